This design comes from an exercise in tuning for small area and a short achievable clock period on the open sky130 flow, not from production work.
In this exercise RTL edits were held to simulation tests only and were not proved equivalent to the original.
Order is by start time. A run may have started before the one above it ended, and the first run may already hold edits.
Some runs may be left out. An edit can pass the tests and still lose a function that they never use.

<file path="flow/config.mk">
export PLATFORM = sky130hd
export DESIGN_NAME = core
export DESIGN_NICKNAME = core
export VERILOG_FILES = /design/flow/design.v
export SDC_FILE = /design/flow/constraint.sdc
export NUM_CORES = 4
export LEC_CHECK = 0
export CAP_MARGIN = 20
export CORE_MARGIN = 2
export CORE_UTILIZATION = 40
export PLACE_DENSITY = 0.6
export SLEW_MARGIN = 20
</file>
<file path="flow/run.sh">
#!/bin/bash
# synth_recipe.tcl (not shown) runs the flow's synth.tcl, then flattens the netlist and writes it again
# the make line also repeats each setting of config.mk as NAME=value (left out here)
make -C /OpenROAD-flow-scripts/flow DESIGN_CONFIG=/design/flow/config.mk WORK_HOME=/design/flow/orfs CLKGATE_MAP_FILE= SYNTH_SCRIPT=/design/flow/synth_recipe.tcl finish
</file>
<file path="flow/constraint.sdc">
create_clock -name core_clock -period 12.5 [get_ports {clk_i}]
set_input_delay 2.5000 -clock core_clock [delete_from_list [all_inputs] [get_ports {clk_i}]]
set_output_delay 2.5000 -clock core_clock [all_outputs]
set_load 0.01 [all_outputs]
</file>
<file path="flow/design.v">
module mux2 (
input logic  [31:0] a_1,
input logic  [31:0] b_0,
input logic         sel,
output logic [31:0] c
);
assign c = sel ? a_1:b_0;
endmodule
module mux32x3 (
input  logic [31:0] in0,
input  logic [31:0] in1,
input  logic [31:0] in2,
input  logic [01:0] sel,
output logic [31:0] out
);
always_comb begin
  case(sel)
    2'd0: out = in0;
    2'd1: out = in1;
    2'd2: out = in2;
    default: out = '0;
  endcase
end
endmodule
module mux32x5 (
input  logic [31:0] in0,
input  logic [31:0] in1,
input  logic [31:0] in2,
input  logic [31:0] in3,
input  logic [31:0] in4,
input  logic [02:0] sel,
output logic [31:0] out
);
always_comb begin
  case(sel)
    3'd0: out = in0;
    3'd1: out = in1;
    3'd2: out = in2;
    3'd3: out = in3;
    3'd4: out = in4;
    default: out = '0;
  endcase
end
endmodule
module and_32_b (
input [31:0] A,
  input [31:0] B,
  output [31:0] out_and
);
assign out_and = A & B;
endmodule
module or_32_b (
  input [31:0] A,
  input [31:0] B,
  output [31:0] out_or
);
assign out_or = A | B;
endmodule
module comp_menshe (
  input [31:0] A,
  input [31:0] B,
  output out
);
wire [31:0] S;
assign S = A-B;
assign out = (A[31] & ~B[31]) | (~A[31] & ~B[31] & S[31]) | (A[31] & B[31] & S[31]);
endmodule
module ALU (
  input [4:0] Upr_ALU,
  input [31:0] A,
  input [31:0] B,
  output C,
  output [31:0] Out_ALU
);
parameter ADD   = 5'b00000;
parameter SUB   = 5'b01000;
parameter SLL   = 5'b00001;
parameter SLTS  = 5'b00010;
parameter SLTU  = 5'b00011;
parameter XOR   = 5'b00100;
parameter SRL   = 5'b00101;
parameter SRA   = 5'b01101;
parameter OR    = 5'b00110;
parameter AND   = 5'b00111;
parameter EQ    = 5'b11000;
parameter NE    = 5'b11001;
parameter LTS   = 5'b11100;
parameter GES   = 5'b11101;
parameter LTU   = 5'b11110;
parameter GEU   = 5'b11111;
wire [31:0] out_or;
wire [31:0] out_and;
wire [31:0] out_add;
wire [31:0] out_sub;
wire [31:0] out_xor;
wire [31:0] out_sll;
wire [31:0] out_slts;
wire [31:0] out_sltu;
wire [31:0] out_srl;
wire [31:0] out_sra;
wire out_A_menshe_B_zn;
wire out_A_ne_menshe_B_zn;
wire out_A_menshe_B;
wire out_A_ne_menshe_B;
wire out_equal;
wire out_notequal;
assign out_A_ne_menshe_B_zn = ~out_A_menshe_B_zn;
assign out_A_ne_menshe_B = ~out_A_menshe_B;
assign out_equal = (A==B) ? 1'b1 : 1'b0;
assign out_A_menshe_B = (A<B) ? 1'b1 : 1'b0;
assign out_notequal = ~out_equal;
assign out_add = A+B;
assign out_sub = A-B;
assign out_sll = A << B[4:0];
assign out_slts = out_A_menshe_B_zn;
assign out_sltu = out_A_menshe_B;
assign out_srl = A >> B[4:0];
assign out_sra = $signed(A) >>> B[4:0];
assign Out_ALU = (Upr_ALU == ADD) ? out_add:
            (Upr_ALU == SUB) ? out_sub:
            (Upr_ALU == SLL) ? out_sll:
            (Upr_ALU == SLTS) ? out_slts:
            (Upr_ALU == SLTU) ? out_sltu:
            (Upr_ALU == XOR) ? out_xor:
            (Upr_ALU == SRL) ? out_srl: 
            (Upr_ALU == SRA) ? out_sra:
            (Upr_ALU == OR) ? out_or:
            (Upr_ALU == AND) ? out_and:32'b0;
assign C = (Upr_ALU == EQ) ? out_equal:
        (Upr_ALU == NE) ? out_notequal:
        (Upr_ALU == LTS) ? out_A_menshe_B_zn:
        (Upr_ALU == GES) ? out_A_ne_menshe_B_zn:
        (Upr_ALU == LTU) ? out_A_menshe_B:
        (Upr_ALU == GEU) ? out_A_ne_menshe_B:1'b0;
or_32_b or_ALU (
  .A(A),
  .B(B),
  .out_or(out_or)
);
and_32_b and_ALU (
  .A(A),
  .B(B),
  .out_and(out_and)
);
assign out_xor = A ^ B;
comp_menshe zn_comp (
  .A(A),
  .B(B),
  .out(out_A_menshe_B_zn)
);      
endmodule
module REG_FILE (
input clk,
input WE,              
input [4:0] WA,        
input [31:0] WD,       
input [4:0] RA1,       
input [4:0] RA2,       
output [31:0] RD1,     
output [31:0] RD2      
);
logic [31:0] register [0:31];
always @(posedge clk) begin
  if (WE)
    register[WA] <= WD;
end
assign RD1 = (RA1 == 5'b0) ? 32'b0 : register[RA1];
assign RD2 = (RA2 == 5'b0) ? 32'b0 : register[RA2];
endmodule
module Decoder_R (
	input [6:0] opcode,
	input [2:0] func3,
	input [6:0] func7,
	output jalr,
	output enpc,
	output jal,
	output b,
	output ws,
	output [4:0] memi,
	output mwe,
	output rfwe,
	output [4:0] aop,
	output [2:0] srcB,
	output [1:0] srcA
);
parameter opcode_R = 7'd51;
parameter opcode_I_1 = 7'd19;
parameter opcode_I_2 = 7'd3;
parameter opcode_I_3 = 7'd103;
parameter opcode_S = 7'd35;
parameter opcode_B= 7'd99;
parameter opcode_J = 7'd111;
parameter opcode_U_lui = 7'd55;
parameter opcode_U_auipc = 7'd23;
wire [31:0] ZAT;	 
assign ZAT = 32'd0;
assign srcA = (opcode == opcode_R) ? 2'd0 :
				  (opcode == opcode_I_1) ? 2'd0 :
				  (opcode == opcode_I_2) ? 2'd0 : 
				  (opcode == opcode_I_3) ? 2'd1 :
				  (opcode == opcode_S) ? 2'd0 :
				  (opcode == opcode_B) ? 2'd0 :
				  (opcode == opcode_J) ? 2'd1 :
				  (opcode == opcode_U_lui) ? 2'd2 :
				  (opcode == opcode_U_auipc) ? 2'd1 : ZAT[1:0];
assign srcB = (opcode == opcode_R) ? 3'd0 :
				  (opcode == opcode_I_1) ? 3'd1 : 
				  (opcode == opcode_I_2) ? 3'd1 :
				  (opcode == opcode_I_3) ? 3'd4 :
				  (opcode == opcode_S) ? 3'd3 :
				  (opcode == opcode_B) ? 3'd0 :
				  (opcode == opcode_J) ? 3'd4 :
				  ((opcode == opcode_U_lui) |(opcode == opcode_U_auipc))  ? 3'd2 : ZAT[2:0];
assign memi = (opcode == opcode_R) ? 5'd0 :
				  (opcode == opcode_I_1) ? 5'd0 :
				  (opcode == opcode_I_2) ? {func3, 1'b0, 1'b1} :  
				  (opcode == opcode_I_3) ? 5'd0 :
				  (opcode == opcode_S) ? {func3, 1'b1, 1'b0} :  
				  (opcode == opcode_B) ? 5'd0 :
				  (opcode == opcode_J) ? 5'd0 : 
				  ((opcode == opcode_U_lui) |(opcode == opcode_U_auipc))  ? 5'd0 : ZAT[4:0];
assign aop = (opcode == opcode_R) ? {func7[6:5], func3} :
				 (opcode == opcode_I_1) ? ((func3 == 3'd5) ? {1'b0, func7[5], func3} : {2'd0, func3}) :
				 (opcode == opcode_I_2) ? 5'd0 :   
				 (opcode == opcode_I_3) ? 5'd0 :
				 (opcode == opcode_S) ? 5'd0 :
				 (opcode == opcode_B) ? {2'd3, func3} : 
				 (opcode == opcode_J) ? 5'd0 :
				 ((opcode == opcode_U_lui) |(opcode == opcode_U_auipc))  ? 5'd0 : ZAT[4:0];
assign enpc = (opcode == opcode_R) ? 1'd1 :
				  (opcode == opcode_I_1) ? 1'd1 :
				  (opcode == opcode_I_2) ? 1'd1 :
				  (opcode == opcode_I_3) ? 1'd1 :
				  (opcode == opcode_S) ? 1'd1 :
				  (opcode == opcode_B) ? 1'd1 :
				  (opcode == opcode_J) ? 1'd1 :
				  ((opcode == opcode_U_lui) |(opcode == opcode_U_auipc))  ? 1'd1 : ZAT[0];
assign ws = (opcode == opcode_R) ? 1'd0 : 
				(opcode == opcode_I_1) ? 1'd0 :
				(opcode == opcode_I_2) ? 1'd1 :
				(opcode == opcode_I_3) ? 1'd0 :
				(opcode == opcode_S) ? 1'd1 : 
				(opcode == opcode_B) ? 1'd0 : 
				(opcode == opcode_J) ? 1'd0 :
				((opcode == opcode_U_lui) |(opcode == opcode_U_auipc))  ? 1'd0 : ZAT[0];
assign mwe = (opcode == opcode_R) ? 1'd0 :
				 (opcode == opcode_I_1) ? 1'd0 :
				 (opcode == opcode_I_2) ? 1'd0 :  
				 (opcode == opcode_I_3) ? 1'd0 :
				 (opcode == opcode_S) ? 1'd1 :
				 (opcode == opcode_B) ? 1'd0 :
				 (opcode == opcode_J) ? 1'd0 :
				 ((opcode == opcode_U_lui) |(opcode == opcode_U_auipc))  ? 1'd0 : ZAT[0];
assign rfwe = (opcode == opcode_R) ? 1'd1 :
				  (opcode == opcode_I_1) ? 1'd1 :
				  (opcode == opcode_I_2) ? 1'd1 :
				  (opcode == opcode_I_3) ? 1'd1 :
				  (opcode == opcode_S) ? 1'd0 :
				  (opcode == opcode_B) ? 1'd0 :
				  (opcode == opcode_J) ? 1'd1 : 
				  ((opcode == opcode_U_lui) |(opcode == opcode_U_auipc))  ? 1'd1 : ZAT[0];
assign jalr = (opcode == opcode_R) ? 1'd0 :
				  (opcode == opcode_I_1) ? 1'd0 :
				  (opcode == opcode_I_2) ? 1'd0 :
				  (opcode == opcode_I_3) ? 1'd1 :
				  (opcode == opcode_S) ? 1'd0 :
				  (opcode == opcode_B) ? 1'd0 :
				  (opcode == opcode_J) ? 1'd0 :
				  ((opcode == opcode_U_lui) |(opcode == opcode_U_auipc))  ? 1'd0 : ZAT[0];
assign jal = (opcode == opcode_R) ? 1'd0 :
				 (opcode == opcode_I_1) ? 1'd0 :
				 (opcode == opcode_I_2) ? 1'd0 :
				 (opcode == opcode_I_3) ? 1'd0 :
				 (opcode == opcode_S) ? 1'd0 :
				 (opcode == opcode_B) ? 1'd0 :
				 (opcode == opcode_J) ? 1'd1 :
				 ((opcode == opcode_U_lui) |(opcode == opcode_U_auipc))  ? 1'd0 : ZAT[0];
assign b = (opcode == opcode_R) ? 1'd0 :
			  (opcode == opcode_I_1) ? 1'd0 :
			  (opcode == opcode_I_2) ? 1'd0 :
			  (opcode == opcode_I_3) ? 1'd0 :
			  (opcode == opcode_S) ? 1'd0 :
			  (opcode == opcode_B) ? 1'd1 : 
			  (opcode == opcode_J) ? 1'd0 :
			  ((opcode == opcode_U_lui) |(opcode == opcode_U_auipc))  ? 1'd0 : ZAT[0];
endmodule
module core (
input  logic         clk_i,
input  logic         rst_i,
input  logic [31:0] instr_i,
output logic [31:0] instr_addr_o,
input  logic [31:0] mem_rd_i,
output logic [31:0] mem_wd_o,
output logic [31:0] mem_addr_o,
output logic [04:0] memi_o,
output logic        mem_we_o
);
logic [31:0] pc;
logic [31:0] pc_next;
logic pc_en;
always_ff @(posedge clk_i) begin
  if (rst_i) begin
    pc <= '0;
  end else begin
    if (pc_en) begin
      pc <= pc_next;
    end
  end
end
assign instr_addr_o = pc;
logic [31:0] fetched_instr;
assign fetched_instr = instr_i;
logic [11:0] cI;
logic [11:0] cS;
logic [12:0] cB;
logic [20:0] cJ;
logic [19:0] cU;
logic [31:0] I;
logic [31:0] S;
logic [31:0] B;
logic [31:0] J;
logic [31:0] U;
assign cI =   fetched_instr[31:20];
assign cS = {
              fetched_instr[31:25], 
              fetched_instr[11:7]
            };
assign cB = {
              fetched_instr[31], 
              fetched_instr[7], 
              fetched_instr[30:25], 
              fetched_instr[11:8], 
              1'b0
            };
assign cJ = {
              fetched_instr[31], 
              fetched_instr[19:12], 
              fetched_instr[20], 
              fetched_instr[30:21], 
              1'b0
            };
assign cU =   fetched_instr[31:12];
assign  I = {{20{cI[11]}}, cI};
assign  S = {{20{cS[11]}}, cS};
assign  B = {{19{cB[12]}}, cB};
assign  J = {{11{cJ[20]}}, cJ};
assign  U = {cU, 12'b0};
logic [1:0]   a_sel;
logic [2:0]   b_sel;
logic [4:0]   alu_oper;
logic [2:0]   csr_oper;
logic         csr_we;
logic         mem_we;
logic         gpr_we;
logic [1:0]   wb_sel;
logic         illegal_instr;
logic         branch;
logic         jal;
logic         jalr;
logic         mret;
logic [4:0]   memi;
assign memi_o     = memi;
assign mem_we_o   = mem_we;
assign pc_en      = illegal_instr;
logic [6:0]  opcode;
logic [2:0]  func3;
logic [6:0]  func7;
assign opcode     = fetched_instr[6:0];
assign func3      = fetched_instr[14:12];
assign func7      = fetched_instr[31:25];
Decoder_R dc2 (
  .opcode(opcode),
  .func3(func3),
  .func7(func7),
  .jalr(jalr),
  .enpc(illegal_instr),
  .jal(jal),
  .b(branch),
  .ws(wb_sel[0]),
  .memi(memi),
  .mwe(mem_we),
  .rfwe(gpr_we),
  .aop(alu_oper),
  .srcB(b_sel),
  .srcA(a_sel)
);
logic [4:0]   ra1; 
logic [4:0]   ra2; 
logic [4:0]   wa; 
logic         we; 
logic [31:0]  wdata; 
logic [31:0]  rd1; 
logic [31:0]  rd2;
assign we  = gpr_we;
assign ra1 = fetched_instr[19:15];
assign ra2 = fetched_instr[24:20];
assign wa  = fetched_instr[11:7];
assign mem_wd_o = rd2;
REG_FILE meme1 (
  .clk(clk_i),
  .WE(we),
  .WA(wa),
  .WD(wdata),
  .RA1(ra1),
  .RA2(ra2),
  .RD1(rd1),
  .RD2(rd2)
);
logic [31:0]  alu_a;
logic [31:0]  alu_b;
logic [31:0]  alu_res;
logic         flag;
assign mem_addr_o = alu_res;
mux32x3 mux_selA(
  .in0(rd1),
  .in1(pc),
  .in2('0),
  .sel(a_sel),
  .out(alu_a)
);
mux32x5 mux_selB(
  .in0(rd2),
  .in1(I),
  .in2(U),
  .in3(S),
  .in4(32'd4),
  .sel(b_sel),
  .out(alu_b)
);
ALU alu1 (
  .A(alu_a),
  .B(alu_b),
  .Upr_ALU(alu_oper),
  .C(flag),
  .Out_ALU(alu_res)
);
mux2 mux_regWD(
  .a_1(mem_rd_i),
  .b_0(alu_res),
  .sel(wb_sel[0]),
  .c(wdata)
);
logic [31:0]  I_addr;
logic [31:0]  bj;
logic [31:0]  bj4;
logic [31:0]  bj4_addr;
logic         bj_sel;
logic         bj4_sel;
assign I_addr   = rd1 + I;
assign bj4_addr = bj4 + pc;
assign bj_sel   = branch;
assign bj4_sel  = jal | (flag & branch);
mux2 mux_bj (
  .a_1(B),
  .b_0(J),
  .sel(bj_sel),
  .c(bj)
);
mux2 mux_bj4 (
  .a_1(bj),
  .b_0(32'd4),
  .sel(bj4_sel),
  .c(bj4)
);
mux2 mux_pc_next (
  .a_1(I_addr),
  .b_0(bj4_addr),
  .sel(jalr),
  .c(pc_next)
);
endmodule
</file>
==> flow_summary.json, run 1 <==
{
  "hold_path_class": "flop to flop",
  "ys_seq_area_frac": 0.501,
  "grt_setup_unrepaired": "false",
  "synthDistinctLibCells": 108,
  "synth_flop_cell": "edfxtp_1",
  "synth-seq-cells": 1056,
  "syn_area_sq_um": 62700,
  "crit_arrival_ns": 9.59,
  "setup_viol_count_final": 0,
  "cts_buffers": 109,
  "drv_slew": 0,
  "dieArea_sq_um": 160000,
  "synth_edf_count": 1024,
  "area_growth_pct": 13.8,
  "place.gp.congestion": 1.09,
  "start_util": 0.402,
  "worstPathRequired_ns": 10.00,
  "dieHeight_um": 400,
  "drc": 0,
  "antenna_left": 0,
  "finalCritPeriodShare": 0.967,
  "synthArstFlopShare": 0,
  "cp_max_fo": 21,
  "tightest_slew_ns": 1.28,
  "track_usage": 0.316,
  "startpoint_type": "primary input",
  "antenna_found_initial": 13,
  "fin_nets": 5153,
  "maxSlewHeadroom": 0.143,
  "gr-total-overflow": 0,
  "cts.sinks": 1056,
  "num-fill-cells": 13900,
  "post-route-min-period_ns": 12.09,
  "die_w_um": 400,
  "clock_latency_ns": 0.77,
  "cts_setup_buffers": 0,
  "drtPass1Iterations": 8,
  "status": "finished clean",
  "setup_tns_ns": 0,
  "row_count": 145,
  "wl_per_cell_um": 36.3,
  "htreeDepth": 3,
  "synthCells": 4709,
  "drtIter0Drc": 7163,
  "worstSetupPathType": "primary input to primary output",
  "synth.avg_cell_area_sq_um": 13.3,
  "fmax_mhz": 82.7,
  "grt_max_degree": 69,
  "routed-via-count": 47900,
  "grt_pass1_vias": 45600,
  "dp_hpwl_mm": 170,
  "routed_wl_mm": 257,
  "finalClockSkew_ns": 0.0620,
  "drive_gt1_frac": 0.204,
  "cts_resized": 0,
  "yosysWarnings": 4,
  "vias_per_cell": 6.77,
  "clockBufferDepth": 3,
  "end_kind": "primary output",
  "clkSlewWorstSetupHoldPaths_ns": 0.06,
  "ioPinCount": 168,
  "cts_tree": "yes",
  "hold_viol": 0,
  "core_sq_um": 156000,
  "io_buffers": 167,
  "cts-root-buf": "clkbuf_16",
  "drv_cap": 0,
  "grt_pass1_wl_mm": 354,
  "postCtsHoldBufs": 0
}
## layout by cell type (no fill, tap or decap), drive strengths merged, types with 158 or more instances in the layout
cell           Yosys  layout
a21oi            286     286
a22oi            188     188
buf              169     290
clkdlybuf4s50      0     160
edfxtp          1024    1024
ha               158     158
mux2i            454     454
mux4             402     402
nand2            285     285
nor2             231     231
o21ai            174     174
## cells in the mapped netlist, drive strengths merged (10+ instances only)
| master | instances | share of area |
|---|---|---|
| edfxtp | 1024 | 0.49 |
| mux2i | 454 | 0.073 |
| mux4 | 402 | 0.14 |
| a21oi | 286 | 0.023 |
| nand2 | 285 | 0.017 |
| nor2 | 231 | 0.014 |
| a22oi | 188 | 0.023 |
| clkbuf | 177 | 0.011 |
| o21ai | 174 | 0.014 |
| buf | 169 | 0.019 |
| ha | 158 | 0.032 |
| inv | 121 | 0.0073 |
| nand3 | 78 | 0.0062 |
| o211ai | 72 | 0.0095 |
| nor3 | 60 | 0.0050 |
| mux2 | 52 | 0.0093 |
| a221oi | 50 | 0.0076 |
| a21o | 46 | 0.0055 |
| nor2b | 46 | 0.0046 |
| nand2b | 34 | 0.0034 |
| o221ai | 33 | 0.0047 |
| o22ai | 33 | 0.0033 |
| dfxtp | 32 | 0.010 |
| a211oi | 30 | 0.0037 |
| a22o | 27 | 0.0038 |
| xnor2 | 27 | 0.0038 |
| a31oi | 26 | 0.0028 |
| and2 | 26 | 0.0026 |
| and3 | 26 | 0.0026 |
| nand4 | 26 | 0.0027 |
| xor2 | 25 | 0.0035 |
| o21bai | 23 | 0.0028 |
| nor4 | 22 | 0.0022 |
| o31ai | 21 | 0.0026 |
| or4 | 17 | 0.0021 |
| o21a | 16 | 0.0019 |
| or3 | 15 | 0.0015 |
| a221o | 14 | 0.0022 |
| a21boi | 12 | 0.0016 |
| a211o | 10 | 0.0014 |
| a32oi | 10 | 0.0014 |
## flip-flops by register name, summed over array words and instances, names as in the netlist
register	cells
meme1.register	1024
pc	32
## stage by stage
stage | utilization | std cells | hold WS, ns | instance area, sq um | setup slack [ns]
4_1_cts | 0.457 | 7069 | 0.552 | 71300 | 0.611
6_report | 0.457 | 7077 | 0.569 | 71400 | 0.413
2_1_floorplan | - | 4709 | 0.493 | 62700 | 0.869
3_3_place_gp | 0.435 | 6870 | 0.540 | 67900 | 0.443
3_5_place_dp | 0.436 | 6871 | 0.543 | 68000 | 0.508
5_1_grt | 0.457 | 7069 | 0.573 | 71300 | 0.110
## final timing paths
check / start / endpoint / slack (ns) / cells past startpoint
hold / removal: pc[0]$_SDFFE_PP0P_ / pc[0]$_SDFFE_PP0P_ / 0.57 / 2
setup / recovery: instr_i[6] / mem_addr_o[20] / 0.41 / 24
setup reg to reg: meme1.register[12][0]$_DFFE_PP_ / pc[19]$_SDFFE_PP0P_ / 3.31 / 40
hold reg to reg: pc[0]$_SDFFE_PP0P_ / pc[0]$_SDFFE_PP0P_ / 0.57 / 2
## per-layer routing
layer / part of all wire / up-vias / GRT usage
li1: - / 19400 / -
met1: 0.37 / 24300 / 0.418
met2: 0.44 / 3489 / 0.478
met3: 0.13 / 726 / 0.0781
met4: 0.065 / 18 / 0.171
met5: 0.00046 / - / 0
## worst max-delay path, cell delays in order
cell	delay (ns)
clkdlybuf4s50_1	0.68
nand2b_1	0.33
nor3_2	0.37
buf_4	0.39
nor3_2	0.08
buf_4	0.24
a22oi_1	0.32
buf_4	0.22
inv_1	0.06
ha_1	0.22
fa_1	0.41
inv_1	0.09
o21ai_0	0.09
a21oi_1	0.28
o21ai_0	0.29
a311o_1	0.47
a2111oi_0	0.73
o31ai_1	0.18
a21o_1	0.24
nand2_1	0.09
nor3_1	0.06
o31ai_1	0.46
and2_1	0.20
clkdlybuf4s50_1	0.57
## logic make-up (layout without fill, tap and decap cells)
kind of cell | count (synthesis) | count (layout) | synth area share
xor gates and xnor gates | 52 | 52 | 0.00726
AOI/OAI and AO/OA | 1147 | 1147 | 0.126
adders and majority gates | 163 | 163 | 0.0331
muxes | 908 | 908 | 0.227
DFF | 1056 | 1056 | 0.501
buffers and inverters | 468 | 770 | 0.0366
and+or+nand+nor | 915 | 915 | 0.0702
other | 0 | 8 | 0
## layout make-up
type	instances	area, sq um	area share
tap	2058	2570	0.0361
clock buffer	135	2850	0.0399
antenna	8	20.0	0.000281
clock inverter	63	522	0.00731
inverter	122	460	0.00645
sequential	1056	31400	0.440
timing repair buffer	450	4030	0.0565
multi-input combinational	3185	29500	0.414
Power of run 1 is not shown: the default activity estimate is doubtful for this run.
==> inputs of run 2 (changes only) <==
==> flow/design.v (replaced) <==
module mux2 (
input  logic [31:0] d,
input  logic [31:0] q,
input  logic        wr,
input  logic        hold,
output logic [31:0] y
);
assign y = ({32{wr}} & d) | ({32{hold}} & q);
endmodule
module mux32x3 (
input  logic [31:1] sel,
input  logic [31:1] d,
output logic        y
);
assign y = |(sel & d);
endmodule
module mux32x5 (
input  logic [31:0] in0,
input  logic [31:0] in1,
input  logic [31:0] in2,
input  logic [31:0] in3,
input  logic [31:0] in4,
input  logic [02:0] sel,
output logic [31:0] out
);
always_comb begin
  case(sel)
    3'd0: out = in0;
    3'd1: out = in1;
    3'd2: out = in2;
    3'd3: out = in3;
    3'd4: out = in4;
    default: out = '0;
  endcase
end
endmodule
module and_32_b (
input [31:0] A,
  input [31:0] B,
  output [31:0] out_and
);
assign out_and = A & B;
endmodule
module or_32_b (
  input [31:0] A,
  input [31:0] B,
  output [31:0] out_or
);
assign out_or = A | B;
endmodule
module comp_menshe (
  input [31:0] A,
  input [31:0] B,
  output out
);
wire [31:0] S;
assign S = A-B;
assign out = (A[31] & ~B[31]) | (~A[31] & ~B[31] & S[31]) | (A[31] & B[31] & S[31]);
endmodule
module ALU (
  input  logic [31:0] A,
  input  logic [31:0] B,
  input  logic        sub,      
  input  logic        sra,      
  input  logic        left,     
  input  logic [7:0]  sel,
  output logic [31:0] Out_ALU,
  output logic        eq,
  output logic        lt,
  output logic        ltu
);
logic [31:0] bb, sum, x, y, xr, yr, xo;
assign bb  = B ^ {32{sub}};
assign sum = A + bb + {31'b0, sub};
assign xo  = A ^ B;
assign eq  = ~|xo;
assign lt  = (A[31] ^ B[31]) ? A[31] : sum[31];
assign ltu = (A[31] ^ B[31]) ? B[31] : sum[31];
always_comb for (int i = 0; i < 32; i++) xr[i] = A[31-i];
assign x = left ? xr : A;
assign y = $signed({sra & ~left & A[31], x}) >>> B[4:0];
always_comb for (int i = 0; i < 32; i++) yr[i] = y[31-i];
assign Out_ALU = ({32{sel[0]}} & sum)
               | ({32{sel[1]}} & yr)
               | ({32{sel[2]}} & {31'b0, lt})
               | ({32{sel[3]}} & {31'b0, ltu})
               | ({32{sel[4]}} & xo)
               | ({32{sel[5]}} & y)
               | ({32{sel[6]}} & (A | B))
               | ({32{sel[7]}} & (A & B));
endmodule
module REG_FILE (
  input  logic        clk,
  input  logic        WE,
  input  logic [4:0]  WA,
  input  logic [31:0] WD,
  input  logic [4:0]  RA1,
  input  logic [4:0]  RA2,
  output logic [31:0] RD1,
  output logic [31:0] RD2
);
logic [31:1][31:0] regs, nxt;
logic [31:1]       s1, s2, wsel, hold;
logic [31:0][31:1] col;
always_comb begin
  for (int k = 1; k < 32; k++) begin
    s1[k]   = (RA1 == 5'(k));
    s2[k]   = (RA2 == 5'(k));
    wsel[k] = WE & (WA == 5'(k));
    hold[k] = ~wsel[k];
  end
end
for (genvar k = 1; k < 32; k++) begin : t
  for (genvar b = 0; b < 32; b++) begin : u
    assign col[b][k] = regs[k][b];
  end
end
for (genvar k = 1; k < 32; k++) begin : w
  mux2 upd (.d(WD), .q(regs[k]), .wr(wsel[k]), .hold(hold[k]), .y(nxt[k]));
end
always_ff @(posedge clk) regs <= nxt;
for (genvar b = 0; b < 32; b++) begin : r
  mux32x3 rd1 (.sel(s1), .d(col[b]), .y(RD1[b]));
  mux32x3 rd2 (.sel(s2), .d(col[b]), .y(RD2[b]));
end
endmodule
module Decoder_R (
	input [6:0] opcode,
	input [2:0] func3,
	input [6:0] func7,
	output jalr,
	output enpc,
	output jal,
	output b,
	output ws,
	output [4:0] memi,
	output mwe,
	output rfwe,
	output [4:0] aop,
	output [2:0] srcB,
	output [1:0] srcA
);
parameter opcode_R = 7'd51;
parameter opcode_I_1 = 7'd19;
parameter opcode_I_2 = 7'd3;
parameter opcode_I_3 = 7'd103;
parameter opcode_S = 7'd35;
parameter opcode_B= 7'd99;
parameter opcode_J = 7'd111;
parameter opcode_U_lui = 7'd55;
parameter opcode_U_auipc = 7'd23;
wire [31:0] ZAT;	 
assign ZAT = 32'd0;
assign srcA = (opcode == opcode_R) ? 2'd0 :
				  (opcode == opcode_I_1) ? 2'd0 :
				  (opcode == opcode_I_2) ? 2'd0 : 
				  (opcode == opcode_I_3) ? 2'd1 :
				  (opcode == opcode_S) ? 2'd0 :
				  (opcode == opcode_B) ? 2'd0 :
				  (opcode == opcode_J) ? 2'd1 :
				  (opcode == opcode_U_lui) ? 2'd2 :
				  (opcode == opcode_U_auipc) ? 2'd1 : ZAT[1:0];
assign srcB = (opcode == opcode_R) ? 3'd0 :
				  (opcode == opcode_I_1) ? 3'd1 : 
				  (opcode == opcode_I_2) ? 3'd1 :
				  (opcode == opcode_I_3) ? 3'd4 :
				  (opcode == opcode_S) ? 3'd3 :
				  (opcode == opcode_B) ? 3'd0 :
				  (opcode == opcode_J) ? 3'd4 :
				  ((opcode == opcode_U_lui) |(opcode == opcode_U_auipc))  ? 3'd2 : ZAT[2:0];
assign memi = (opcode == opcode_R) ? 5'd0 :
				  (opcode == opcode_I_1) ? 5'd0 :
				  (opcode == opcode_I_2) ? {func3, 1'b0, 1'b1} :  
				  (opcode == opcode_I_3) ? 5'd0 :
				  (opcode == opcode_S) ? {func3, 1'b1, 1'b0} :  
				  (opcode == opcode_B) ? 5'd0 :
				  (opcode == opcode_J) ? 5'd0 : 
				  ((opcode == opcode_U_lui) |(opcode == opcode_U_auipc))  ? 5'd0 : ZAT[4:0];
assign aop = (opcode == opcode_R) ? {func7[6:5], func3} :
				 (opcode == opcode_I_1) ? ((func3 == 3'd5) ? {1'b0, func7[5], func3} : {2'd0, func3}) :
				 (opcode == opcode_I_2) ? 5'd0 :   
				 (opcode == opcode_I_3) ? 5'd0 :
				 (opcode == opcode_S) ? 5'd0 :
				 (opcode == opcode_B) ? {2'd3, func3} : 
				 (opcode == opcode_J) ? 5'd0 :
				 ((opcode == opcode_U_lui) |(opcode == opcode_U_auipc))  ? 5'd0 : ZAT[4:0];
assign enpc = (opcode == opcode_R) ? 1'd1 :
				  (opcode == opcode_I_1) ? 1'd1 :
				  (opcode == opcode_I_2) ? 1'd1 :
				  (opcode == opcode_I_3) ? 1'd1 :
				  (opcode == opcode_S) ? 1'd1 :
				  (opcode == opcode_B) ? 1'd1 :
				  (opcode == opcode_J) ? 1'd1 :
				  ((opcode == opcode_U_lui) |(opcode == opcode_U_auipc))  ? 1'd1 : ZAT[0];
assign ws = (opcode == opcode_R) ? 1'd0 : 
				(opcode == opcode_I_1) ? 1'd0 :
				(opcode == opcode_I_2) ? 1'd1 :
				(opcode == opcode_I_3) ? 1'd0 :
				(opcode == opcode_S) ? 1'd1 : 
				(opcode == opcode_B) ? 1'd0 : 
				(opcode == opcode_J) ? 1'd0 :
				((opcode == opcode_U_lui) |(opcode == opcode_U_auipc))  ? 1'd0 : ZAT[0];
assign mwe = (opcode == opcode_R) ? 1'd0 :
				 (opcode == opcode_I_1) ? 1'd0 :
				 (opcode == opcode_I_2) ? 1'd0 :  
				 (opcode == opcode_I_3) ? 1'd0 :
				 (opcode == opcode_S) ? 1'd1 :
				 (opcode == opcode_B) ? 1'd0 :
				 (opcode == opcode_J) ? 1'd0 :
				 ((opcode == opcode_U_lui) |(opcode == opcode_U_auipc))  ? 1'd0 : ZAT[0];
assign rfwe = (opcode == opcode_R) ? 1'd1 :
				  (opcode == opcode_I_1) ? 1'd1 :
				  (opcode == opcode_I_2) ? 1'd1 :
				  (opcode == opcode_I_3) ? 1'd1 :
				  (opcode == opcode_S) ? 1'd0 :
				  (opcode == opcode_B) ? 1'd0 :
				  (opcode == opcode_J) ? 1'd1 : 
				  ((opcode == opcode_U_lui) |(opcode == opcode_U_auipc))  ? 1'd1 : ZAT[0];
assign jalr = (opcode == opcode_R) ? 1'd0 :
				  (opcode == opcode_I_1) ? 1'd0 :
				  (opcode == opcode_I_2) ? 1'd0 :
				  (opcode == opcode_I_3) ? 1'd1 :
				  (opcode == opcode_S) ? 1'd0 :
				  (opcode == opcode_B) ? 1'd0 :
				  (opcode == opcode_J) ? 1'd0 :
				  ((opcode == opcode_U_lui) |(opcode == opcode_U_auipc))  ? 1'd0 : ZAT[0];
assign jal = (opcode == opcode_R) ? 1'd0 :
				 (opcode == opcode_I_1) ? 1'd0 :
				 (opcode == opcode_I_2) ? 1'd0 :
				 (opcode == opcode_I_3) ? 1'd0 :
				 (opcode == opcode_S) ? 1'd0 :
				 (opcode == opcode_B) ? 1'd0 :
				 (opcode == opcode_J) ? 1'd1 :
				 ((opcode == opcode_U_lui) |(opcode == opcode_U_auipc))  ? 1'd0 : ZAT[0];
assign b = (opcode == opcode_R) ? 1'd0 :
			  (opcode == opcode_I_1) ? 1'd0 :
			  (opcode == opcode_I_2) ? 1'd0 :
			  (opcode == opcode_I_3) ? 1'd0 :
			  (opcode == opcode_S) ? 1'd0 :
			  (opcode == opcode_B) ? 1'd1 : 
			  (opcode == opcode_J) ? 1'd0 :
			  ((opcode == opcode_U_lui) |(opcode == opcode_U_auipc))  ? 1'd0 : ZAT[0];
endmodule
module core (
input  logic         clk_i,
input  logic         rst_i,
input  logic [31:0] instr_i,
output logic [31:0] instr_addr_o,
input  logic [31:0] mem_rd_i,
output logic [31:0] mem_wd_o,
output logic [31:0] mem_addr_o,
output logic [04:0] memi_o,
output logic        mem_we_o
);
logic [31:0] pc;
logic [31:0] ins;
assign ins          = instr_i;
assign instr_addr_o = pc;
logic [6:0] opcode;
logic [2:0] f3;
assign opcode = ins[6:0];
assign f3     = ins[14:12];
logic is_op, is_opi, is_ld, is_st, is_br, is_jal, is_jalr, is_lui, is_auipc;
logic valid, rfwe;
assign is_op    = (opcode == 7'b0110011);
assign is_opi   = (opcode == 7'b0010011);
assign is_ld    = (opcode == 7'b0000011);
assign is_st    = (opcode == 7'b0100011);
assign is_br    = (opcode == 7'b1100011);
assign is_jal   = (opcode == 7'b1101111);
assign is_jalr  = (opcode == 7'b1100111);
assign is_lui   = (opcode == 7'b0110111);
assign is_auipc = (opcode == 7'b0010111);
assign rfwe  = is_op | is_opi | is_ld | is_jal | is_jalr | is_lui | is_auipc;
assign valid = rfwe | is_st | is_br;
assign memi_o   = {f3 & {3{is_ld | is_st}}, is_st, is_ld};
assign mem_we_o = is_st;
logic [31:0] immI, immS, immB, immJ, immU;
assign immI = {{20{ins[31]}}, ins[31:20]};
assign immS = {{20{ins[31]}}, ins[31:25], ins[11:7]};
assign immB = {{19{ins[31]}}, ins[31], ins[7], ins[30:25], ins[11:8], 1'b0};
assign immJ = {{11{ins[31]}}, ins[31], ins[19:12], ins[20], ins[30:21], 1'b0};
assign immU = {ins[31:12], 12'b0};
logic [31:0] rs1v, rs2v, wdata;
REG_FILE meme1 (
  .clk(clk_i),
  .WE(rfwe),
  .WA(ins[11:7]),
  .WD(wdata),
  .RA1(ins[19:15]),
  .RA2(ins[24:20]),
  .RD1(rs1v),
  .RD2(rs2v)
);
assign mem_wd_o = rs2v;
logic [31:0] agu;
assign agu        = rs1v + (is_st ? immS : immI);
assign mem_addr_o = agu;
logic        alu_any, zero_res, sub;
logic [7:0]  sel;
logic [31:0] alu_res;
logic        eq, lt, ltu;
assign alu_any  = is_op | is_opi;
assign zero_res = is_op & (ins[31] | (ins[30] & (f3 != 3'd0) & (f3 != 3'd5)));
assign sub      = is_br | (f3[2:1] == 2'b01) | (is_op & ins[30] & (f3 == 3'd0));
always_comb for (int k = 0; k < 8; k++) sel[k] = alu_any & ~zero_res & (f3 == 3'(k));
ALU alu1 (
  .A(rs1v),
  .B((is_op | is_br) ? rs2v : immI),
  .sub(sub),
  .sra(ins[30]),
  .left(~f3[2]),
  .sel(sel),
  .Out_ALU(alu_res),
  .eq(eq),
  .lt(lt),
  .ltu(ltu)
);
logic cond;
assign cond = f3[2] ? ((f3[1] ? ltu : lt) ^ f3[0]) : (~f3[1] & (eq ^ f3[0]));
logic [31:0] pc4, tgt;
assign pc4 = pc + 32'd4;
assign tgt = pc + (is_jal ? immJ : is_auipc ? immU : immB);
always_ff @(posedge clk_i) begin
  if (rst_i)
    pc <= '0;
  else if (valid) begin
    if (is_jalr)
      pc <= agu;
    else if (is_jal | (is_br & cond))
      pc <= tgt;
    else
      pc <= pc4;
  end
end
assign wdata = ({32{is_ld}}            & mem_rd_i)
             | ({32{is_lui}}           & immU)
             | ({32{is_auipc}}         & tgt)
             | ({32{is_jal | is_jalr}} & pc4)
             | alu_res;
endmodule
--- a/flow/config.mk
+++ b/flow/config.mk
@@ -11,2 +11,3 @@
 export PLACE_DENSITY = 0.6
 export SLEW_MARGIN = 20
+export SYNTH_HIERARCHICAL = 1
==> run 2 against run 1 <==
Still clean. Critical path depth shrank 7. Via count grew 16%. Non-clock buffer count shrank 64. First-iteration DRC count grew 45%. Final cell count grew 7.7%. Global-route usage grew 7.4 points. Design area shrank 12%. Fmax grew 0.26%. Worst setup slack gained 0.032 ns. Core utilization shrank 0.10 points. Sequential cell count shrank 32. Critical path type unchanged.
==> flow_summary.json, run 2 <==
{
  "status": "finished clean",
  "drtIter0Drc": 10400,
  "grt_setup_unrepaired": "false",
  "start_util": 0.402,
  "cts-root-buf": "clkbuf_16",
  "multi_input_area_sq_um": 32300,
  "maxSlewHeadroom": 0.149,
  "synth.avg_cell_area_sq_um": 9.92,
  "vias_per_cell": 7.33,
  "yosysWarnings": 9,
  "netlist_top_cells_count": "1024 x dfxtp_1, 994 x a22o_1, 782 x a22oi_1",
  "maxUsedRoutingLayer": "met5",
  "synth-seq-cells": 1024,
  "clock_latency_ns": 0.78,
  "yosysTopAreaCell": "dfxtp_1",
  "cp_max_fo": 25,
  "cts.sinks": 1024,
  "postCtsHoldBufs": 0,
  "area_growth_pct": 13.6,
  "row_count": 136,
  "post-route-min-period_ns": 12.06,
  "rr_worst_depth": 20,
  "synth_edf_count": 0,
  "wl_met3_mm": 39.1,
  "place.gp.congestion": 1.06,
  "top_register": "meme1.regs",
  "final_cell_mix": "1024 x dfxtp_1, 994 x a22o_1, 782 x a22oi_1",
  "fin_nets": 5946,
  "drv_slew": 0,
  "tightest_slew_ns": 1.28,
  "startpoint_type": "primary input",
  "worstPathRequired_ns": 10.00,
  "drtPass1Iterations": 10,
  "setup_tns_ns": 0,
  "finalCritPeriodShare": 0.964,
  "grt_pass1_wl_mm": 399,
  "drc": 0,
  "clockBufferDepth": 3,
  "grt_pass1_vias": 50800,
  "synth_flop_cell": "dfxtp_1",
  "setup_viol_count_final": 0,
  "register_area_sq_um": 20500,
  "met2_wirelength_mm": 116,
  "hold_path_class": "flop to flop",
  "layout_commonest_cell": "dfxtp_1",
  "syn_area_sq_um": 55100,
  "reg_top3": "meme1.regs: 992 flops, pc: 32 flops",
  "synthDistinctLibCells": 100,
  "fin_util": 0.456,
  "track_usage": 0.390,
  "finalClockSkew_ns": 0.0433,
  "antenna_left": 0,
  "antenna_found_initial": 49,
  "core_sq_um": 137000,
  "routed-via-count": 55800,
  "dieArea_sq_um": 141000,
  "end_kind": "primary output",
  "die_w_um": 375,
  "hold_viol": 0,
  "whs_path_depth": 1,
  "synth_top_cell_area_share": 0.372,
  "gr-total-overflow": 0,
  "synthArstFlopShare": 0,
  "ioPinCount": 168,
  "drive_gt1_frac": 0.128,
  "clkSlewWorstSetupHoldPaths_ns": 0.05,
  "cts_resized": 0,
  "num-fill-cells": 13000,
  "routed_wl_mm": 288,
  "synth_area_leaders": "dfxtp_1 37%, a22o_1 16%, a22oi_1 11%",
  "ys_seq_area_frac": 0.372,
  "synthCells": 5558,
  "cts_setup_buffers": 0,
  "grt_max_degree": 51,
  "wl_per_cell_um": 37.7,
  "dp_hpwl_mm": 195,
  "largest_reg_flops": 992,
  "io_buffers": 167,
  "cts_tree": "yes",
  "worstSetupPathType": "primary input to primary output",
  "fmax_mhz": 83.0,
  "synthMostInstantiatedCell": "dfxtp_1",
  "wl_met1_mm": 106,
  "cts_buffers": 108,
  "crit_arrival_ns": 9.56,
  "dieHeight_um": 375,
  "htreeDepth": 3,
  "drv_cap": 0
}
## run 2: changes by cell type after synthesis, moves of 61 or more
cell,delta
edfxtp_1,-1024
a22oi_1,+595
buf_6,+151
nand4_1,+144
a222oi_1,+96
a21oi_1,-143
nand3_1,+97
mux4_2,-375
a22o_2,+61
clkbuf_1,-72
a22o_1,+968
dfxtp_1,+992
mux2i_1,-432
## run 2: final cells by class
cell class,instances,area share
multi-input combinational,4072,0.515
sequential,1024,0.328
timing repair buffer,386,0.0540
clock buffer,158,0.0514
tap,1794,0.0359
inverter,128,0.00768
clock inverter,36,0.00724
antenna,21,0.000840
## run 2: cells by family after synthesis
logic type               synth area share
XOR/XNOR                           0.0227
AND/OR/NAND/NOR                     0.101
flip-flops                          0.372
adder cells (fa/ha/maj)            0.0367
buffers and inverters              0.0586
AO/OA/AOI/OAI                       0.386
multiplexers                       0.0229
## run 2: final timing paths
path,start,end,slack (ns)
worst min register to register,meme1.regs[904]$_DFF_P_,meme1.regs[904]$_DFF_P_,0.50
worst max-delay path,instr_i[16],mem_addr_o[31],0.44
worst max register to register,meme1.regs[352]$_DFF_P_,meme1.regs[990]$_DFF_P_,5.36
worst min-delay path,meme1.regs[904]$_DFF_P_,meme1.regs[904]$_DFF_P_,0.50
## run 2: layer usage
layer  vias up  GRT usage
li1      23100          -
met1     27300      0.486
met2      4368      0.548
met3       989      0.133
met4        54      0.302
met5         -          0
## run 2: modules after synthesis (local to each module, per instance)
| module | flip-flops and latches | area, sq um | times used |
|---|---|---|---|
| mux2 | 0 | 350 | 31 |
| core | 32 | 7170 | 1 |
| mux32x3 | 0 | 154 | 64 |
| ALU | 0 | 6420 | 1 |
| REG_FILE | 992 | 20800 | 1 |
## run 2: metrics by stage
stage / setup WS [ns] / hold slack (ns) / instances / instance area [sq um]
finish: 0.445 / 0.497 / 7619 / 62600
global placement: 0.831 / 0.474 / 7401 / 58800
detailed placement: 0.803 / 0.478 / 7403 / 58800
global route: 0.557 / 0.508 / 7603 / 62500
CTS: 0.790 / 0.496 / 7597 / 62500
floorplan: 2.51 / 0.460 / 5558 / 55100
## run 2: critical path, stage by stage
cell and delay (ns):
clkdlybuf4s50_1 0.90, nand2b_1 0.86, nor2_4 0.39, buf_4 0.30, a22oi_1 0.18, nand4_1 0.68
or4_1 1.03, ha_1 0.34, a21oi_1 0.25, o21bai_1 0.14, a211o_1 0.34, or2_1 0.26
a21oi_1 0.32, o211a_1 0.23, xor2_1 0.23, inv_1 0.08, clkdlybuf4s50_1 0.48
Power of run 2 is not shown: the default activity estimate is doubtful for this run.
==> inputs of run 3 (changes only) <==
==> flow/flow/run.sh (new file) <==
#!/bin/bash
# Standard ORFS layout (standard.sh, unchanged synthesis), with the port
# buffers that buffer_ports inserts made plain buf_2 cells instead of the
# default delay-buffer cells. The make output goes to flow_make.log here.
set -euo pipefail
bash standard.sh "BUFFER_PORTS_ARGS=-buffer_cell sky130_fd_sc_hd__buf_2" finish > flow_make.log 2>&1
==> flow/standard.sh (new file) <==
#!/bin/bash
# synth_recipe.tcl (not shown) runs the flow's synth.tcl, then flattens the netlist and writes it again
# the make line also repeats each setting of config.mk as NAME=value (left out here)
make -C /OpenROAD-flow-scripts/flow DESIGN_CONFIG=/design/flow/config.mk WORK_HOME=/design/flow/orfs CLKGATE_MAP_FILE= SYNTH_SCRIPT=/design/flow/synth_recipe.tcl "${@:-finish}"
--- a/flow/config.mk
+++ b/flow/config.mk
@@ -10,4 +10,6 @@
 export CORE_UTILIZATION = 40
 export PLACE_DENSITY = 0.6
+export SETUP_SLACK_MARGIN = 4.0
 export SLEW_MARGIN = 20
 export SYNTH_HIERARCHICAL = 1
+export TNS_END_PERCENT = 0
removed: flow/run.sh
==> run 3 against run 2 <==
Core utilization up 1.4 points. Hold slack worse by 0.015 ns. Final cell count up 1.3%. Critical path type unchanged. Clock-buffer cell count up 1. Still clean. Highest routed layer unchanged.
==> flow_summary.json, run 3 <==
{
  "wl_per_cell_um": 38.1,
  "start_util": 0.402,
  "drv_slew": 0,
  "track_usage": 0.396,
  "clkSlewWorstSetupHoldPaths_ns": 0.06,
  "cts_buffers": 108,
  "finalCritPeriodShare": 0.742,
  "largest_reg_flops": 992,
  "synth.avg_cell_area_sq_um": 9.92,
  "die_w_um": 375,
  "final_cell_mix": "1024 x dfxtp_1, 993 x a22o_1, 771 x a22oi_1",
  "slowest_stage": "or4_4",
  "setup_tns_ns": 0,
  "synth_flop_cell": "dfxtp_1",
  "grt_util_met2": 0.534,
  "yosysTopAreaCell": "dfxtp_1",
  "synth_top_cell_area_share": 0.372,
  "use_met1": 0.514,
  "reg_top3": "meme1.regs: 992 flops, pc: 32 flops",
  "synthCells": 5558,
  "synth-adder-area-share": 0.0367,
  "drive_gt1_frac": 0.202,
  "dp_hpwl_mm": 191,
  "core_sq_um": 137000,
  "tightest_slew_ns": 1.32,
  "path_cells": "buf_12 -> or3b_4 -> buf_4 -> nor2_4 -> buf_6 -> a22oi_2 -> nand4_1 -> or4_4 -> ha_4 -> a211oi_4 -> o211a_4 -> nor4_4 -> buf_4 -> o21ai_4 -> nand2_1 -> a21o_1 -> xnor2_2 -> inv_1 -> buf_2",
  "io_buffers": 167,
  "yosys.area_share.simple": 0.101,
  "grt_max_degree": 51,
  "synthDistinctLibCells": 100,
  "holdWs_ns": 0.482,
  "fmax_mhz": 108,
  "cp_max_fo": 17,
  "ys_seq_area_frac": 0.372,
  "final_area_sq_um": 64400,
  "num-fill-cells": 12900,
  "gr-total-overflow": 0,
  "antenna_found_initial": 41,
  "synth_top_family_by_area": "compound AO/OA/AOI/OAI gates",
  "layout_commonest_cell": "dfxtp_1",
  "cts.sinks": 1024,
  "synth_area_leaders": "dfxtp_1 37%, a22o_1 16%, a22oi_1 11%",
  "dieArea_sq_um": 141000,
  "grt_setup_unrepaired": "true",
  "crit_path_max_incr_delay_ns": 0.76,
  "finalClockSkew_ns": 0.0683,
  "dieHeight_um": 375,
  "status": "finished clean",
  "maxSlewHeadroom": 0.122,
  "worstPathRequired_ns": 10.00,
  "syn_area_sq_um": 55100,
  "htreeDepth": 3,
  "grt_pass1_vias": 50600,
  "synthArstFlopShare": 0,
  "vias_per_cell": 7.38,
  "synth-compound-area-share": 0.386,
  "row_count": 136,
  "crit_arrival_ns": 6.77,
  "crit_top_cell": "buf_4",
  "synth_edf_count": 0,
  "synth.mux.area_fraction": 0.0229,
  "r2r_slack_ns": 5.86,
  "setup_viol_count_final": 0,
  "top_usage_layer": "met2",
  "worstSetupPathType": "primary input to primary output",
  "top_register": "meme1.regs",
  "ioPinCount": 168,
  "hold_viol": 0,
  "routed-via-count": 57000,
  "clockBufferDepth": 3,
  "cts_tree": "yes",
  "synth-seq-cells": 1024,
  "clock_latency_ns": 0.79,
  "fin_nets": 6049,
  "cts-root-buf": "clkbuf_16",
  "drc": 0,
  "synthXorXnorAreaFrac": 0.0227,
  "drtIter0Drc": 9856,
  "place_area_sq_um": 57700,
  "place.gp.congestion": 1.03,
  "netlist_top_cells_count": "1024 x dfxtp_1, 994 x a22o_1, 782 x a22oi_1",
  "post-route-min-period_ns": 9.27,
  "antenna_left": 0,
  "drv_cap": 0,
  "gr-usage-met3": 0.165,
  "area_growth_pct": 16.9,
  "end_kind": "primary output",
  "hold_path_class": "flop to flop",
  "yosysWarnings": 9,
  "drtPass1Iterations": 12,
  "routed_wl_mm": 294,
  "startpoint_type": "primary input",
  "grt_pass1_wl_mm": 404,
  "synthMostInstantiatedCell": "dfxtp_1"
}
==> run 3: modules after synthesis (local to each module, per instance) <==
module | cells inside | flops+latches | area, sq um
ALU | 893 | 0 | 6420
REG_FILE | 1184 | 992 | 20800
core | 1023 | 32 | 7170
mux2 | 38 | 0 | 350
mux32x3 | 20 | 0 | 154
==> run 3: worst paths after layout <==
path | start | end | depth (start not counted)
setup / recovery | instr_i[15] | mem_addr_o[29] | 19
hold / removal | pc[0]$_SDFFE_PP0P_ | pc[0]$_SDFFE_PP0P_ | 2
setup reg to reg | meme1.regs[447]$_DFF_P_ | meme1.regs[366]$_DFF_P_ | 17
hold reg to reg | pc[0]$_SDFFE_PP0P_ | pc[0]$_SDFFE_PP0P_ | 2
==> run 3: final cells by class <==
class,instances,area [sq um],share of cell area
multi-input cells,4073,33400,0.519
flip-flops and latches,1024,20500,0.318
repair buffers,488,3910,0.0607
clock buffers,159,3230,0.0502
well taps,1794,2240,0.0348
clock inverters,38,592,0.00918
inverters,128,480,0.00746
diodes,13,32.5,0.000505
==> run 3: stage by stage <==
stage	utilization	setup WS (ns)	std cells
after CTS	0.463	3.42	7658
after global routing	0.470	3.26	7705
final	0.470	3.23	7717
after global placement	0.421	1.86	7364
after floorplan	-	3.66	5558
after detailed placement	0.421	1.80	7365
==> run 3: timing repair <==
| item | in CTS | in global routing |
|---|---|---|
| buffers inserted | 93 | 37 |
| hold buffers | 0 | 0 |
| resized for setup | 226 | 96 |
| pin swaps | 123 | 70 |
| setup endpoints to repair | 1029 | 1052 |
| cloned | 3 | 4 |
==> run 3: logic make-up (layout without fill, tap and decap cells) <==
group	Yosys count	in the layout
AND/OR/NAND/NOR	1073	1074
buffers and inverters	462	813
adder cells (fa/ha/maj)	160	160
other	0	13
multiplexers	79	79
XOR/XNOR	143	143
flip-flops	1024	1024
AO/OA/AOI/OAI	2617	2617
==> run 3: routing by layer <==
layer  wire (um)  vias to the layer above  part of all wire
met5         246                        -           0.00084
met4       23900                       34             0.082
met3       45600                      978              0.16
met2      113000                     4700              0.39
met1      111000                    27900              0.38
li1            -                    23300                 -
==> run 3: critical path, delay by kind of cell <==
family / cells / cell delay [ns]
and+or+nand+nor: 6 / 2.07
buffers and inverters: 6 / 0.92
AOI/OAI and AO/OA: 5 / 0.76
adders and majority gates: 1 / 0.33
xor gates and xnor gates: 1 / 0.16
Power of run 3 is not shown: the default activity estimate is doubtful for this run.
==> inputs of run 4 (changes only) <==
--- a/flow/design.v
+++ b/flow/design.v
@@ -35,10 +35,96 @@
 end
 endmodule
+module ks_pre (
+input  logic [31:0] a,
+input  logic [31:0] b,
+input  logic        cin,
+output logic [31:0] g,
+output logic [31:0] t
+);
+assign g = (a & b) | {31'b0, (a[0] | b[0]) & cin};
+assign t = a | b;
+endmodule
+module ks_xor (
+input  logic [31:0] a,
+input  logic [31:0] b,
+output logic [31:0] y
+);
+assign y = a ^ b;
+endmodule
+module ks_xnor (
+input  logic [31:0] a,
+input  logic [31:0] b,
+output logic [31:0] y
+);
+assign y = ~(a ^ b);
+endmodule
+module ks_aoi (
+input  logic gh, th, gl, tl,
+output logic gn, tn
+);
+assign gn = ~(gh | (th & gl));
+assign tn = ~(th & tl);
+endmodule
+module ks_oai (
+input  logic ghn, thn, gln, tln,
+output logic g, t
+);
+assign g = ~(ghn & (thn | gln));
+assign t = ~(thn | tln);
+endmodule
+module ks_inv (
+input  logic a, b,
+output logic an, bn
+);
+assign an = ~a;
+assign bn = ~b;
+endmodule
 module and_32_b (
-input [31:0] A,
-  input [31:0] B,
-  output [31:0] out_and
+input  logic [31:0] a,
+input  logic [31:0] b,
+input  logic        cin,
+output logic [31:0] s
 );
-assign out_and = A & B;
+logic [31:0] g0, t0, h, c;
+logic [31:0] g1, t1, g2, t2, g3, t3, g4, t4, g5, t5;
+ks_pre pre (.a(a), .b(b), .cin(cin), .g(g0), .t(t0));
+ks_xor hx  (.a(a), .b(b), .y(h));
+for (genvar i = 0; i < 32; i++) begin : l1
+  if (i >= 1) begin : n
+    ks_aoi c (.gh(g0[i]), .th(t0[i]), .gl(g0[i-1]), .tl(t0[i-1]), .gn(g1[i]), .tn(t1[i]));
+  end else begin : p
+    ks_inv c (.a(g0[i]), .b(t0[i]), .an(g1[i]), .bn(t1[i]));
+  end
+end
+for (genvar i = 0; i < 32; i++) begin : l2
+  if (i >= 2) begin : n
+    ks_oai c (.ghn(g1[i]), .thn(t1[i]), .gln(g1[i-2]), .tln(t1[i-2]), .g(g2[i]), .t(t2[i]));
+  end else begin : p
+    ks_inv c (.a(g1[i]), .b(t1[i]), .an(g2[i]), .bn(t2[i]));
+  end
+end
+for (genvar i = 0; i < 32; i++) begin : l3
+  if (i >= 4) begin : n
+    ks_aoi c (.gh(g2[i]), .th(t2[i]), .gl(g2[i-4]), .tl(t2[i-4]), .gn(g3[i]), .tn(t3[i]));
+  end else begin : p
+    ks_inv c (.a(g2[i]), .b(t2[i]), .an(g3[i]), .bn(t3[i]));
+  end
+end
+for (genvar i = 0; i < 32; i++) begin : l4
+  if (i >= 8) begin : n
+    ks_oai c (.ghn(g3[i]), .thn(t3[i]), .gln(g3[i-8]), .tln(t3[i-8]), .g(g4[i]), .t(t4[i]));
+  end else begin : p
+    ks_inv c (.a(g3[i]), .b(t3[i]), .an(g4[i]), .bn(t4[i]));
+  end
+end
+for (genvar i = 0; i < 32; i++) begin : l5
+  if (i >= 16) begin : n
+    ks_aoi c (.gh(g4[i]), .th(t4[i]), .gl(g4[i-16]), .tl(t4[i-16]), .gn(g5[i]), .tn(t5[i]));
+  end else begin : p
+    ks_inv c (.a(g4[i]), .b(t4[i]), .an(g5[i]), .bn(t5[i]));
+  end
+end
+assign c = {g5[30:0], ~cin};
+ks_xnor sx (.a(h), .b(c), .y(s));
 endmodule
 module or_32_b (
@@ -50,11 +136,35 @@
 endmodule
 module comp_menshe (
-  input [31:0] A,
-  input [31:0] B,
-  output out
+  input  logic [31:0] A,
+  input  logic [31:0] B,
+  output logic        eq,
+  output logic        lt,
+  output logic        ltu
 );
-wire [31:0] S;
-assign S = A-B;
-assign out = (A[31] & ~B[31]) | (~A[31] & ~B[31] & S[31]) | (A[31] & B[31] & S[31]);
+logic [31:0] g0, t0;
+logic [15:0] g1, t1;
+logic [7:0]  g2, t2;
+logic [3:0]  g3, t3;
+logic [1:0]  g4, t4;
+logic        g5, t5;
+logic [31:0] d;
+ks_pre pre (.a(~A), .b(B), .cin(1'b0), .g(g0), .t(t0));
+for (genvar i = 0; i < 16; i++) begin : l1
+  ks_aoi c (.gh(g0[2*i+1]), .th(t0[2*i+1]), .gl(g0[2*i]), .tl(t0[2*i]), .gn(g1[i]), .tn(t1[i]));
+end
+for (genvar i = 0; i < 8; i++) begin : l2
+  ks_oai c (.ghn(g1[2*i+1]), .thn(t1[2*i+1]), .gln(g1[2*i]), .tln(t1[2*i]), .g(g2[i]), .t(t2[i]));
+end
+for (genvar i = 0; i < 4; i++) begin : l3
+  ks_aoi c (.gh(g2[2*i+1]), .th(t2[2*i+1]), .gl(g2[2*i]), .tl(t2[2*i]), .gn(g3[i]), .tn(t3[i]));
+end
+for (genvar i = 0; i < 2; i++) begin : l4
+  ks_oai c (.ghn(g3[2*i+1]), .thn(t3[2*i+1]), .gln(g3[2*i]), .tln(t3[2*i]), .g(g4[i]), .t(t4[i]));
+end
+ks_aoi l5 (.gh(g4[1]), .th(t4[1]), .gl(g4[0]), .tl(t4[0]), .gn(g5), .tn(t5));
+assign ltu = ~g5;
+assign lt  = ~g5 ^ A[31] ^ B[31];
+ks_xor dx (.a(A), .b(B), .y(d));
+assign eq = ~|d;
 endmodule
 module ALU (
@@ -66,5 +176,4 @@
   input  logic [7:0]  sel,
   output logic [31:0] Out_ALU,
-  output logic        eq,
   output logic        lt,
   output logic        ltu
@@ -74,5 +183,4 @@
 assign sum = A + bb + {31'b0, sub};
 assign xo  = A ^ B;
-assign eq  = ~|xo;
 assign lt  = (A[31] ^ B[31]) ? A[31] : sum[31];
 assign ltu = (A[31] ^ B[31]) ? B[31] : sum[31];
@@ -295,5 +403,5 @@
 assign mem_wd_o = rs2v;
 logic [31:0] agu;
-assign agu        = rs1v + (is_st ? immS : immI);
+and_32_b agu_add (.a(rs1v), .b(is_st ? immS : immI), .cin(1'b0), .s(agu));
 assign mem_addr_o = agu;
 logic        alu_any, zero_res, sub;
@@ -301,11 +409,12 @@
 logic [31:0] alu_res;
 logic        eq, lt, ltu;
+logic        alu_lt, alu_ltu;
 assign alu_any  = is_op | is_opi;
 assign zero_res = is_op & (ins[31] | (ins[30] & (f3 != 3'd0) & (f3 != 3'd5)));
-assign sub      = is_br | (f3[2:1] == 2'b01) | (is_op & ins[30] & (f3 == 3'd0));
+assign sub      = (f3[2:1] == 2'b01) | (is_op & ins[30] & (f3 == 3'd0));
 always_comb for (int k = 0; k < 8; k++) sel[k] = alu_any & ~zero_res & (f3 == 3'(k));
 ALU alu1 (
   .A(rs1v),
-  .B((is_op | is_br) ? rs2v : immI),
+  .B(is_op ? rs2v : immI),
   .sub(sub),
   .sra(ins[30]),
@@ -313,4 +422,10 @@
   .sel(sel),
   .Out_ALU(alu_res),
+  .lt(alu_lt),
+  .ltu(alu_ltu)
+);
+comp_menshe bcmp (
+  .A(rs1v),
+  .B(rs2v),
   .eq(eq),
   .lt(lt),
==> flow/flow/run.sh (replaced) <==
#!/bin/bash
# Standard ORFS layout (standard.sh, unchanged synthesis), with
#  - plain buf_2 port buffers instead of the default delay-buffer cells,
#  - a clock tree of clkbuf_8 cells without dummy balancing loads.
# The make output goes to flow_make.log here; ORFS keeps per-step logs in orfs/logs.
set -euo pipefail
bash standard.sh \
  "BUFFER_PORTS_ARGS=-buffer_cell sky130_fd_sc_hd__buf_2" \
  "CTS_ARGS=-sink_clustering_enable -repair_clock_nets -dont_use_dummy_load -buf_list sky130_fd_sc_hd__clkbuf_8" \
  finish > flow_make.log 2>&1
==> run 4 against run 3 <==
Worst setup slack gained 0.18 ns. Critical endpoint is now meme1.regs[539]$_DFF_P_. Highest routed layer unchanged. Synthesized cell count grew 6.2%. Hold slack gained 0.011 ns. Global-route usage grew 0.96 points. Fmax grew 2.0%. Core utilization shrank 0.70 points. Sequential share of layout area shrank 0.60 points. Critical path type is now primary input to flop. Routed wire length grew 5.4%.
==> flow_summary.json, run 4 <==
{
  "die_w_um": 382,
  "drtIter0Drc": 9201,
  "cts-root-buf": "clkbuf_8",
  "fin_nets": 6462,
  "cp_max_fo": 32,
  "track_usage": 0.405,
  "cts_tree": "yes",
  "r2r_slack_ns": 5.87,
  "row_count": 138,
  "finalCritPeriodShare": 0.727,
  "largest_reg_flops": 992,
  "htreeDepth": 4,
  "area_growth_pct": 14.6,
  "clock_latency_ns": 0.93,
  "cts.sinks": 1024,
  "crit_arrival_ns": 9.82,
  "maxSlewHeadroom": 0.169,
  "setup_viol_count_final": 0,
  "antenna_found_initial": 61,
  "dieArea_sq_um": 146000,
  "hold_viol": 0,
  "routed_wl_mm": 309,
  "grt_pass1_vias": 54600,
  "synthCells": 5904,
  "place.gp.congestion": 1.04,
  "grt_pass1_wl_mm": 428,
  "start_util": 0.404,
  "end_kind": "flop",
  "yosysWarnings": 9,
  "reg_top3": "meme1.regs: 992 flops, pc: 32 flops",
  "drive_gt1_frac": 0.221,
  "layout_commonest_cell": "dfxtp_1",
  "dp_hpwl_mm": 202,
  "finalClockSkew_ns": 0.115,
  "grt_setup_unrepaired": "true",
  "grt_max_degree": 69,
  "drv_cap": 0,
  "status": "finished clean",
  "worstSetupPathType": "primary input to flop",
  "vias_per_cell": 7.25,
  "antenna_left": 0,
  "clockBufferDepth": 3,
  "syn_area_sq_um": 57300,
  "dieHeight_um": 382,
  "synth.avg_cell_area_sq_um": 9.70,
  "drv_slew": 0,
  "io_buffers": 167,
  "final_cell_mix": "1024 x dfxtp_1, 994 x a22o_1, 761 x a22oi_1",
  "setup_tns_ns": 0,
  "cts_buffers": 173,
  "worstPathRequired_ns": 13.23,
  "fmax_mhz": 110,
  "tightest_slew_ns": 1.24,
  "drtPass1Iterations": 9,
  "core_sq_um": 142000,
  "routed-via-count": 59300,
  "ioPinCount": 168,
  "startpoint_type": "primary input",
  "gr-total-overflow": 0,
  "hold_path_class": "flop to flop",
  "drc": 0,
  "top_register": "meme1.regs",
  "wl_per_cell_um": 37.8,
  "post-route-min-period_ns": 9.09,
  "clkSlewWorstSetupHoldPaths_ns": 0.06
}
-- run 4: critical path, cell delays in order --
cell and delay [ns]:
buf_2 0.41, nand3b_1 0.37, nor2_2 0.06, buf_4 0.30, a22o_1 0.28, a221oi_2 0.19
nand3_1 0.55, or4_4 0.85, a21o_1 0.24, xor2_1 0.18, ha_1 0.45, nand2_1 0.17
or3_1 0.33, a211o_1 0.33, a21oi_2 0.30, nor2b_1 0.13, o21bai_1 0.19, xor2_1 0.14
a221o_1 0.34, a221oi_1 0.24, o21ai_0 0.26, or3_4 0.63, a22o_1 0.33
-- run 4: layout make-up --
cell class | instances | area [sq um]
flip-flops and latches | 1024 | 20500
diodes | 24 | 60.1
well taps | 1890 | 2360
clock buffers | 173 | 2380
inverters | 168 | 633
multi-input cells | 4390 | 35400
fillers | 13600 | 76200
repair buffers | 511 | 4340
-- run 4: worst paths after layout --
| path | to | cells after the start | from |
|---|---|---|---|
| max | meme1.regs[539]$_DFF_P_ | 23 | instr_i[22] |
| min | meme1.regs[135]$_DFF_P_ | 1 | meme1.regs[135]$_DFF_P_ |
| max reg2reg | meme1.regs[539]$_DFF_P_ | 18 | meme1.regs[361]$_DFF_P_ |
| min reg2reg | meme1.regs[135]$_DFF_P_ | 1 | meme1.regs[135]$_DFF_P_ |
-- run 4: layer usage --
| layer | GRT usage | part of all wire | vias up |
|---|---|---|---|
| met1 | 0.498 | 0.37 | 29000 |
| met3 | 0.151 | 0.14 | 1150 |
| met4 | 0.297 | 0.089 | 68 |
| li1 | - | - | 24400 |
| met5 | 0.00926 | 0.0021 | - |
| met2 | 0.576 | 0.40 | 4688 |
-- run 4: repair_timing --
item / CTS / global route
cloned: 9 / 0
gates resized for setup: 323 / 14
hold buffers: 0 / 0
pin swaps: 118 / 21
buffers inserted: 117 / 20
endpoints found under the setup margin: 1054 / 910
-- run 4: stage by stage --
| stage | util | cells | cell area, sq um | worst slack [ns] | hold slack [ns] |
|---|---|---|---|---|---|
| detailed placement | 0.424 | 7836 | 60100 | 1.66 | 0.480 |
| global placement | 0.424 | 7836 | 60100 | 1.57 | 0.474 |
| CTS | 0.460 | 8135 | 65300 | 3.75 | 0.494 |
| finish | 0.463 | 8180 | 65700 | 3.41 | 0.493 |
| global route | 0.462 | 8163 | 65600 | 3.50 | 0.507 |
| floorplan | - | 5905 | 57300 | 3.62 | 0.460 |
Power of run 4 is not shown: the default activity estimate is doubtful for this run.
==> inputs of run 5 (changes only) <==
--- a/flow/design.v
+++ b/flow/design.v
@@ -8,10 +8,50 @@
 assign y = ({32{wr}} & d) | ({32{hold}} & q);
 endmodule
+module rd_aoi222 (
+input  logic s0, d0, s1, d1, s2, d2,
+output logic yn
+);
+assign yn = ~((s0 & d0) | (s1 & d1) | (s2 & d2));
+endmodule
+module rd_nand2 (
+input  logic a, b,
+output logic y
+);
+assign y = ~(a & b);
+endmodule
+module rd_nand4 (
+input  logic a, b, c, d,
+output logic y
+);
+assign y = ~(a & b & c & d);
+endmodule
+module rd_nand3 (
+input  logic a, b, c,
+output logic y
+);
+assign y = ~(a & b & c);
+endmodule
+module rd_or3 (
+input  logic a, b, c,
+output logic y
+);
+assign y = a | b | c;
+endmodule
 module mux32x3 (
 input  logic [31:1] sel,
 input  logic [31:1] d,
+output logic [2:0]  u,      
 output logic        y
 );
-assign y = |(sel & d);
+logic [10:0] tn;
+for (genvar i = 0; i < 10; i++) begin : l1
+  rd_aoi222 c (.s0(sel[3*i+1]), .d0(d[3*i+1]), .s1(sel[3*i+2]), .d1(d[3*i+2]),
+               .s2(sel[3*i+3]), .d2(d[3*i+3]), .yn(tn[i]));
+end
+rd_nand2 l1x (.a(sel[31]), .b(d[31]), .y(tn[10]));
+rd_nand4 l2a (.a(tn[0]), .b(tn[1]), .c(tn[2]),  .d(tn[3]), .y(u[0]));
+rd_nand4 l2b (.a(tn[4]), .b(tn[5]), .c(tn[6]),  .d(tn[7]), .y(u[1]));
+rd_nand3 l2c (.a(tn[8]), .b(tn[9]), .c(tn[10]), .y(u[2]));
+rd_or3 l3 (.a(u[0]), .b(u[1]), .c(u[2]), .y(y));
 endmodule
 module mux32x5 (
@@ -39,9 +79,20 @@
 input  logic [31:0] b,
 input  logic        cin,
-output logic [31:0] g,
-output logic [31:0] t
+output logic [31:0] gn,
+output logic [31:0] tn
 );
-assign g = (a & b) | {31'b0, (a[0] | b[0]) & cin};
-assign t = a | b;
+assign gn = ~((a & b) | {31'b0, (a[0] | b[0]) & cin});
+assign tn = ~(a | b);
+endmodule
+module ks_pre3 (
+input  logic [31:0] u0,
+input  logic [31:0] u1,
+input  logic [31:0] u2,
+input  logic [31:0] b,
+output logic [31:0] gn,
+output logic [31:0] tn
+);
+assign gn = ~((u0 | u1 | u2) & b);
+assign tn = ~(u0 | u1 | u2 | b);
 endmodule
 module ks_xor (
@@ -88,9 +139,9 @@
 logic [31:0] g0, t0, h, c;
 logic [31:0] g1, t1, g2, t2, g3, t3, g4, t4, g5, t5;
-ks_pre pre (.a(a), .b(b), .cin(cin), .g(g0), .t(t0));
+ks_pre pre (.a(a), .b(b), .cin(cin), .gn(g0), .tn(t0));
 ks_xor hx  (.a(a), .b(b), .y(h));
 for (genvar i = 0; i < 32; i++) begin : l1
   if (i >= 1) begin : n
-    ks_aoi c (.gh(g0[i]), .th(t0[i]), .gl(g0[i-1]), .tl(t0[i-1]), .gn(g1[i]), .tn(t1[i]));
+    ks_oai c (.ghn(g0[i]), .thn(t0[i]), .gln(g0[i-1]), .tln(t0[i-1]), .g(g1[i]), .t(t1[i]));
   end else begin : p
     ks_inv c (.a(g0[i]), .b(t0[i]), .an(g1[i]), .bn(t1[i]));
@@ -99,5 +150,5 @@
 for (genvar i = 0; i < 32; i++) begin : l2
   if (i >= 2) begin : n
-    ks_oai c (.ghn(g1[i]), .thn(t1[i]), .gln(g1[i-2]), .tln(t1[i-2]), .g(g2[i]), .t(t2[i]));
+    ks_aoi c (.gh(g1[i]), .th(t1[i]), .gl(g1[i-2]), .tl(t1[i-2]), .gn(g2[i]), .tn(t2[i]));
   end else begin : p
     ks_inv c (.a(g1[i]), .b(t1[i]), .an(g2[i]), .bn(t2[i]));
@@ -106,5 +157,5 @@
 for (genvar i = 0; i < 32; i++) begin : l3
   if (i >= 4) begin : n
-    ks_aoi c (.gh(g2[i]), .th(t2[i]), .gl(g2[i-4]), .tl(t2[i-4]), .gn(g3[i]), .tn(t3[i]));
+    ks_oai c (.ghn(g2[i]), .thn(t2[i]), .gln(g2[i-4]), .tln(t2[i-4]), .g(g3[i]), .t(t3[i]));
   end else begin : p
     ks_inv c (.a(g2[i]), .b(t2[i]), .an(g3[i]), .bn(t3[i]));
@@ -113,5 +164,5 @@
 for (genvar i = 0; i < 32; i++) begin : l4
   if (i >= 8) begin : n
-    ks_oai c (.ghn(g3[i]), .thn(t3[i]), .gln(g3[i-8]), .tln(t3[i-8]), .g(g4[i]), .t(t4[i]));
+    ks_aoi c (.gh(g3[i]), .th(t3[i]), .gl(g3[i-8]), .tl(t3[i-8]), .gn(g4[i]), .tn(t4[i]));
   end else begin : p
     ks_inv c (.a(g3[i]), .b(t3[i]), .an(g4[i]), .bn(t4[i]));
@@ -120,18 +171,61 @@
 for (genvar i = 0; i < 32; i++) begin : l5
   if (i >= 16) begin : n
-    ks_aoi c (.gh(g4[i]), .th(t4[i]), .gl(g4[i-16]), .tl(t4[i-16]), .gn(g5[i]), .tn(t5[i]));
+    ks_oai c (.ghn(g4[i]), .thn(t4[i]), .gln(g4[i-16]), .tln(t4[i-16]), .g(g5[i]), .t(t5[i]));
   end else begin : p
     ks_inv c (.a(g4[i]), .b(t4[i]), .an(g5[i]), .bn(t5[i]));
   end
 end
-assign c = {g5[30:0], ~cin};
-ks_xnor sx (.a(h), .b(c), .y(s));
+assign c = {g5[30:0], cin};
+ks_xor sx (.a(h), .b(c), .y(s));
 endmodule
 module or_32_b (
-  input [31:0] A,
-  input [31:0] B,
-  output [31:0] out_or
+input  logic [31:0] a,
+input  logic [31:0] u0,
+input  logic [31:0] u1,
+input  logic [31:0] u2,
+input  logic [31:0] b,
+output logic [31:0] s
 );
-assign out_or = A | B;
+logic [31:0] g0, t0, h, c;
+logic [31:0] g1, t1, g2, t2, g3, t3, g4, t4, g5, t5;
+ks_pre3 pre (.u0(u0), .u1(u1), .u2(u2), .b(b), .gn(g0), .tn(t0));
+ks_xor hx  (.a(a), .b(b), .y(h));
+for (genvar i = 0; i < 32; i++) begin : l1
+  if (i >= 1) begin : n
+    ks_oai c (.ghn(g0[i]), .thn(t0[i]), .gln(g0[i-1]), .tln(t0[i-1]), .g(g1[i]), .t(t1[i]));
+  end else begin : p
+    ks_inv c (.a(g0[i]), .b(t0[i]), .an(g1[i]), .bn(t1[i]));
+  end
+end
+for (genvar i = 0; i < 32; i++) begin : l2
+  if (i >= 2) begin : n
+    ks_aoi c (.gh(g1[i]), .th(t1[i]), .gl(g1[i-2]), .tl(t1[i-2]), .gn(g2[i]), .tn(t2[i]));
+  end else begin : p
+    ks_inv c (.a(g1[i]), .b(t1[i]), .an(g2[i]), .bn(t2[i]));
+  end
+end
+for (genvar i = 0; i < 32; i++) begin : l3
+  if (i >= 4) begin : n
+    ks_oai c (.ghn(g2[i]), .thn(t2[i]), .gln(g2[i-4]), .tln(t2[i-4]), .g(g3[i]), .t(t3[i]));
+  end else begin : p
+    ks_inv c (.a(g2[i]), .b(t2[i]), .an(g3[i]), .bn(t3[i]));
+  end
+end
+for (genvar i = 0; i < 32; i++) begin : l4
+  if (i >= 8) begin : n
+    ks_aoi c (.gh(g3[i]), .th(t3[i]), .gl(g3[i-8]), .tl(t3[i-8]), .gn(g4[i]), .tn(t4[i]));
+  end else begin : p
+    ks_inv c (.a(g3[i]), .b(t3[i]), .an(g4[i]), .bn(t4[i]));
+  end
+end
+for (genvar i = 0; i < 32; i++) begin : l5
+  if (i >= 16) begin : n
+    ks_oai c (.ghn(g4[i]), .thn(t4[i]), .gln(g4[i-16]), .tln(t4[i-16]), .g(g5[i]), .t(t5[i]));
+  end else begin : p
+    ks_inv c (.a(g4[i]), .b(t4[i]), .an(g5[i]), .bn(t5[i]));
+  end
+end
+assign c = {g5[30:0], 1'b0};
+ks_xor sx (.a(h), .b(c), .y(s));
 endmodule
 module comp_menshe (
@@ -149,20 +243,20 @@
 logic        g5, t5;
 logic [31:0] d;
-ks_pre pre (.a(~A), .b(B), .cin(1'b0), .g(g0), .t(t0));
+ks_pre pre (.a(~A), .b(B), .cin(1'b0), .gn(g0), .tn(t0));
 for (genvar i = 0; i < 16; i++) begin : l1
-  ks_aoi c (.gh(g0[2*i+1]), .th(t0[2*i+1]), .gl(g0[2*i]), .tl(t0[2*i]), .gn(g1[i]), .tn(t1[i]));
+  ks_oai c (.ghn(g0[2*i+1]), .thn(t0[2*i+1]), .gln(g0[2*i]), .tln(t0[2*i]), .g(g1[i]), .t(t1[i]));
 end
 for (genvar i = 0; i < 8; i++) begin : l2
-  ks_oai c (.ghn(g1[2*i+1]), .thn(t1[2*i+1]), .gln(g1[2*i]), .tln(t1[2*i]), .g(g2[i]), .t(t2[i]));
+  ks_aoi c (.gh(g1[2*i+1]), .th(t1[2*i+1]), .gl(g1[2*i]), .tl(t1[2*i]), .gn(g2[i]), .tn(t2[i]));
 end
 for (genvar i = 0; i < 4; i++) begin : l3
-  ks_aoi c (.gh(g2[2*i+1]), .th(t2[2*i+1]), .gl(g2[2*i]), .tl(t2[2*i]), .gn(g3[i]), .tn(t3[i]));
+  ks_oai c (.ghn(g2[2*i+1]), .thn(t2[2*i+1]), .gln(g2[2*i]), .tln(t2[2*i]), .g(g3[i]), .t(t3[i]));
 end
 for (genvar i = 0; i < 2; i++) begin : l4
-  ks_oai c (.ghn(g3[2*i+1]), .thn(t3[2*i+1]), .gln(g3[2*i]), .tln(t3[2*i]), .g(g4[i]), .t(t4[i]));
+  ks_aoi c (.gh(g3[2*i+1]), .th(t3[2*i+1]), .gl(g3[2*i]), .tl(t3[2*i]), .gn(g4[i]), .tn(t4[i]));
 end
-ks_aoi l5 (.gh(g4[1]), .th(t4[1]), .gl(g4[0]), .tl(t4[0]), .gn(g5), .tn(t5));
-assign ltu = ~g5;
-assign lt  = ~g5 ^ A[31] ^ B[31];
+ks_oai l5 (.ghn(g4[1]), .thn(t4[1]), .gln(g4[0]), .tln(t4[0]), .g(g5), .t(t5));
+assign ltu = g5;
+assign lt  = g5 ^ A[31] ^ B[31];
 ks_xor dx (.a(A), .b(B), .y(d));
 assign eq = ~|d;
@@ -175,4 +269,5 @@
   input  logic        left,     
   input  logic [7:0]  sel,
+  input  logic [31:0] other,    
   output logic [31:0] Out_ALU,
   output logic        lt,
@@ -196,5 +291,6 @@
                | ({32{sel[5]}} & y)
                | ({32{sel[6]}} & (A | B))
-               | ({32{sel[7]}} & (A & B));
+               | ({32{sel[7]}} & (A & B))
+               | other;
 endmodule
 module REG_FILE (
@@ -206,4 +302,7 @@
   input  logic [4:0]  RA2,
   output logic [31:0] RD1,
+  output logic [31:0] RD1u0,   
+  output logic [31:0] RD1u1,
+  output logic [31:0] RD1u2,
   output logic [31:0] RD2
 );
@@ -229,6 +328,6 @@
 always_ff @(posedge clk) regs <= nxt;
 for (genvar b = 0; b < 32; b++) begin : r
-  mux32x3 rd1 (.sel(s1), .d(col[b]), .y(RD1[b]));
-  mux32x3 rd2 (.sel(s2), .d(col[b]), .y(RD2[b]));
+  mux32x3 rd1 (.sel(s1), .d(col[b]), .u({RD1u2[b], RD1u1[b], RD1u0[b]}), .y(RD1[b]));
+  mux32x3 rd2 (.sel(s2), .d(col[b]), .u(), .y(RD2[b]));
 end
 endmodule
@@ -391,4 +490,5 @@
 assign immU = {ins[31:12], 12'b0};
 logic [31:0] rs1v, rs2v, wdata;
+logic [31:0] rs1u0, rs1u1, rs1u2;
 REG_FILE meme1 (
   .clk(clk_i),
@@ -399,13 +499,16 @@
   .RA2(ins[24:20]),
   .RD1(rs1v),
+  .RD1u0(rs1u0),
+  .RD1u1(rs1u1),
+  .RD1u2(rs1u2),
   .RD2(rs2v)
 );
 assign mem_wd_o = rs2v;
 logic [31:0] agu;
-and_32_b agu_add (.a(rs1v), .b(is_st ? immS : immI), .cin(1'b0), .s(agu));
+or_32_b agu_add (.a(rs1v), .u0(rs1u0), .u1(rs1u1), .u2(rs1u2), .b(is_st ? immS : immI), .s(agu));
 assign mem_addr_o = agu;
 logic        alu_any, zero_res, sub;
 logic [7:0]  sel;
-logic [31:0] alu_res;
+logic [31:0] wb_other;
 logic        eq, lt, ltu;
 logic        alu_lt, alu_ltu;
@@ -421,5 +524,6 @@
   .left(~f3[2]),
   .sel(sel),
-  .Out_ALU(alu_res),
+  .other(wb_other),
+  .Out_ALU(wdata),
   .lt(alu_lt),
   .ltu(alu_ltu)
@@ -449,8 +553,7 @@
   end
 end
-assign wdata = ({32{is_ld}}            & mem_rd_i)
-             | ({32{is_lui}}           & immU)
-             | ({32{is_auipc}}         & tgt)
-             | ({32{is_jal | is_jalr}} & pc4)
-             | alu_res;
+assign wb_other = ({32{is_ld}}            & mem_rd_i)
+                | ({32{is_lui}}           & immU)
+                | ({32{is_auipc}}         & tgt)
+                | ({32{is_jal | is_jalr}} & pc4);
 endmodule
==> run 5 against run 4 <==
Fmax up 3.0%. Final cell count fell by 6.2%. Critical path depth up 2. Worst setup slack improved by 0.27 ns. Die area decreased by 3.1%. Core utilization is 0.82 points lower. Design area fell by 4.7%. Synthesized area down 3.1%. Sequential share of layout area grew 1.6 points. Register-to-register slack better by 0.45 ns. Critical endpoint is now pc[11]$_SDFFE_PP0P_.
==> flow_summary.json, run 5 <==
{
  "r2r-start": "meme1.regs[2]$_DFF_P_",
  "worstSetupPathType": "primary input to flop",
  "cts_buffers": 173,
  "place.gp.congestion": 1.04,
  "clockBufferDepth": 3,
  "hold_path_class": "flop to flop",
  "final_cell_mix": "1024 x dfxtp_1, 937 x a22o_1, 661 x a222oi_1",
  "dp_hpwl_mm": 187,
  "finalCritPeriodShare": 0.706,
  "drtIter0Drc": 12200,
  "cts_tree": "yes",
  "cts-root-buf": "clkbuf_8",
  "r2r_slack_ns": 6.32,
  "dieArea_sq_um": 142000,
  "postCtsHoldBufs": 0,
  "crit_path_max_incr_delay_ns": 0.62,
  "synth.avg_cell_area_sq_um": 10.0,
  "finalClockSkew_ns": 0.121,
  "multi_input_area_sq_um": 33300,
  "drive_gt1_frac": 0.204,
  "io_buffers": 167,
  "vias_per_cell": 7.46,
  "grt_max_degree": 67,
  "largest_reg_flops": 992,
  "ioPinCount": 168,
  "reg2reg_to": "meme1.regs[671]$_DFF_P_",
  "slowest_stage": "nand4_1",
  "reg_top3": "meme1.regs: 992 flops, pc: 32 flops",
  "antenna_left": 0,
  "synthCells": 5533,
  "whs_path_depth": 2,
  "drc": 0,
  "cts.sinks": 1024,
  "drv_cap": 0,
  "start_util": 0.403,
  "fmax_mhz": 113,
  "antenna_found_initial": 27,
  "rr_worst_depth": 16,
  "post-route-min-period_ns": 8.82,
  "area_growth_pct": 12.7,
  "min_from": "pc[0]$_SDFFE_PP0P_",
  "clkSlewWorstSetupHoldPaths_ns": 0.05,
  "grt_pass1_vias": 53000,
  "row_count": 136,
  "num-fill-cells": 13100,
  "status": "finished clean",
  "syn_area_sq_um": 55500,
  "min_to": "pc[0]$_SDFFE_PP0P_",
  "layout_commonest_cell": "dfxtp_1",
  "routed_wl_mm": 287,
  "startpoint_type": "primary input",
  "dieHeight_um": 377,
  "crit_arrival_ns": 9.62,
  "gr-total-overflow": 0,
  "routed-via-count": 57300,
  "crit_top_cell": "nor2_1",
  "crit_family": "simple AND/OR/NAND/NOR gates",
  "core_sq_um": 138000,
  "setup_tns_ns": 0,
  "register_area_sq_um": 20500,
  "hold_viol": 0,
  "maxSlewHeadroom": 0.171,
  "worst_slack_ns": 3.68,
  "place_area_sq_um": 58200,
  "final_area_sq_um": 62600,
  "yosysWarnings": 9,
  "htreeDepth": 4,
  "track_usage": 0.388,
  "cp_max_fo": 18,
  "tightest_slew_ns": 1.24,
  "top_register": "meme1.regs",
  "clock_latency_ns": 0.92,
  "post-place-ws_ns": 2.33,
  "drtPass1Iterations": 14,
  "setup_viol_count_final": 0,
  "fin_nets": 6058,
  "holdWs_ns": 0.491,
  "grt_pass1_wl_mm": 401,
  "die_w_um": 377,
  "drv_slew": 0,
  "grt_setup_unrepaired": "true",
  "critPathBufInv": 3,
  "worstPathRequired_ns": 13.30,
  "end_kind": "flop",
  "wl_per_cell_um": 37.4
}
[run 5: changes by cell type in the layout (fill, tap and decap cells not counted), sizes merged, moves of 41 or more]
cell | before | now
or2 | 67 | 9
or4 | 65 | 3
a222oi | 64 | 661
and2 | 80 | 19
nand2 | 301 | 369
buf | 506 | 465
a221oi | 100 | 10
or3 | 8 | 70
nor2 | 240 | 318
a22o | 1056 | 999
a21oi | 224 | 183
nand3 | 170 | 113
a22oi | 785 | 25
[run 5: cell type report]
cell class | instances | share of cell area
inverter | 174 | 0.0105
antenna | 18 | 0.000720
timing repair buffer | 465 | 0.0556
tap | 1794 | 0.0359
clock buffer | 173 | 0.0380
sequential | 1024 | 0.328
multi-input combinational | 4026 | 0.532
[run 5: worst max path at each step]
stage | from | end | slack [ns] | cells after the start
global placement | instr_i[24] | meme1.regs[190]$_DFF_P_ | 2.43 | 19
global route | instr_i[16] | mem_addr_o[23] | 3.70 | 14
detailed placement | instr_i[24] | meme1.regs[382]$_DFF_P_ | 2.33 | 19
CTS | instr_i[16] | mem_addr_o[22] | 3.91 | 14
floorplan | instr_i[20] | meme1.regs[127]$_DFF_P_ | 3.40 | 19
finish | instr_i[20] | pc[11]$_SDFFE_PP0P_ | 3.68 | 25
[run 5: stage by stage]
step	util	instances
2_1_floorplan	-	5534
3_3_place_gp	0.421	7357
3_5_place_dp	0.423	7366
4_1_cts	0.452	7641
5_1_grt	0.454	7657
6_report	0.455	7674
[run 5: routing by layer]
metal	GRT usage	vias up	part of all wire
met5	0.00686	-	0.00070
met4	0.276	14	0.084
met3	0.155	1140	0.15
met2	0.540	4822	0.40
met1	0.483	27700	0.36
li1	-	23600	-
[run 5: what timing repair did]
action                                  in CTS  in global routing
gates cloned                                 6                  0
pin swaps                                   79                 22
endpoints found under the setup margin     740                799
setup buffers                               96                  9
gates resized for setup                    125                 22
[run 5: worst register-to-register path, stage by stage (launching register included)]
cell      delay (ns)
dfxtp_1         0.33
a222oi_1        0.37
nand4_1         0.68
or3_4           0.71
mux2_2          0.56
xor2_1          0.27
ha_1            0.36
a21oi_1         0.19
o211ai_1        0.19
a32oi_1         0.43
o221ai_1        0.24
o211ai_1        0.20
nand2_1         0.22
xnor3_1         0.34
o21ai_4         0.18
buf_4           0.47
a22o_2          0.35
Power of run 5 is not shown: the default activity estimate is doubtful for this run.
==> inputs of run 6 (changes only) <==
--- a/flow/config.mk
+++ b/flow/config.mk
@@ -8,6 +8,6 @@
 export CAP_MARGIN = 20
 export CORE_MARGIN = 2
-export CORE_UTILIZATION = 40
-export PLACE_DENSITY = 0.6
+export CORE_UTILIZATION = 55
+export PLACE_DENSITY = 0.72
 export SETUP_SLACK_MARGIN = 4.0
 export SLEW_MARGIN = 20
==> run 6 against run 5 <==
Critical path depth fell by 6. Highest routed layer unchanged. Via count rose by 2.5%. Synthesized area did not move. Still clean. Sequential cell count did not move. Clock-buffer cell count fell by 8. Die area fell by 27%. Final cell count fell by 6.4%.
==> flow_summary.json, run 6 <==
{
  "crit_arrival_ns": 9.56,
  "path_cells": "buf_2 -> or2_4 -> nor2_4 -> buf_4 -> a222oi_1 -> nand4_1 -> or3_1 -> mux2_2 -> xor2_1 -> ha_1 -> nand2_1 -> o21ai_0 -> a211oi_1 -> a21oi_1 -> a21oi_1 -> xor2_1 -> o21ai_4 -> buf_4 -> a22o_1",
  "largest_reg_flops": 992,
  "synthCells": 5533,
  "reg2reg_to": "meme1.regs[434]$_DFF_P_",
  "htreeDepth": 4,
  "row_count": 116,
  "end_kind": "flop",
  "rr_worst_depth": 15,
  "antenna_left": 0,
  "dp_hpwl_mm": 169,
  "layout_commonest_cell": "dfxtp_1",
  "setup_tns_ns": 0,
  "slowest_stage": "or3_1",
  "worstPathRequired_ns": 13.29,
  "setup_viol_count_final": 0,
  "drtIter0Drc": 13700,
  "startpoint_type": "primary input",
  "final_cell_mix": "1024 x dfxtp_1, 937 x a22o_1, 661 x a222oi_1",
  "r2r-start": "meme1.regs[104]$_DFF_P_",
  "top_register": "meme1.regs",
  "holdWs_ns": 0.469,
  "gr-total-overflow": 0,
  "area_growth_pct": 11.8,
  "worstSetupPathType": "primary input to flop",
  "tightest_slew_ns": 1.38,
  "min_to": "pc[0]$_SDFFE_PP0P_",
  "grt_max_degree": 45,
  "drive_gt1_frac": 0.207,
  "start_util": 0.554,
  "die_w_um": 322,
  "core_sq_um": 100000,
  "drv_slew": 0,
  "min_from": "pc[0]$_SDFFE_PP0P_",
  "clkSlewWorstSetupHoldPaths_ns": 0.06,
  "track_usage": 0.494,
  "use_met1": 0.590,
  "drtPass1Iterations": 17,
  "reg_top3": "meme1.regs: 992 flops, pc: 32 flops",
  "ioPinCount": 168,
  "io_buffers": 167,
  "syn_area_sq_um": 55500,
  "post-route-min-period_ns": 8.77,
  "routed_wl_mm": 270,
  "grt_pass1_vias": 52900,
  "wl_per_cell_um": 37.6,
  "hold_path_class": "flop to flop",
  "cts.sinks": 1024,
  "grt_pass1_wl_mm": 377,
  "final_area_sq_um": 62000,
  "antenna_found_initial": 31,
  "clock_latency_ns": 0.91,
  "vias_per_cell": 8.17,
  "r2r_slack_ns": 6.16,
  "routed-via-count": 58700,
  "drv_cap": 0,
  "status": "finished clean",
  "drc": 0,
  "finalCritPeriodShare": 0.702,
  "yosysWarnings": 9,
  "finalClockSkew_ns": 0.109,
  "synth.avg_cell_area_sq_um": 10.0,
  "cts_buffers": 165,
  "cts_tree": "yes",
  "grt_setup_unrepaired": "true",
  "place_area_sq_um": 57200,
  "cts-root-buf": "clkbuf_8",
  "whs_path_depth": 2,
  "top_usage_layer": "met2",
  "fmax_mhz": 114,
  "cp_max_fo": 32,
  "place.gp.congestion": 1.06,
  "maxSlewHeadroom": 0.0784,
  "grt_util_met2": 0.670,
  "crit_path_max_incr_delay_ns": 0.93,
  "gr-usage-met3": 0.243,
  "clockBufferDepth": 3,
  "dieArea_sq_um": 104000,
  "dieHeight_um": 322,
  "fin_util": 0.620,
  "hold_viol": 0,
  "fin_nets": 6065
}
## run 6: cell count changes in the layout (fill, tap and decap cells not counted), sizes merged
cell	previous run	this run
nand3	113	112
o21ai	203	202
buf	465	472
nor2	318	322
clkbuf	173	171
## run 6: how the worst max path moves through the flow
stage / from / to / slack [ns]
3_3_place_gp: instr_i[24] / meme1.regs[152]$_DFF_P_ / 2.52
2_1_floorplan: instr_i[20] / meme1.regs[127]$_DFF_P_ / 3.40
5_1_grt: instr_i[24] / meme1.regs[411]$_DFF_P_ / 3.97
3_5_place_dp: instr_i[24] / meme1.regs[312]$_DFF_P_ / 2.44
6_report: instr_i[24] / meme1.regs[434]$_DFF_P_ / 3.73
4_1_cts: instr_i[21] / meme1.regs[411]$_DFF_P_ / 3.95
## run 6: through the flow
step           instances  setup WS (ns)
6_report            7185           3.73
5_1_grt             7169           3.97
4_1_cts             7124           3.95
3_5_place_dp        6842           2.44
3_3_place_gp        6842           2.52
2_1_floorplan       5534           3.40
## run 6: layer usage
layer | wire, um | part of all wire
met1 | 91200 | 0.34
met4 | 27700 | 0.10
met3 | 47500 | 0.18
met2 | 104000 | 0.38
met5 | 331 | 0.0012
## run 6: critical path, delay by kind of cell
family          cells  cell delay (ns)
compound gates      7             2.69
simple gates        5             1.96
buf+inv             3             1.08
mux                 1             0.46
fa+ha+maj           1             0.40
xor+xnor            2             0.38
## run 6: repair_timing
item	4_1_cts	5_1_grt
hold buffers	0	0
buffers inserted	112	37
gates cloned	5	5
setup endpoints to repair	664	705
resized for setup	108	94
pin swaps	73	60
## run 6: layout make-up
class | count | area (sq um)
Antenna cell | 18 | 45.0
Tap cell | 1298 | 1620
Clock buffer | 165 | 2270
Sequential cell | 1024 | 20500
Fill cell | 8478 | 38100
Multi-Input combinational cell | 4028 | 33400
Inverter | 174 | 653
Timing Repair Buffer | 478 | 3590
Power of run 6 is not shown: the default activity estimate is doubtful for this run.
==> inputs of run 7 (changes only) <==
==> flow/flow/run.sh (replaced) <==
#!/bin/bash
# Standard ORFS layout (standard.sh, unchanged synthesis), with
#  - plain buf_2 port buffers instead of the default delay-buffer cells,
#  - a clock tree of clkbuf_8 cells in sink clusters of at most 16 flip-flops
#    within 50 um, without dummy balancing loads.
# The make output goes to flow_make.log here; ORFS keeps per-step logs in orfs/logs.
set -euo pipefail
bash standard.sh \
  "BUFFER_PORTS_ARGS=-buffer_cell sky130_fd_sc_hd__buf_2" \
  "CTS_ARGS=-sink_clustering_enable -repair_clock_nets -dont_use_dummy_load -buf_list sky130_fd_sc_hd__clkbuf_8 -sink_clustering_size 16 -sink_clustering_max_diameter 50" \
  finish > flow_make.log 2>&1
--- a/flow/config.mk
+++ b/flow/config.mk
@@ -10,5 +10,5 @@
 export CORE_UTILIZATION = 55
 export PLACE_DENSITY = 0.72
-export SETUP_SLACK_MARGIN = 4.0
+export SETUP_SLACK_MARGIN = 4.5
 export SLEW_MARGIN = 20
 export SYNTH_HIERARCHICAL = 1
==> run 7 against run 6 <==
Still clean on timing, DRC and antenna. Non-clock buffer count is 38 higher. Fmax is 2.9% higher. Synthesized cell count is the same. Sequential share of layout area up 0.061 points. Design area decreased by 0.19%. Die area unchanged. Clock skew about the same. Routed wire length down 1.9%. First-iteration DRC count down 5.0%. Via count shrank 0.86%. Clock-buffer cell count fell by 72. Critical path depth up 3. Critical path type unchanged. Critical endpoint is now meme1.regs[853]$_DFF_P_. Largest cell class unchanged.
==> flow_summary.json, run 7 <==
{
  "routed_wl_mm": 265,
  "area_growth_pct": 11.5,
  "finalClockSkew_ns": 0.109,
  "clock_latency_ns": 0.84,
  "status": "finished clean",
  "finalCritPeriodShare": 0.682,
  "hold_path_class": "flop to flop",
  "hold_viol": 0,
  "drtPass1Iterations": 15,
  "synthCells": 5533,
  "start_util": 0.554,
  "setup_viol_count_final": 0,
  "end_kind": "flop",
  "drive_gt1_frac": 0.209,
  "whs_path_depth": 1,
  "row_count": 116,
  "gr-total-overflow": 0,
  "dieArea_sq_um": 104000,
  "crit_arrival_ns": 9.16,
  "wl_per_cell_um": 37.1,
  "drv_cap": 0,
  "tightest_slew_ns": 1.26,
  "drc": 0,
  "vias_per_cell": 8.14,
  "grt_pass1_wl_mm": 374,
  "drv_slew": 0,
  "reg2reg_to": "meme1.regs[853]$_DFF_P_",
  "setup_tns_ns": 0,
  "maxSlewHeadroom": 0.162,
  "fmax_mhz": 117,
  "core_sq_um": 100000,
  "final_cell_mix": "1024 x dfxtp_1, 937 x a22o_1, 661 x a222oi_1",
  "crit_top_cell": "buf_4",
  "postCtsHoldBufs": 0,
  "cts_tree": "yes",
  "min_to": "meme1.regs[624]$_DFF_P_",
  "reg_top3": "meme1.regs: 992 flops, pc: 32 flops",
  "min_from": "meme1.regs[624]$_DFF_P_",
  "cts_buffers": 93,
  "crit_path_max_incr_delay_ns": 0.78,
  "crit_family": "compound AO/OA/AOI/OAI gates",
  "post-route-min-period_ns": 8.52,
  "dp_hpwl_mm": 169,
  "path_cells": "clkbuf_4 -> nand2b_4 -> buf_12 -> nor2_4 -> buf_4 -> a222oi_1 -> nand4_1 -> or3_4 -> mux2_2 -> xor2_1 -> ha_1 -> a21oi_1 -> o21ai_0 -> a32oi_2 -> buf_4 -> o211a_1 -> or2_2 -> o21bai_1 -> xor2_1 -> a221o_4 -> buf_4 -> a22o_1",
  "num-fill-cells": 8380,
  "place.gp.congestion": 1.08,
  "track_usage": 0.488,
  "largest_reg_flops": 992,
  "yosysWarnings": 9,
  "ioPinCount": 168,
  "holdWs_ns": 0.497,
  "cts.sinks": 1024,
  "antenna_found_initial": 32,
  "worstSetupPathType": "primary input to flop",
  "top_register": "meme1.regs",
  "cp_max_fo": 32,
  "rr_worst_depth": 17,
  "critPathBufInv": 5,
  "clockBufferDepth": 3,
  "io_buffers": 167,
  "routed-via-count": 58200,
  "clkSlewWorstSetupHoldPaths_ns": 0.06,
  "synth.avg_cell_area_sq_um": 10.0,
  "worstPathRequired_ns": 13.14,
  "antenna_left": 0,
  "grt_max_degree": 41,
  "r2r-start": "meme1.regs[584]$_DFF_P_",
  "r2r_slack_ns": 6.48,
  "slowest_stage": "nand4_1",
  "drtIter0Drc": 13000,
  "startpoint_type": "primary input",
  "layout_commonest_cell": "dfxtp_1",
  "htreeDepth": 3,
  "die_w_um": 322,
  "dieHeight_um": 322,
  "fin_nets": 6034,
  "grt_setup_unrepaired": "true",
  "cts-root-buf": "clkbuf_8",
  "syn_area_sq_um": 55500,
  "grt_pass1_vias": 53000
}
-- run 7: layer usage --
| metal | global-route usage | up-vias | wire length, um |
|---|---|---|---|
| li1 | - | 23500 | - |
| met1 | 0.587 | 27600 | 89700 |
| met2 | 0.664 | 5559 | 102000 |
| met3 | 0.230 | 1441 | 46900 |
| met4 | 0.377 | 32 | 26600 |
| met5 | 0.00993 | - | 305 |
-- run 7: area by class of cell --
class / instances / area, sq um / share of cell area
Timing Repair Buffer: 516 / 4180 / 0.0674
Multi-Input combinational cell: 4031 / 33700 / 0.543
Tap cell: 1298 / 1620 / 0.0262
Sequential cell: 1024 / 20500 / 0.331
Antenna cell: 16 / 40.0 / 0.000646
Clock buffer: 93 / 1280 / 0.0207
Inverter: 174 / 653 / 0.0105
-- run 7: worst max-delay path by stage --
stage,startpoint,endpoint,slack (ns),cells past startpoint
6_report,instr_i[24],meme1.regs[853]$_DFF_P_,3.98,22
5_1_grt,instr_i[15],mem_addr_o[15],4.09,15
4_1_cts,instr_i[15],mem_addr_o[31],4.26,15
3_5_place_dp,instr_i[24],meme1.regs[412]$_DFF_P_,2.52,21
3_3_place_gp,instr_i[24],meme1.regs[732]$_DFF_P_,2.55,21
2_1_floorplan,instr_i[23],meme1.regs[126]$_DFF_P_,4.48,19
-- run 7: worst reg2reg max path, delay by kind of cell, from the launching register on --
| family | cells | cell delay (ns) |
|---|---|---|
| buf+inv | 2 | 0.50 |
| fa+ha+maj | 1 | 0.40 |
| compound gates | 6 | 1.85 |
| xor+xnor | 2 | 0.27 |
| flops | 1 | 0.34 |
| simple gates | 5 | 2.13 |
| mux | 1 | 0.38 |
-- run 7: repair_timing --
action / in CTS / in global routing
setup endpoints to repair: 1085 / 858
pin swaps: 142 / 72
gates cloned: 13 / 1
buffers inserted: 153 / 24
gates resized for setup: 221 / 64
-- run 7: per-stage QoR --
stage	std cells	area [sq um]	setup slack, ns	util
2_1_floorplan	5534	55800	4.48	-
3_3_place_gp	6850	57300	2.55	0.572
3_5_place_dp	6850	57300	2.52	0.572
4_1_cts	7109	61300	4.26	0.612
5_1_grt	7137	61900	4.09	0.618
6_report	7152	61900	3.98	0.618
Power of run 7 is not shown: the default activity estimate is doubtful for this run.
==> inputs of run 8 (changes only) <==
--- a/flow/config.mk
+++ b/flow/config.mk
@@ -8,6 +8,6 @@
 export CAP_MARGIN = 20
 export CORE_MARGIN = 2
-export CORE_UTILIZATION = 55
-export PLACE_DENSITY = 0.72
+export CORE_UTILIZATION = 65
+export PLACE_DENSITY = 0.8
 export SETUP_SLACK_MARGIN = 4.5
 export SLEW_MARGIN = 20
==> run 8 against run 7 <==
Highest routed layer unchanged. Fmax down 0.98%. Largest cell class unchanged. Clock-buffer cell count rose by 2. Critical path depth is 1 lower. Synthesized area did not move. First-iteration DRC count grew 2.4%. Clock skew rose by 0.066 ns. Critical path type unchanged.
==> flow_summary.json, run 8 <==
{
  "top_register": "meme1.regs",
  "dieHeight_um": 296,
  "grt_max_degree": 51,
  "io_buffers": 167,
  "final_cell_mix": "1024 x dfxtp_1, 937 x a22o_1, 661 x a222oi_1",
  "tightest_slew_ns": 1.32,
  "drtPass1Iterations": 17,
  "multi_input_area_sq_um": 33600,
  "clock_latency_ns": 0.86,
  "row_count": 107,
  "worstSetupPathType": "primary input to flop",
  "synthCells": 5533,
  "cts_tree": "yes",
  "crit_path_max_incr_delay_ns": 0.78,
  "hold_viol": 0,
  "grt_pass1_vias": 53700,
  "status": "finished clean",
  "fmax_mhz": 116,
  "largest_reg_flops": 992,
  "register_area_sq_um": 20500,
  "clockBufferDepth": 3,
  "maxSlewHeadroom": 0.121,
  "htreeDepth": 3,
  "crit_family": "compound AO/OA/AOI/OAI gates",
  "dp_hpwl_mm": 169,
  "startpoint_type": "primary input",
  "core_sq_um": 84900,
  "start_util": 0.654,
  "cts.sinks": 1024,
  "end_kind": "flop",
  "gr-total-overflow": 0,
  "setup_tns_ns": 0,
  "yosysWarnings": 9,
  "synth.avg_cell_area_sq_um": 10.0,
  "place.gp.congestion": 1.15,
  "cts-root-buf": "clkbuf_8",
  "crit_arrival_ns": 9.32,
  "track_usage": 0.576,
  "critPathBufInv": 4,
  "ioPinCount": 168,
  "path_cells": "clkbuf_4 -> or3b_4 -> nor2_4 -> buf_4 -> a222oi_1 -> nand4_1 -> or3_4 -> mux2_2 -> buf_4 -> xor2_1 -> ha_1 -> a21oi_2 -> o211ai_1 -> a32oi_2 -> o221ai_1 -> o211ai_1 -> nand2_1 -> xnor3_1 -> o311ai_4 -> buf_6 -> a22o_1",
  "drive_gt1_frac": 0.199,
  "slowest_stage": "nand4_1",
  "wl_per_cell_um": 38.2,
  "drv_slew": 0,
  "dieArea_sq_um": 87800,
  "drv_cap": 0,
  "die_w_um": 296,
  "cp_max_fo": 32,
  "worstPathRequired_ns": 13.21,
  "drtIter0Drc": 13300,
  "layout_commonest_cell": "dfxtp_1",
  "vias_per_cell": 8.48,
  "reg_top3": "meme1.regs: 992 flops, pc: 32 flops",
  "area_growth_pct": 10.1,
  "antenna_found_initial": 28,
  "setup_viol_count_final": 0,
  "syn_area_sq_um": 55500,
  "hold_path_class": "flop to flop",
  "routed-via-count": 58800,
  "finalClockSkew_ns": 0.175,
  "grt_setup_unrepaired": "true",
  "num-fill-cells": 6542,
  "grt_pass1_wl_mm": 371,
  "routed_wl_mm": 265,
  "post-route-min-period_ns": 8.61,
  "finalCritPeriodShare": 0.689,
  "antenna_left": 0,
  "cts_buffers": 95,
  "fin_nets": 5970,
  "clkSlewWorstSetupHoldPaths_ns": 0.06,
  "drc": 0
}
==> run 8: worst reg2reg max path, delay by kind of cell, from the launching register on <==
kind,cells,cell delay [ns]
compound gates,8,2.31
simple gates,3,1.68
buf+inv,2,0.59
xor+xnor,2,0.53
flops,1,0.34
mux,1,0.29
fa+ha+maj,1,0.26
==> run 8: cell type report <==
class,count,area share
Sequential cell,1024,0.335
Timing Repair Buffer,457,0.0587
Tap cell,1144,0.0234
Multi-Input combinational cell,4024,0.549
Antenna cell,24,0.000983
Clock buffer,95,0.0214
Inverter,174,0.0108
==> run 8: worst paths after layout <==
kind         cells past startpoint  slack, ns                       to               startpoint
max reg2reg                     17       6.41  meme1.regs[896]$_DFF_P_  meme1.regs[195]$_DFF_P_
min reg2reg                      2       0.48       pc[0]$_SDFFE_PP0P_       pc[0]$_SDFFE_PP0P_
max                             21       3.89  meme1.regs[896]$_DFF_P_              instr_i[23]
min                              2       0.48       pc[0]$_SDFFE_PP0P_       pc[0]$_SDFFE_PP0P_
==> run 8: timing repair <==
action	in CTS	in global routing
buffers inserted	114	5
gates resized for setup	269	21
hold buffers	0	0
cloned	6	3
pin swaps	147	22
endpoints found under the setup margin	1081	903
==> run 8: layer usage <==
metal	routed length, um	track usage	share of wire	vias up
met4	30500	0.476	0.12	24
li1	-	-	-	23400
met1	83500	0.664	0.32	27500
met2	100000	0.778	0.38	6052
met3	49800	0.299	0.19	1910
met5	859	0.0704	0.0032	-
==> run 8: metrics by stage <==
| stage | cell area [sq um] | hold WS (ns) | std cells | utilization | setup slack [ns] |
|---|---|---|---|---|---|
| 2_1_floorplan | 55800 | 0.460 | 5534 | - | 4.48 |
| 3_3_place_gp | 57000 | 0.458 | 6694 | 0.672 | 2.18 |
| 3_5_place_dp | 57000 | 0.471 | 6694 | 0.672 | 2.20 |
| 4_1_cts | 60800 | 0.476 | 6909 | 0.716 | 4.39 |
| 5_1_grt | 61100 | 0.509 | 6929 | 0.720 | 4.08 |
| 6_report | 61100 | 0.480 | 6942 | 0.720 | 3.89 |
Power of run 8 is not shown: the default activity estimate is doubtful for this run.
==> inputs of run 9 (changes only) <==
==> flow/flow/run.sh (replaced) <==
#!/bin/bash
# Standard ORFS layout (standard.sh, unchanged synthesis), with
#  - plain buf_2 port buffers instead of the default delay-buffer cells,
#  - a clock tree of clkbuf_8 cells in sink clusters of at most 14 flip-flops
#    within 45 um, without dummy balancing loads.
# The make output goes to flow_make.log here; ORFS keeps per-step logs in orfs/logs.
set -euo pipefail
bash standard.sh \
  "BUFFER_PORTS_ARGS=-buffer_cell sky130_fd_sc_hd__buf_2" \
  "CTS_ARGS=-sink_clustering_enable -repair_clock_nets -dont_use_dummy_load -buf_list sky130_fd_sc_hd__clkbuf_8 -sink_clustering_size 14 -sink_clustering_max_diameter 45" \
  finish > flow_make.log 2>&1
--- a/flow/config.mk
+++ b/flow/config.mk
@@ -8,6 +8,6 @@
 export CAP_MARGIN = 20
 export CORE_MARGIN = 2
-export CORE_UTILIZATION = 65
-export PLACE_DENSITY = 0.8
+export CORE_UTILIZATION = 60
+export PLACE_DENSITY = 0.76
 export SETUP_SLACK_MARGIN = 4.5
 export SLEW_MARGIN = 20
==> run 9 against run 8 <==
Hold slack better by 0.016 ns. Core utilization down 4.6 points. Die area up 8.2%. Design area up 1.1%. Sequential cell count unchanged. Sequential share of layout area down 0.38 points. Final cell count up 1.1%. Critical path depth down 1. Non-clock buffer count up 32.
==> flow_summary.json, run 9 <==
{
  "htreeDepth": 3,
  "hold_path_class": "flop to flop",
  "dieHeight_um": 308,
  "reg_top3": "meme1.regs: 992 flops, pc: 32 flops",
  "clkSlewWorstSetupHoldPaths_ns": 0.06,
  "worstPathRequired_ns": 13.13,
  "post-place-ws_ns": 2.65,
  "routed-via-count": 58700,
  "crit_end": "meme1.regs[411]$_DFF_P_",
  "largest_reg_flops": 992,
  "drv_cap": 0,
  "layout_commonest_cell": "dfxtp_1",
  "cp.depth": 20,
  "tightest_slew_ns": 1.27,
  "yosysWarnings": 9,
  "synthCells": 5533,
  "reg2reg_to": "meme1.regs[411]$_DFF_P_",
  "clock_latency_ns": 0.86,
  "setup_viol_count_final": 0,
  "die_w_um": 308,
  "crit_arrival_ns": 9.24,
  "rr_worst_depth": 16,
  "cts.sinks": 1024,
  "grt_pass1_wl_mm": 378,
  "grt_setup_unrepaired": "true",
  "antenna_found_initial": 24,
  "cp-startpoint": "instr_i[20]",
  "drtIter0Drc": 13700,
  "r2r-start": "meme1.regs[20]$_DFF_P_",
  "cts_tree": "yes",
  "clockBufferDepth": 3,
  "grt_pass1_vias": 53400,
  "ioPinCount": 168,
  "synth.avg_cell_area_sq_um": 10.0,
  "dp_hpwl_mm": 171,
  "end_kind": "flop",
  "drtPass1Iterations": 15,
  "drv_slew": 0,
  "status": "finished clean",
  "fin_nets": 6015,
  "post-route-min-period_ns": 8.61,
  "syn_area_sq_um": 55500,
  "vias_per_cell": 8.36,
  "worst_slack_ns": 3.89,
  "final_cell_mix": "1024 x dfxtp_1, 937 x a22o_1, 661 x a222oi_1",
  "core_sq_um": 91700,
  "fmax_mhz": 116,
  "cts-root-buf": "clkbuf_8",
  "setup_tns_ns": 0,
  "critPathBufInv": 3,
  "cts_buffers": 103,
  "antenna_left": 0,
  "startpoint_type": "primary input",
  "routed_wl_mm": 271,
  "r2r_slack_ns": 6.39,
  "drc": 0,
  "maxSlewHeadroom": 0.154,
  "drive_gt1_frac": 0.207,
  "crit_family": "compound AO/OA/AOI/OAI gates",
  "postCtsHoldBufs": 0,
  "track_usage": 0.542,
  "place.gp.congestion": 1.08,
  "grt_max_degree": 64,
  "dieArea_sq_um": 95000,
  "wl_per_cell_um": 38.6,
  "slowest_stage": "nand4_1",
  "cp_max_fo": 31,
  "finalCritPeriodShare": 0.688,
  "top_register": "meme1.regs",
  "worstSetupPathType": "primary input to flop",
  "io_buffers": 167,
  "hold_viol": 0,
  "area_growth_pct": 11.3,
  "crit_path_max_incr_delay_ns": 0.82,
  "row_count": 111,
  "finalClockSkew_ns": 0.119,
  "start_util": 0.606,
  "gr-total-overflow": 0,
  "path_cells": "buf_2 -> or3b_4 -> nor2_4 -> buf_4 -> a222oi_1 -> nand4_1 -> or3_4 -> a21o_1 -> xor2_1 -> ha_1 -> a21o_1 -> a21oi_1 -> a32oi_1 -> a311oi_1 -> o31ai_2 -> a311oi_1 -> nor2_1 -> a221o_1 -> buf_4 -> a22o_1"
}
==> run 9: worst min-delay path by stage <==
stage	cells after the start	start	slack, ns	to
final	1	meme1.regs[291]$_DFF_P_	0.50	meme1.regs[291]$_DFF_P_
after global placement	1	meme1.regs[590]$_DFF_P_	0.47	meme1.regs[590]$_DFF_P_
after global routing	1	meme1.regs[148]$_DFF_P_	0.51	meme1.regs[148]$_DFF_P_
after CTS	1	meme1.regs[912]$_DFF_P_	0.50	meme1.regs[912]$_DFF_P_
after floorplan	1	meme1.regs[100]$_DFF_P_	0.46	meme1.regs[100]$_DFF_P_
after detailed placement	1	meme1.regs[904]$_DFF_P_	0.48	meme1.regs[904]$_DFF_P_
==> run 9: cell type report <==
| class | instances | area (sq um) |
|---|---|---|
| Clock buffer | 103 | 1420 |
| Multi-Input combinational cell | 4029 | 33800 |
| Inverter | 174 | 654 |
| Antenna cell | 11 | 27.5 |
| Sequential cell | 1024 | 20500 |
| Fill cell | 7368 | 29900 |
| Tap cell | 1186 | 1480 |
| Timing Repair Buffer | 489 | 3950 |
==> run 9: per-stage QoR <==
stage	instance area (sq um)	std cells	util	hold slack [ns]
floorplan	55800	5534	-	0.460
finish	61800	7016	0.674	0.497
global placement	57100	6727	0.622	0.473
global route	61800	7007	0.674	0.512
detailed placement	57100	6727	0.622	0.477
CTS	61000	6966	0.665	0.495
==> run 9: routing by layer <==
metal | part of all wire | up-vias | GRT usage
met1 | 0.32 | 27700 | 0.632
met4 | 0.11 | 33 | 0.437
met5 | 0.0022 | - | 0.0331
met2 | 0.39 | 5734 | 0.748
li1 | - | 23500 | -
met3 | 0.18 | 1697 | 0.261
==> run 9: worst reg2reg max path, stage by stage (launching register included) <==
cell and delay, ns:
dfxtp_1 0.34, a222oi_1 0.47, nand4_1 0.78, or3_1 0.79, a21o_1 0.30, xor2_1 0.18, ha_1 0.40, a21oi_1 0.25
nor2b_1 0.18, a32oi_1 0.16, a311oi_1 0.38, o31ai_2 0.17, a311oi_1 0.29, nor2_1 0.07, a221o_1 0.44, buf_4 0.33
a22o_1 0.35
==> run 9: what timing repair did <==
item / 4_1_cts / 5_1_grt
gates cloned: 10 / 3
pin swaps: 137 / 76
resized for setup: 227 / 82
setup endpoints to repair: 1025 / 845
setup buffers: 126 / 35
Power of run 9 is not shown: the default activity estimate is doubtful for this run.

==> port drivers added, routing unchanged <==
The flow's constraints put no driver on any port. The routed layouts listed below were extracted and timed again, unchanged, in two steps. Step 1 sets driving cells, clkbuf_16 on the clock port and buf_2 on the other inputs (assumed; they add their load-dependent delay and slew). Step 2 moves the port delays by t, midway between the first and last clock arrival at a register: inputs arrive t later, outputs are due t later. That takes back most of the time a late clock gives input paths. Slacks: ideal ports / drivers / drivers and shift; pairs: ideal ports / drivers.
run | t (ns) | setup WS [ns] | worst setup path at the end | clock arrival spread, ns | worst slew at a driven data input, ns
run 1 | 0.825 | 0.413 / 0.388 / 0.247 | input to register | 0.063 / 0.062 | 0.14
run 2 | 0.845 | 0.445 / 0.410 / 0.410 | input to output | 0.043 / 0.043 | 0.12
run 3 | 0.852 | 3.227 / 3.076 / 2.593 | input to register | 0.069 / 0.068 | 0.22
run 4 | 0.946 | 3.412 / 3.279 / 2.357 | input to register | 0.114 / 0.114 | 0.27
run 5 | 0.934 | 3.680 / 3.710 / 2.792 | input to register | 0.121 / 0.120 | 0.04
run 6 | 0.928 | 3.730 / 3.781 / 2.852 | input to register | 0.109 / 0.109 | 0.09
run 7 | 0.862 | 3.975 / 3.858 / 3.156 | input to register | 0.109 / 0.109 | 0.23
run 8 | 0.842 | 3.891 / 3.941 / 3.099 | input to register | 0.175 / 0.175 | 0.19
run 9 | 0.872 | 3.895 / 3.851 / 3.073 | input to register | 0.119 / 0.119 | 0.18
After both steps every run listed still meets setup and hold. For run 4, which loses most, drivers alone change the setup slack by -0.133 ns; drivers and shift together by -1.055 ns.
